This is an optimization exercise on Yosys and OpenROAD, whose aim is small area, not a production implementation.
In this exercise RTL edits were held to simulation tests only and were not proved equivalent to the original.
Order is by start time. A run may have started before the one above it ended, and the first run may already hold edits.
The series may have gaps, and a smaller design here may also do less where the tests do not look.
The clock port is modelled as an ideal driver, which makes a skipped or thinned clock tree look cheaper than it is; a real chip needs a root buffer or a tree.
Power and IR drop assume default switching activity.

`run.sh`:
```
#!/bin/bash
# synth_recipe.tcl (not shown) runs the flow's synth.tcl, then flattens the netlist and writes it again
# the make line also repeats each setting of config.mk as NAME=value (left out here)
make -C /OpenROAD-flow-scripts/flow DESIGN_CONFIG=/design/flow/config.mk WORK_HOME=/design/flow/orfs CLKGATE_MAP_FILE= SYNTH_SCRIPT=/design/flow/synth_recipe.tcl finish
```
`constraint.sdc`:
```
create_clock -name core_clock -period 12.0 [get_ports {clk}]
set_input_delay 2.4000 -clock core_clock [delete_from_list [all_inputs] [get_ports {clk}]]
set_output_delay 2.4000 -clock core_clock [all_outputs]
set_load 0.01 [all_outputs]
```
`design.v`:
```
`timescale 1ns / 1ps
module pulseDriver  #(
    parameter minPulse = 500,
              maxPulse = 2500,
              clkDiv = 100
    )
    (
    input wire [11:0] value,
    input wire clk, rst_n, en_n,
    output reg pulse
    );
    reg [19:0] counter;  
    always @ (posedge clk, negedge rst_n)
    begin
        if(~rst_n)
        begin
            pulse <= 0;
            counter <= 5'h0_0000;
        end
        else
        begin
            if(value >= minPulse && value <= maxPulse)
            begin
                counter <= counter+1;
                if(counter/clkDiv > value)
                begin
                    counter <= 5'h0_0000;
                    pulse <= ~pulse;
                end
            end
            else
                pulse <= 0;
        end
    end
endmodule
`timescale 1ns / 1ps
module servoDriver  #(
    parameter minPulse = 500,
              maxPulse = 2500,
              clkDiv = 100,
              minAngle = 0,
              maxAngle = 270
    )
    (
    input wire [8:0] angle,
    output wire servoPwm,
    input wire rst_n, clk
    );
    localparam slope = ((maxPulse - minPulse))/((maxAngle - minAngle));
    reg [11:0] transVal;
    pulseDriver #(minPulse, maxPulse, clkDiv) pd1(.value(transVal), .clk(clk), .rst_n(rst_n), .pulse(servoPwm));
    always @ (posedge clk)
    begin
        if(!rst_n)
            transVal <= 0;
        else
            transVal <= 500 + (slope*angle);
    end
endmodule
```
`config.mk`:
```
export PLATFORM = sky130hd
export DESIGN_NAME = servoDriver
export DESIGN_NICKNAME = servoDriver
export VERILOG_FILES = /design/flow/design.v
export SDC_FILE = /design/flow/constraint.sdc
export NUM_CORES = 4
export LEC_CHECK = 0
export CAP_MARGIN = 20
export CORE_MARGIN = 2
export CORE_UTILIZATION = 40
export SLEW_MARGIN = 20
```
==> metrics.cfg, run 1 <==
[synth]
synth-compound-area-share_pct=37.8
syn_area_mm2=0.00543
synth_fp_nets=794
async_reset_ff_share_pct=63.6
synth_xor_area_share_pct=3.68
yosys-top-cells-area=dfrtp_1 9.7%, ha_1 8.3%, o21ai_0 4.7%
synth_flop_cell=dfrtp_1
synth_adder_area_share_pct=11.4
synth_simple_gate_area_share_pct=23.7
yosysTopAreaCellShare_pct=9.67
synthCells=740
syn_area_per_cell_um2=7.34
synth_edf_count=0
ys_seq_elements=33
synth_cell_type_count=95
synthMuxAreaShare_pct=1.52
yosysSeqAreaShare_pct=14.1
ys_warn_count=2
yosys.area.top_type=dfrtp_1
synth_top_family_by_area=compound AO/OA/AOI/OAI gates

[sta]
rsz0062_at_grt=false
setup_viol=0
fin_skew_ns=0.00756
finalMaxSlewViolations=0
period_share_pct=90.5
final.setup.tns_ns=0
final_hold_viol_count=0
fin_crit_ns=10.86
fin_ws_ns=1.14
relSlewSlack_pct=39.1
max_clock_freq_mhz=92.1
worst_pin_slew_ns=0.910

[setup_path]
crit_type=reg -> reg
crit_buf_inv=2
crit_family=compound AO/OA/AOI/OAI gates
timing.rr.end=pd1.counter[16]
reg2reg_from=pd1.counter[18]
end_kind=flop
cp_data_arrival_time_ns=11.05
crit_required_ns=12.20
crit_path_start_kind=flop
worstPathMaxFanout=24
worst-r2r-cell-count=42
slowest_stage=dfrtp_1
cp-startpoint=pd1.counter[18]
critPathMaxStageDelay_ns=0.65
r2r_slack_ns=1.14

[place]
dp_slack_ns=0.829
place_area_mm2=0.00559
place_congestion=0.866
dp_hpwl_um=10300
place_inst=885
portBuffers=11

[pwr]
ir_drop_uv=62.9
cellLeakagePower_nw=2.38
cellPowerDensity_mw_per_mm2=71.1

[grt]
grt_pass1_vias=5203
grt_use_total_pct=19.7
grt_max_degree=34
top_usage_layer=met2
antenna_found_initial=0
met1_usage_pct=27.2
grt_remaining_overflow=0
grtUsageMet3_pct=1.84
grt_pass1_wl_um=24200
grtUsageMet2_pct=33.0

[layout]
final_util_pct=43.6
insertedDiodeCount=0
area_growth_pct=6.33
fill_cells=1355
fin_area_mm2=0.00578
final_common_cell=nor2_1
nets=770
final_cell_mix=62 x nor2_1, 54 x nand2_1, 52 x inv_1
fin_cells=893
multi_input_area_mm2=0.00428
seqCellArea_um2=771
drive_gt1_share_pct=8.79

[die]
ioPinCount=12
die_area_mm2=0.0145
start_util_pct=41.0
core.rowCount=42
core-area_mm2=0.0132
die_w_um=121
fp.dieH_um=121

[detailed_routing]
wl_um=13900
ant_nets=0
wire_per_inst_um=15.6
drt-vias-per-instance=6.18
drtIter0Drc=486
drtPass1Iterations=5
drt_drc_violations_left=0
vias=5519

[clock_network]
clock-sinks=33
insertion_delay_ns=0.28
cts_buffer_depth=2
path_clk_slew_ns=0.05
cts_root_buffer=clkbuf_16
post-cts-setup-buffers=0
ctsHoldBuffers=0
cts_tree=built
cts-buffers-inserted=5
post_cts_resized=0
cts.htree.levels=2

[run_status]
status=no timing/DRC/antenna violations

[hold_path]
hold_path.class=reg -> reg
hold_end=pd1.pulse
min_from=pd1.pulse
hold_path_depth=1

[flow_run]
cap_violations=0

cell usage after synthesis, types with 9 or more instances:
cell and instances:
a21o_1 15, a21oi_1 46, a31oi_1 14, and2_1 18, and3_1 18, buf_2 16
clkbuf_1 26, dfrtp_1 21, dfxtp_1 12, ha_1 36, inv_1 53, nand2_1 54
nand3_1 27, nor2_1 62, nor2b_1 9, nor3_1 13, o211ai_1 12, o21ai_0 51
o31ai_1 11, xnor2_1 13
final cells by class:
cell class	instances	share of cell area, %
Timing Repair Buffer	15	2.43
Clock buffer	8	2.53
Sequential cell	33	13.3
Tap cell	176	3.81
Inverter	57	3.77
Multi-Input combinational cell	604	74.1
flip-flops by register name, summed over array words and instances, names as in the netlist:
signal / count
pd1.counter: 20
transVal: 12
pd1.pulse: 1
stage by stage:
stage / hold WS, ns / total power [mW]
finish: 0.550 / 0.411
global route: 0.573 / 0.443
CTS: 0.544 / 0.413
detailed placement: 0.533 / 0.285
global placement: 0.533 / 0.280
floorplan: 0.509 / 0.244
worst register-to-register path: cells and delay by family, from the launching register on:
family          cells  cell delay (ns)
fa+ha+maj           1             0.22
xor+xnor            1             0.12
compound gates     27             7.46
buf+inv             2             0.45
simple gates       11             1.89
flops               1             0.65
per-layer routing:
metal,wire [µm],part of all wire (%)
met1,6480,47
met2,6690,48
met3,582,4.2
met4,180,1.3
met5,0,0
where the power goes:
group / internal (mW) / switching [mW]
combinational: 0.0599 / 0.0797
clock: 0.0826 / 0.0441
sequential: 0.127 / 0.0174
total: 0.269 / 0.141
cell families after synthesis:
| logic type | after synthesis |
|---|---|
| flip-flops | 33 |
| buffers and inverters | 103 |
| AND/OR/NAND/NOR | 252 |
| AO/OA/AOI/OAI | 276 |
| adder cells (fa/ha/maj) | 46 |
| multiplexers | 8 |
| XOR/XNOR | 22 |
worst max path at each step:
| stage | end | slack, ns | cells past startpoint |
|---|---|---|---|
| detailed placement | pd1.counter[14] | 0.83 | 41 |
| global placement | pd1.counter[17] | 0.92 | 41 |
| global route | pd1.counter[17] | 0.009 | 42 |
| CTS | pd1.counter[14] | 0.75 | 41 |
| finish | pd1.counter[16] | 1.14 | 42 |
| floorplan | pd1.counter[7] | 3.18 | 43 |
==> run 2, diff against run 1 <==
==> design.v (replaced) <==
`timescale 1ns / 1ps
module pulseDriver (
    input  wire [8:0] angle,
    input  wire       clk, rst_n,
    output reg        pulse
    );
    reg [6:0] r;
    reg [2:0] t;
    reg [8:0] k;
    reg       en;     
    reg       fire;   
    wire clr   = fire | ~rst_n;
    wire rwrap = r[6] & r[5] & r[1] & r[0];    
    wire twrap = t[2] & t[1];                  
    wire [6:0] r_n = clr ? 7'd0   : en ? (rwrap ? 7'd0 : r + 7'd1) : r;
    wire [2:0] t_n = clr ? 3'd3   : (en & rwrap) ? (twrap ? 3'd0 : t + 3'd1) : t;
    wire [8:0] k_n = clr ? 9'd440 : (en & rwrap & twrap) ? k + 9'd1 : k;
    wire inr = ~angle[8] | (~angle[7] & ~angle[6] & ~angle[5] &
                            ~(angle[4] & angle[3] & angle[2] & angle[1]));   
    wire neg = k_n[8] & k_n[7];
    always @(posedge clk) begin
        r    <= r_n;
        t    <= t_n;
        k    <= k_n;
        en   <= rst_n & inr;
        fire <= rst_n & inr & ~neg & (k_n >= angle);
    end
    always @(posedge clk, negedge rst_n)
        if (~rst_n)
            pulse <= 1'b0;
        else
            pulse <= en & (pulse ^ fire);
endmodule
`timescale 1ns / 1ps
module servoDriver (
    input  wire [8:0] angle,
    output wire       servoPwm,
    input  wire       rst_n, clk
    );
    pulseDriver pd1 (.angle(angle), .clk(clk), .rst_n(rst_n), .pulse(servoPwm));
endmodule
--- a/config.mk
+++ b/config.mk
@@ -10,2 +10,4 @@
 export CORE_UTILIZATION = 40
+export CTS_BUF_LIST = sky130_fd_sc_hd__clkbuf_8 sky130_fd_sc_hd__clkbuf_16
+export CTS_CLUSTER_SIZE = 30
 export SLEW_MARGIN = 20
==> metrics.cfg, run 2 <==
[run_status]
status=no timing/DRC/antenna violations

[layout]
final_common_cell=dfxtp_1
reg.largest.list=pd1.k (9), pd1.r (7), pd1.t (3)
seqCellArea_um2=445  ; -42%
nets=181  ; -76%
largest_reg_flops=9  ; -55%
final_cell_mix=21 x dfxtp_1, 14 x nor2_1, 13 x nand2_1
insertedDiodeCount=0  ; unchanged
area_growth_pct=17.4
fill_cells=304  ; -78%
drive_gt1_share_pct=7.01  ; -1.8 points
multi_input_area_um2=772  ; -82%
regMostFlops=pd1.k

[clock_network]
cts.htree.levels=1  ; -1
post_cts_resized=0  ; unchanged
clock-sinks=22  ; -33%
cts_tree=built
post-cts-setup-buffers=0  ; unchanged
path_clk_slew_ns=0.09  ; +0.04 ns
cts-buffers-inserted=3  ; -2
insertion_delay_ns=0.26  ; -0.02 ns
ctsHoldBuffers=0  ; unchanged
cts_root_buffer=clkbuf_8
cts_buffer_depth=2  ; unchanged

[synth]
synth_fp_nets=167  ; -79%
ys_warn_count=1  ; -1
synth.most_common_cell=dfxtp_1
yosysTopAreaCellShare_pct=33.1  ; +23 points
yosys-top-cells-count=21 x dfxtp_1, 14 x nor2_1, 13 x nand2_1
syn_area_per_cell_um2=8.82  ; +20%
synth_flop_cell=dfxtp_1
synth_edf_count=0  ; unchanged
yosys-top-cells-area=dfxtp_1 33%, ha_1 12%, xnor2_1 4.8%
syn_area_mm2=0.00127  ; -77%
yosysSeqAreaShare_pct=35.1  ; +21 points
yosys.area.top_type=dfxtp_1
async_reset_ff_share_pct=4.55  ; -59 points
ys_seq_elements=22  ; -33%
synth_cell_type_count=39  ; -59%
synthCells=144  ; -81%

[sta]
setup_viol=0  ; unchanged
fin_crit_ns=4.52  ; -6.34 ns
final_hold_viol_count=0  ; unchanged
max_clock_freq_mhz=221  ; +140%
finalMaxSlewViolations=0  ; unchanged
rsz0062_at_grt=false
worst_pin_slew_ns=0.721  ; -0.189 ns
fin_skew_ns=0.00636  ; -0.00120 ns
period_share_pct=37.7  ; -53 points
final.setup.tns_ns=0  ; unchanged
relSlewSlack_pct=51.9  ; +13 points

[setup_path]
reg2reg_from=pd1.k[0]
crit_path_start_kind=input port
cp-startpoint=rst_n
crit_type=in -> reg
crit_required_ns=12.19  ; about the same
cp_data_arrival_time_ns=4.71  ; -6.34 ns
endpoint=pd1.fire
r2r_slack_ns=9.49  ; +8.35 ns
timing.rr.end=pd1.fire
end_kind=flop
worstPathMaxFanout=10  ; -58%
worst-r2r-cell-count=10  ; -76%

[grt]
antenna_found_initial=0  ; unchanged
grt_max_degree=14  ; -59%
grt_remaining_overflow=0  ; unchanged
grt_pass1_wl_um=3850  ; -84%
grt_pass1_vias=957  ; -82%
grt_use_total_pct=14.1  ; -5.6 points

[pwr]
power_mw=0.156  ; -62%
cellPowerDensity_mw_per_mm2=104  ; +47%
ir_drop_uv=46.7  ; -26%
cellLeakagePower_nw=0.573  ; -76%

[die]
fp.dieH_um=60.3  ; -50%
ioPinCount=12  ; unchanged
die_area_mm2=0.00364  ; -75%
core-area_mm2=0.00303  ; -77%
die_w_um=60.3  ; -50%
core.rowCount=20  ; -52%
start_util_pct=41.9  ; +0.91 points

[detailed_routing]
drt-vias-per-instance=5.23  ; -15%
vias=1051  ; -81%
drtIter0Drc=21  ; -96%
drt_drc_violations_left=0  ; unchanged
wl_um=2360  ; -83%
drtPass1Iterations=4  ; -1
wire_per_inst_um=11.7  ; -25%
ant_nets=0  ; unchanged

[place]
place_congestion=0.865  ; -0.18%
dp_hpwl_um=1880  ; -82%
portBuffers=11  ; unchanged

[flow_run]
cap_violations=0  ; unchanged

[hold_path]
hold_path.class=reg -> reg

run 2: cell count changes in the layout (fill, tap and decap cells not counted), sizes merged, moves of 24 or more:
cell	change
o21ai	-53
a21oi	-46
nand2	-41
inv	-45
nor2	-50
ha	-24
run 2: cell type report:
type,count,area share (%)
clock buffer,3,2.77
clock inverter,1,2.01
timing repair buffer,11,7.38
tap,44,3.69
sequential,22,29.9
multi-input combinational,110,51.8
inverter,10,2.52
run 2: worst max-delay path, stage by stage:
cell             delay (ns)
clkdlybuf4s50_1        0.52
nor2b_1                0.61
nand2_1                0.20
ha_1                   0.33
o2111ai_1              0.12
o221a_2                0.29
nor4_2                 0.24
run 2: logic make-up after synthesis:
kind of cell,share of synthesized area (%)
xor+xnor,8.97
compound gates,10.6
mux,1.58
fa+ha+maj,11.8
buf+inv,4.14
simple gates,27.8
flops,35.1
run 2: power breakdown:
group	internal [mW]	switching [mW]	leakage, nW	total (mW)
logic	0.00623	0.00489	0.353	0.0111
clock network	0.0445	0.0249	0.0357	0.0695
registers	0.0737	0.00144	0.184	0.0752
run 2: worst min path at each step:
stage,cells after the start,startpoint,to
after floorplan,1,pd1.t[0],pd1.t[0]
after global placement,2,pd1.r[4],pd1.r[4]
after detailed placement,1,pd1.t[0],pd1.t[0]
after CTS,1,pd1.t[0],pd1.t[0]
after global routing,1,pd1.t[0],pd1.t[0]
final,1,pd1.t[0],pd1.t[0]
run 2: metrics by stage:
step           setup WS (ns)  instance area [µm²]  hold WS, ns  instances  util, %
6_report                7.48                 1490        0.510        201     49.3
5_1_grt                 7.33                 1490        0.527        201     49.3
4_1_cts                 7.47                 1490        0.513        201     49.3
3_5_place_dp            7.19                 1420        0.497        197     46.9
3_3_place_gp            7.24                 1420        0.492        197     46.9
2_1_floorplan           8.14                 1270        0.472        144        -
run 2: metal layers:
layer | wire [µm] | part of all wire, % | GRT usage [%] | vias up
met2 | 1130 | 48 | 25.2 | 25
li1 | - | - | - | 538
met3 | 80 | 3.4 | 2.56 | 4
met4 | 44 | 1.9 | 7.30 | 0
met5 | 0 | 0 | 0 | -
met1 | 1100 | 47 | 15.9 | 484
==> run 3, diff against run 2 <==
--- a/config.mk
+++ b/config.mk
@@ -10,4 +10,3 @@
 export CORE_UTILIZATION = 40
-export CTS_BUF_LIST = sky130_fd_sc_hd__clkbuf_8 sky130_fd_sc_hd__clkbuf_16
-export CTS_CLUSTER_SIZE = 30
+export CTS_BUF_LIST = sky130_fd_sc_hd__clkbuf_8
 export SLEW_MARGIN = 20
==> metrics.cfg, run 3 <==
[pwr]
seq_power_share_pct=48.3  ; about the same
switching_share_pct=20.1  ; unchanged
cellLeakagePower_nw=0.573  ; unchanged
pwr-share-clk_pct=44.6  ; about the same
comb_power_share_pct=7.1  ; about the same
ir_drop_uv=46.7  ; unchanged
p_switching_mw=0.0313  ; unchanged
internal_power_mw=0.125  ; unchanged
cellPowerDensity_mw_per_mm2=104  ; unchanged

[clock_network]
post-cts-setup-buffers=0  ; unchanged
clock-sinks=22  ; unchanged
cts.htree.levels=1  ; unchanged
post_cts_resized=0  ; unchanged
cts_buffer_depth=2  ; unchanged
ctsHoldBuffers=0  ; unchanged
cts-buffers-inserted=3  ; unchanged
insertion_delay_ns=0.26  ; about the same
path_clk_slew_ns=0.09  ; about the same
cts_root_buffer=clkbuf_8
cts_tree=built

[setup_path]
r2r_slack_ns=9.49  ; about the same
path_cells=clkdlybuf4s50_1, nor2b_1, nand2_1, ha_1, o2111ai_1, o221a_2, nor4_2
crit_type=in -> reg
crit_path_start_kind=input port
crit_required_ns=12.19  ; about the same
reg2reg_from=pd1.k[0]
worst-r2r-cell-count=10  ; unchanged
worstPathMaxFanout=10  ; unchanged
timing.rr.end=pd1.fire
critPathMaxStageDelay_ns=0.61  ; about the same
slowest_stage=nor2b_1
cp_data_arrival_time_ns=4.71  ; about the same
end_kind=flop

[detailed_routing]
ant_nets=0  ; unchanged
drtPass1Iterations=4  ; unchanged
drt-vias-per-instance=5.23  ; unchanged
wl_um=2360  ; unchanged
drtIter0Drc=21  ; unchanged
wire_per_inst_um=11.7  ; unchanged
vias=1051  ; unchanged
drt_drc_violations_left=0  ; unchanged

[die]
ioPinCount=12  ; unchanged
fp.dieH_um=60.3  ; unchanged
core-area_mm2=0.00303  ; unchanged
core.rowCount=20  ; unchanged
die_w_um=60.3  ; unchanged
die_area_mm2=0.00364  ; unchanged
start_util_pct=41.9  ; unchanged

[place]
dp_hpwl_um=1880  ; unchanged
place_inst=197  ; unchanged
portBuffers=11  ; unchanged
place_congestion=0.865  ; unchanged

[synth]
ys_seq_elements=22  ; unchanged
synth_fp_nets=167  ; unchanged
synth_cell_type_count=39  ; unchanged
synth_flop_cell=dfxtp_1
synthCells=144  ; unchanged
synth.most_common_cell=dfxtp_1
async_reset_ff_share_pct=4.55  ; unchanged
yosysTopAreaCellShare_pct=33.1  ; unchanged
syn_area_mm2=0.00127  ; unchanged
syn_area_per_cell_um2=8.82  ; unchanged
synth_edf_count=0  ; unchanged
yosys.area.top_type=dfxtp_1
yosys-top-cells-area=dfxtp_1 33%, ha_1 12%, xnor2_1 4.8%
yosys-top-cells-count=21 x dfxtp_1, 14 x nor2_1, 13 x nand2_1
ys_warn_count=1  ; unchanged
yosysSeqAreaShare_pct=35.1  ; unchanged

[sta]
rsz0062_at_grt=false
fin_skew_ns=0.00636  ; unchanged
final_hold_viol_count=0  ; unchanged
setup_viol=0  ; unchanged
final.setup.tns_ns=0  ; unchanged
period_share_pct=37.7  ; unchanged
worst_pin_slew_ns=0.721  ; unchanged
fin_crit_ns=4.52  ; unchanged
finalMaxSlewViolations=0  ; unchanged
relSlewSlack_pct=51.9  ; unchanged
max_clock_freq_mhz=221  ; unchanged

[layout]
drive_gt1_share_pct=7.01  ; unchanged
nets=181  ; unchanged
fin_cells=201  ; unchanged
regMostFlops=pd1.k
fill_cells=304  ; unchanged
insertedDiodeCount=0  ; unchanged
reg.largest.list=pd1.k (9), pd1.r (7), pd1.t (3)
final_common_cell=dfxtp_1
final_cell_mix=21 x dfxtp_1, 14 x nor2_1, 13 x nand2_1
largest_reg_flops=9  ; unchanged
area_growth_pct=17.4  ; unchanged

[grt]
antenna_found_initial=0  ; unchanged
grt_use_total_pct=14.1  ; unchanged
grt_remaining_overflow=0  ; unchanged
grt_pass1_vias=957  ; unchanged
grt_pass1_wl_um=3850  ; unchanged
grt_max_degree=14  ; unchanged

[hold_path]
min_from=pd1.t[0]
hold_end=pd1.t[0]
hold_path_depth=1  ; unchanged
hold_path.class=reg -> reg

[run_status]
status=no timing/DRC/antenna violations

[flow_run]
cap_violations=0  ; unchanged

==> run 3: cell counts in the layout (fill, tap and decap cells not counted) <==
No cell type changed its count.
==> run 3: worst max-delay path: cells and delay by family <==
kind / cells / cell delay [ns]
simple gates: 3 / 1.05
fa+ha+maj: 1 / 0.33
compound gates: 2 / 0.41
buf+inv: 1 / 0.52
==> run 3: kinds of logic after synthesis <==
group / count (synthesis) / synth area share (%)
compound gates: 19 / 10.6
xor+xnor: 13 / 8.97
fa+ha+maj: 12 / 11.8
buf+inv: 12 / 4.14
flops: 22 / 35.1
mux: 2 / 1.58
simple gates: 64 / 27.8
==> run 3: power groups by stage <==
stage,sequential (mW),combinational (mW),clock [mW]
2_1_floorplan,0.0762,0.00703,0
3_3_place_gp,0.0768,0.0109,0
3_5_place_dp,0.0769,0.0114,0
4_1_cts,0.0752,0.0114,0.0702
5_1_grt,0.0754,0.0124,0.0736
6_report,0.0752,0.0111,0.0695
==> run 3: layout make-up <==
type                    instances  area, µm²  area share (%)
inverters                      10       37.5            2.52
well taps                      44       55.1            3.69
flip-flops and latches         22        445            29.9
clock inverters                 1       30.0            2.01
clock buffers                   3       41.3            2.77
multi-input cells             110        772            51.8
repair buffers                 11        110            7.38
==> run 3: worst max path at each step <==
stage	from	end	cells after the start
global placement	rst_n	pd1.fire	8
global route	rst_n	pd1.fire	7
CTS	rst_n	pd1.fire	7
floorplan	rst_n	pd1.fire	8
finish	rst_n	pd1.fire	7
detailed placement	rst_n	pd1.fire	7
==> run 3: stage by stage <==
| step | cell area, µm² | utilization [%] | total power, mW | hold WS (ns) | setup WS, ns |
|---|---|---|---|---|---|
| 5_1_grt | 1490 | 49.3 | 0.161 | 0.527 | 7.33 |
| 6_report | 1490 | 49.3 | 0.156 | 0.510 | 7.48 |
| 3_5_place_dp | 1420 | 46.9 | 0.0883 | 0.497 | 7.19 |
| 3_3_place_gp | 1420 | 46.9 | 0.0878 | 0.492 | 7.24 |
| 2_1_floorplan | 1270 | - | 0.0833 | 0.472 | 8.14 |
| 4_1_cts | 1490 | 49.3 | 0.157 | 0.513 | 7.47 |
==> run 3: metal layers <==
metal / global-route usage [%] / up-vias / routed length, µm
met5: 0 / - / 0
li1: - / 538 / -
met1: 15.9 / 484 / 1100
met4: 7.30 / 0 / 44
met2: 25.2 / 25 / 1130
met3: 2.56 / 4 / 80
==> run 4, diff against run 3 <==
--- a/design.v
+++ b/design.v
@@ -14,8 +14,28 @@
     wire twrap = t[2] & t[1];                  
-    wire [6:0] r_n = clr ? 7'd0   : en ? (rwrap ? 7'd0 : r + 7'd1) : r;
-    wire [2:0] t_n = clr ? 3'd3   : (en & rwrap) ? (twrap ? 3'd0 : t + 3'd1) : t;
-    wire [8:0] k_n = clr ? 9'd440 : (en & rwrap & twrap) ? k + 9'd1 : k;
+    wire tinc  = en & rwrap;
+    wire kinc  = tinc & twrap;
+    wire [7:0] cr;
+    wire [9:0] ck;
+    wire [9:0] ge;
+    assign cr[0] = en;
+    assign ck[0] = kinc;
+    assign ge[0] = 1'b1;
+    wire [6:0] r_n = (clr | tinc) ? 7'd0 : r ^ cr[6:0];
+    wire [2:0] t_n = clr ? 3'd3 : ~tinc ? t :
+                     twrap ? 3'd0 : {t[2] ^ (t[1] & t[0]), t[1] ^ t[0], ~t[0]};
+    wire [8:0] kk  = k ^ ck[8:0];               
+    wire [8:0] k_n = clr ? 9'd440 : kk;
+    genvar i;
+    generate
+        for (i = 0; i < 7; i = i + 1) begin : rc
+            assign cr[i+1] = cr[i] & r[i];
+        end
+        for (i = 0; i < 9; i = i + 1) begin : kc
+            assign ck[i+1] = ck[i] & k[i];
+            assign ge[i+1] = (kk[i] & ~angle[i]) | ((kk[i] | ~angle[i]) & ge[i]);
+        end
+    endgenerate
     wire inr = ~angle[8] | (~angle[7] & ~angle[6] & ~angle[5] &
                             ~(angle[4] & angle[3] & angle[2] & angle[1]));   
-    wire neg = k_n[8] & k_n[7];
+    wire neg = kk[8] & kk[7];
     always @(posedge clk) begin
@@ -25,3 +45,3 @@
         en   <= rst_n & inr;
-        fire <= rst_n & inr & ~neg & (k_n >= angle);
+        fire <= ~clr & inr & ~neg & ge[9];
     end
==> flow/run.sh (new file) <==
#!/bin/bash
# Layout flow: the standard ORFS flow, with three changes to how the
# layout is made:
#  - synthesis maps with an area-only ABC script (flow/abc_area.script) and
#    without the hard adder cells, so the counters and comparator are mapped
#    as plain gates;
#  - the port buffers are the smallest buffer cell;
#  - clock tree synthesis uses clkbuf_8 and no dummy loads.
# Each make step writes its full output to a log in this folder; ORFS's own
# per-step logs are under orfs/logs/.
set -euo pipefail
cd "$(dirname "$0")/.."
work=$PWD

rm -rf "$work/abc_scripts"
cp -r "$FLOW_HOME/scripts" "$work/abc_scripts"
cp "$work/flow/abc_area.script" "$work/abc_scripts/abc_area.script"

bash standard.sh SCRIPTS_DIR="$work/abc_scripts" ABC_AREA=1 ADDER_MAP_FILE= synth \
  > "$work/synth.log" 2>&1

bash standard.sh \
  BUFFER_PORTS_ARGS="-buffer_cell sky130_fd_sc_hd__buf_1" \
  CTS_ARGS="-sink_clustering_enable -repair_clock_nets -dont_use_dummy_load -buf_list sky130_fd_sc_hd__clkbuf_8" \
  finish > "$work/layout.log" 2>&1
==> flow/abc_area.script (new file) <==
strash
dch
amap
mfs2
strash
dch
amap
topo
==> standard.sh (new file) <==
#!/bin/bash
# synth_recipe.tcl (not shown) runs the flow's synth.tcl, then flattens the netlist and writes it again
# the make line also repeats each setting of config.mk as NAME=value (left out here)
make -C /OpenROAD-flow-scripts/flow DESIGN_CONFIG=/design/flow/config.mk WORK_HOME=/design/flow/orfs CLKGATE_MAP_FILE= SYNTH_SCRIPT=/design/flow/synth_recipe.tcl "${@:-finish}"
--- a/config.mk
+++ b/config.mk
@@ -8,5 +8,4 @@
 export CAP_MARGIN = 20
-export CORE_MARGIN = 2
-export CORE_UTILIZATION = 40
-export CTS_BUF_LIST = sky130_fd_sc_hd__clkbuf_8
+export CORE_AREA = 2 2 60 60
+export DIE_AREA = 0 0 62.1 62.1
 export SLEW_MARGIN = 20
removed: run.sh
==> metrics.cfg, run 4 <==
[sta]
hold_slack_ns=0.450  ; -0.0600 ns
rsz0062_at_grt=false
max_clock_freq_mhz=255  ; +15%
fin_crit_ns=3.92  ; -0.603 ns
fin_ws_ns=8.08  ; +0.603 ns
worst_pin_slew_ns=0.609  ; -0.112 ns
final_hold_viol_count=0  ; unchanged
setup_viol=0  ; unchanged
relSlewSlack_pct=59.2  ; +7.4 points
final.setup.tns_ns=0  ; unchanged
finalMaxSlewViolations=0  ; unchanged
period_share_pct=32.6  ; -5.0 points
fin_skew_ns=0.0156  ; +0.00928 ns

[layout]
insertedDiodeCount=0  ; unchanged
fin_area_mm2=0.00106  ; -29%
final_cell_mix=27 x nor2_1, 21 x dfxtp_1, 16 x clkinv_1
drive_gt1_share_pct=2.21  ; -4.8 points
reg.largest.list=pd1.k (9), pd1.r (7), pd1.t (3)
regMostFlops=pd1.k
final_util_pct=32.3  ; -17 points
area_growth_pct=15.2
nets=149  ; -18%
final_common_cell=nor2_1
fin_cells=182  ; -9.5%
largest_reg_flops=9  ; unchanged

[detailed_routing]
drtIter0Drc=13  ; -38%
wl_um=1870  ; -21%
drtPass1Iterations=4  ; unchanged
drt-vias-per-instance=4.64  ; -11%
wire_per_inst_um=10.2  ; -13%
drt_drc_violations_left=0  ; unchanged
vias=845  ; -20%
ant_nets=0  ; unchanged

[synth]
async_reset_ff_share_pct=4.55  ; unchanged
syn_area_per_cell_um2=7.56  ; -14%
yosys-top-cells-count=27 x nor2_1, 21 x dfxtp_1, 16 x clkinv_1
synthCells=122  ; -15%
syn_area_um2=922  ; -27%
yosysSeqAreaShare_pct=48.3  ; +13 points
synth_edf_count=0  ; unchanged
yosys.area.top_type=dfxtp_1
synth.most_common_cell=nor2_1
synth_flop_cell=dfxtp_1
yosysTopAreaCellShare_pct=45.6  ; +12 points
synth_cell_type_count=21  ; -46%
ys_warn_count=1  ; unchanged
synth_fp_nets=133  ; -20%
yosys-top-cells-area=dfxtp_1 46%, nor2_1 11%, clkinv_1 6.5%
ys_seq_elements=22  ; unchanged

[setup_path]
r2r_slack_ns=8.75  ; -0.74 ns
crit_family=buffers and inverters
worst-r2r-cell-count=19  ; +9
path_common_cell=clkinv_1
crit_path_start_kind=input port
end_kind=flop
cp_data_arrival_time_ns=4.04  ; -0.67 ns
critPathMaxStageDelay_ns=0.53  ; -0.08 ns
path_cells=buf_1, clkinv_1, nor2_1, clkinv_1, a2111oi_0
crit_cells=5  ; -2
reg2reg_from=pd1.r[0]
crit_required_ns=12.12  ; -0.07 ns
timing.rr.end=pd1.fire
slowest_stage=a2111oi_0
worstPathMaxFanout=9  ; -1
crit_buf_inv=3  ; +2
crit_type=in -> reg

[hold_path]
hold_end=pd1.pulse
hold_path_depth=2  ; +1
min_from=pd1.en
hold_path.class=reg -> reg

[clock_network]
post_cts_resized=0  ; unchanged
cts-buffers-inserted=3  ; unchanged
post-cts-setup-buffers=0  ; unchanged
ctsHoldBuffers=0  ; unchanged
clock-sinks=22  ; unchanged
cts_buffer_depth=2  ; unchanged
cts_tree=built
cts.htree.levels=1  ; unchanged
cts_root_buffer=clkbuf_8
insertion_delay_ns=0.26  ; about the same
path_clk_slew_ns=0.08  ; about the same

[flow_run]
cap_violations=0  ; unchanged

[die]
die_w_um=62.1  ; +2.9%
core-area_mm2=0.00328  ; +8.5%
die_area_mm2=0.00386  ; +5.9%
fp.dieH_um=62.1  ; +2.9%
start_util_pct=28.1  ; -14 points
core.rowCount=21  ; +5.0%
ioPinCount=12  ; unchanged

[grt]
grt_max_degree=14  ; unchanged
grt_remaining_overflow=0  ; unchanged
grt_use_total_pct=10.1  ; -4.0 points
antenna_found_initial=0  ; unchanged
grt_pass1_wl_um=3130  ; -19%
grt_pass1_vias=749  ; -22%

[pwr]
cellPowerDensity_mw_per_mm2=118  ; +13%
cellLeakagePower_nw=0.382  ; -33%
power_mw=0.125  ; -19%
ir_drop_uv=79.4  ; +70%

[place]
dp_hpwl_um=1470  ; -22%
place_area_mm2=0.00102  ; -28%
place_inst=179  ; -9.1%
place_congestion=0.802  ; -7.2%
portBuffers=11  ; unchanged
dp_slack_ns=7.80  ; +0.609 ns

[run_status]
status=no timing/DRC/antenna violations

[run 4: cell types whose count changed after synthesis, moves of 5 or more]
cell	change
o21ai_0	+6
clkinv_1	+16
nor2_1	+13
inv_1	-10
nor4_1	-5
xnor2_1	-7
nor3_1	+7
nand4_1	-6
xor2_1	-6
ha_1	-12
nand3_1	-5
[run 4: kinds of logic after synthesis]
group | synth area share (%)
AND/OR/NAND/NOR | 28.8
buffers and inverters | 6.51
flip-flops | 48.3
AO/OA/AOI/OAI | 16.4
[run 4: layer usage]
metal	routed length [µm]	part of all wire, %	GRT usage [%]	up-vias
met5	0	0	0	-
met4	12	0.64	1.67	0
met3	90	4.8	3.99	2
met2	859	46	17.4	21
met1	904	48	12.1	378
li1	-	-	-	444
[run 4: where the power goes]
| part | switching, mW | internal, mW |
|---|---|---|
| clock | 0.0226 | 0.0224 |
| combinational | 0.00406 | 0.00246 |
| sequential | 0.000383 | 0.0737 |
[run 4: final cells by class]
class	count	area [µm²]
Sequential cell	22	445
Multi-Input combinational cell	84	417
Inverter	16	60.1
Timing Repair Buffer	11	41.3
Tap cell	46	57.6
Clock buffer	3	41.3
Fill cell	360	2220
[run 4: worst max path at each step]
| stage | start | endpoint |
|---|---|---|
| final | rst_n | pd1.fire |
| after CTS | rst_n | pd1.fire |
| after global routing | rst_n | pd1.fire |
| after detailed placement | rst_n | pd1.fire |
| after floorplan | angle[3] | pd1.fire |
| after global placement | rst_n | pd1.fire |
[run 4: worst min-delay path, cell delays in order (launching register included)]
cell and delay [ns]:
dfxtp_1 0.33, clkinv_1 0.06, a211oi_1 0.04
==> run 5, diff against run 4 <==
==> run.sh (new file) <==
#!/bin/bash
# synth_recipe.tcl (not shown) runs the flow's synth.tcl, then flattens the netlist and writes it again
# the make line also repeats each setting of config.mk as NAME=value (left out here)
make -C /OpenROAD-flow-scripts/flow DESIGN_CONFIG=/design/flow/config.mk WORK_HOME=/design/flow/orfs CLKGATE_MAP_FILE= SYNTH_SCRIPT=/design/flow/synth_recipe.tcl finish
--- a/config.mk
+++ b/config.mk
@@ -9,2 +9,3 @@
 export CORE_AREA = 2 2 60 60
+export CTS_BUF_LIST = sky130_fd_sc_hd__clkbuf_8
 export DIE_AREA = 0 0 62.1 62.1
removed: flow/run.sh
removed: flow/abc_area.script
removed: standard.sh
==> metrics.cfg, run 5 <==
[layout]
fin_cells=164  ; -9.9%
final_cell_mix=21 x dfxtp_1, 15 x ha_1, 11 x clkdlybuf4s50_1
drive_gt1_share_pct=6.78  ; +4.6 points
area_growth_pct=20.4
fin_area_mm2=0.00126  ; +19%
nets=145  ; -2.7%
insertedDiodeCount=0  ; unchanged
reg.largest.list=pd1.k (9), pd1.r (7), pd1.t (3)
regMostFlops=pd1.k
largest_reg_flops=9  ; unchanged
final_common_cell=dfxtp_1

[grt]
antenna_found_initial=0  ; unchanged
grt_max_degree=17  ; +3
grt_remaining_overflow=0  ; unchanged
grt_pass1_vias=790  ; +5.5%
grt_pass1_wl_um=3210  ; +2.4%
grt_use_total_pct=10.5  ; +0.37 points

[synth]
yosys-top-cells-count=21 x dfxtp_1, 15 x ha_1, 9 x inv_1
ys_warn_count=1  ; unchanged
yosysSeqAreaShare_pct=42.4  ; -5.9 points
synth_cell_type_count=31  ; +48%
ys_seq_elements=22  ; unchanged
synth_fp_nets=131  ; -1.5%
synth_edf_count=0  ; unchanged
synth.most_common_cell=dfxtp_1
yosys-top-cells-area=dfxtp_1 40%, ha_1 18%, and3_1 4.8%
async_reset_ff_share_pct=4.55  ; unchanged
yosysTopAreaCellShare_pct=40.0  ; -5.5 points
synthCells=105  ; -14%
syn_area_mm2=0.00105  ; +14%
synth_flop_cell=dfxtp_1
yosys.area.top_type=dfxtp_1
syn_area_per_cell_um2=10.0  ; +32%

[sta]
final.setup.tns_ns=0  ; unchanged
final_hold_viol_count=0  ; unchanged
relSlewSlack_pct=37.0  ; -22 points
finalMaxSlewViolations=0  ; unchanged
fin_crit_ns=3.84  ; -0.0730 ns
rsz0062_at_grt=false
setup_viol=0  ; unchanged
period_share_pct=32.0  ; -0.61 points
max_clock_freq_mhz=260  ; +1.9%
worst_pin_slew_ns=0.943  ; +0.334 ns
fin_skew_ns=0.00124  ; -0.0144 ns

[die]
die_area_mm2=0.00386  ; unchanged
fp.dieH_um=62.1  ; unchanged
core.rowCount=21  ; unchanged
core-area_mm2=0.00328  ; unchanged
die_w_um=62.1  ; unchanged
start_util_pct=32.0  ; +3.9 points
ioPinCount=12  ; unchanged

[place]
portBuffers=11  ; unchanged
place_congestion=0.733  ; -8.6%
dp_hpwl_um=1420  ; -3.7%
place_area_mm2=0.00121  ; +18%
place_inst=160  ; -11%

[clock_network]
ctsHoldBuffers=0  ; unchanged
post_cts_resized=0  ; unchanged
path_clk_slew_ns=0.08  ; about the same
cts_tree=built
cts-buffers-inserted=3  ; unchanged
cts.htree.levels=1  ; unchanged
cts_root_buffer=clkbuf_8
insertion_delay_ns=0.26  ; about the same
clock-sinks=22  ; unchanged
cts_buffer_depth=2  ; unchanged
post-cts-setup-buffers=0  ; unchanged

[hold_path]
hold_path_depth=1  ; -1
hold_path.class=reg -> reg

[setup_path]
reg2reg_from=pd1.en
crit_path_start_kind=input port
crit_cells=4  ; -1
crit_type=in -> reg
r2r_slack_ns=8.75  ; about the same
crit_family=simple AND/OR/NAND/NOR gates
cp_data_arrival_time_ns=4.04  ; about the same
end_kind=flop
path_cells=clkdlybuf4s50_1, nor2b_1, o2111ai_1, a21oi_1
endpoint=pd1.fire
worstPathMaxFanout=16  ; +7
crit_required_ns=12.19  ; +0.07 ns
worst-r2r-cell-count=15  ; -4
crit_buf_inv=1  ; -2
critPathMaxStageDelay_ns=0.77  ; +0.24 ns
cp-startpoint=rst_n
slowest_stage=nor2b_1
timing.rr.end=pd1.fire

[detailed_routing]
wire_per_inst_um=11.1  ; +8.2%
ant_nets=0  ; unchanged
vias=756  ; -11%
drtPass1Iterations=4  ; unchanged
drt_drc_violations_left=0  ; unchanged
drt-vias-per-instance=4.61  ; -0.71%
wl_um=1820  ; -2.5%
drtIter0Drc=21  ; +8

[flow_run]
cap_violations=0  ; unchanged

[run_status]
status=no timing/DRC/antenna violations

[pwr]
ir_drop_uv=37.9  ; -52%
cellPowerDensity_mw_per_mm2=107  ; -9.5%
cellLeakagePower_nw=0.617  ; +61%

==> run 5: layer usage <==
layer / wire length (µm) / track usage [%] / vias up
met4: 14 / 4.44 / 0
met2: 920 / 18.8 / 11
li1: - / - / 394
met3: 61 / 2.72 / 2
met5: 0 / 0 / -
met1: 822 / 11.7 / 349
==> run 5: logic make-up (layout without fill, tap and decap cells) <==
| family | Yosys count | count (layout) | synth area share, % |
|---|---|---|---|
| simple gates | 37 | 37 | 20.4 |
| fa+ha+maj | 17 | 17 | 19.8 |
| compound gates | 14 | 14 | 10.0 |
| buf+inv | 11 | 24 | 4.05 |
| xor+xnor | 4 | 4 | 3.34 |
| flops | 22 | 22 | 42.4 |
==> run 5: worst min path at each step <==
stage | slack [ns] | startpoint | to
finish | 0.51 | pd1.en | pd1.pulse
global placement | 0.47 | pd1.t[2] | pd1.t[2]
floorplan | 0.46 | pd1.en | pd1.pulse
global route | 0.53 | pd1.en | pd1.pulse
detailed placement | 0.50 | pd1.en | pd1.pulse
CTS | 0.51 | pd1.en | pd1.pulse
==> run 5: power by group <==
part	internal [mW]	leakage (nW)	switching [mW]
registers	0.0737	0.184	0.000416
clock network	0.0292	0.0288	0.0232
logic	0.00497	0.404	0.00372
total	0.108	0.617	0.0273
==> run 5: per-stage QoR <==
stage	utilization [%]	hold WS, ns	setup WS, ns	total power, mW
finish	38.5	0.507	8.16	0.135
global route	38.5	0.529	8.07	0.141
CTS	38.5	0.510	8.16	0.137
detailed placement	36.8	0.497	7.90	0.0846
global placement	36.8	0.472	7.91	0.0844
floorplan	-	0.459	8.85	0.0795
==> run 5: final cells by class <==
type | count | area, µm²
Clock buffer | 4 | 55.1
Fill cell | 336 | 2020
Inverter | 9 | 33.8
Multi-Input combinational cell | 72 | 562
Sequential cell | 22 | 445
Tap cell | 46 | 57.6
Timing Repair Buffer | 11 | 110
==> run 6, diff against run 5 <==
==> flow/run.sh (new file) <==
#!/bin/bash
# Layout flow: the standard ORFS flow, with three changes to how the
# layout is made:
#  - synthesis maps with an area-only ABC script (flow/abc_area.script) and
#    without the hard adder cells, so the counters and comparator are mapped
#    as plain gates;
#  - the port buffers are the smallest buffer cell;
#  - the clock tree is one clkbuf_8 driving every register: CTS runs as usual
#    and flow/flatten_clk.tcl then folds its leaf buffers into the root.
# Each make step writes its full output to a log in this folder; ORFS's own
# per-step logs are under orfs/logs/.
set -euo pipefail
cd "$(dirname "$0")/.."
work=$PWD

rm -rf "$work/abc_scripts"
cp -r "$FLOW_HOME/scripts" "$work/abc_scripts"
cp "$work/flow/abc_area.script" "$work/abc_scripts/abc_area.script"

bash standard.sh SCRIPTS_DIR="$work/abc_scripts" ABC_AREA=1 ADDER_MAP_FILE= synth \
  > "$work/synth.log" 2>&1

bash standard.sh \
  BUFFER_PORTS_ARGS="-buffer_cell sky130_fd_sc_hd__buf_1" \
  CTS_ARGS="-sink_clustering_enable -repair_clock_nets -dont_use_dummy_load -buf_list sky130_fd_sc_hd__clkbuf_8" \
  POST_CTS_TCL="$work/flow/flatten_clk.tcl" \
  finish > "$work/layout.log" 2>&1
==> flow/abc_area.script (new file) <==
strash
dch
amap
mfs2
strash
dch
amap
topo
==> flow/flatten_clk.tcl (new file) <==
# Replace the clock tree that CTS built with its root buffer alone: every
# leaf buffer's sinks move onto the root buffer's output net and the leaf
# buffers are removed. The root buffer is then sized to clkbuf_8.
set block [ord::get_db_block]
set root [$block findInst clkbuf_0_clk]
set root_net [[$root findITerm X] getNet]
foreach inst [$block getInsts] {
  set name [$inst getName]
  if { [string match clkbuf_*_clk $name] && $name ne "clkbuf_0_clk" } {
    set out_net [[$inst findITerm X] getNet]
    foreach it [$out_net getITerms] {
      if { [$it getInst] ne $inst } {
        $it disconnect
        $it connect $root_net
      }
    }
    odb::dbInst_destroy $inst
    odb::dbNet_destroy $out_net
  }
}
$root swapMaster [[ord::get_db] findMaster sky130_fd_sc_hd__clkbuf_8]
detailed_placement
estimate_parasitics -placement
==> standard.sh (new file) <==
#!/bin/bash
# synth_recipe.tcl (not shown) runs the flow's synth.tcl, then flattens the netlist and writes it again
# the make line also repeats each setting of config.mk as NAME=value (left out here)
make -C /OpenROAD-flow-scripts/flow DESIGN_CONFIG=/design/flow/config.mk WORK_HOME=/design/flow/orfs CLKGATE_MAP_FILE= SYNTH_SCRIPT=/design/flow/synth_recipe.tcl "${@:-finish}"
--- a/config.mk
+++ b/config.mk
@@ -9,4 +9,4 @@
 export CORE_AREA = 2 2 60 60
-export CTS_BUF_LIST = sky130_fd_sc_hd__clkbuf_8
 export DIE_AREA = 0 0 62.1 62.1
+export PLACE_DENSITY = 0.85
 export SLEW_MARGIN = 20
removed: run.sh
==> metrics.cfg, run 6 <==
[grt]
grt_max_degree=23  ; +6
grt_use_total_pct=10.2  ; -0.32 points
grt_pass1_vias=704  ; -11%
antenna_found_initial=0  ; unchanged
grt_remaining_overflow=0  ; unchanged
grt_pass1_wl_um=2750  ; -14%

[pwr]
ir_drop_uv=54.0  ; +43%
seq_power_share_pct=69.6  ; +15 points
cellLeakagePower_nw=0.368  ; -40%
pwr-share-clk_pct=24.3  ; -14 points
internal_power_mw=0.0840  ; -22%
power_mw=0.106  ; -21%
p_switching_mw=0.0223  ; -18%
switching_share_pct=21.0  ; +0.82 points
comb_power_share_pct=6.1  ; -0.3 points
cellPowerDensity_mw_per_mm2=103  ; -3.9%

[layout]
fin_cells=180  ; +9.8%
insertedDiodeCount=0  ; unchanged
reg.largest.list=pd1.k (9), pd1.r (7), pd1.t (3)
regMostFlops=pd1.k
drive_gt1_share_pct=0.746  ; -6.0 points
area_growth_pct=12.2
nets=147  ; +1.4%
fin_area_mm2=0.00103  ; -18%
final_util_pct=31.5  ; -7.0 points
final_common_cell=nor2_1
final_cell_mix=27 x nor2_1, 21 x dfxtp_1, 16 x clkinv_1
largest_reg_flops=9  ; unchanged

[sta]
final.setup.tns_ns=0  ; unchanged
relSlewSlack_pct=61.4  ; +24 points
rsz0062_at_grt=false
setup_viol=0  ; unchanged
fin_skew_ns=0.00341  ; +0.00217 ns
finalMaxSlewViolations=0  ; unchanged
final_hold_viol_count=0  ; unchanged
max_clock_freq_mhz=263  ; +1.0%
period_share_pct=31.7  ; -0.33 points
fin_crit_ns=3.81  ; -0.0392 ns
worst_pin_slew_ns=0.577  ; -0.366 ns

[detailed_routing]
wl_met3_um=155  ; +150%
drt_drc_violations_left=0  ; unchanged
vias=821  ; +8.6%
drtIter0Drc=35  ; +67%
ant_nets=0  ; unchanged
wl_um=1580  ; -13%
m1WireLength_um=695  ; -15%
drtPass1Iterations=6  ; +2
top_layer=met4
met2WireLength_um=713  ; -23%
drt-vias-per-instance=4.56  ; -1.1%
wire_per_inst_um=8.78  ; -21%

[setup_path]
end_kind=flop
cp-startpoint=rst_n
timing.rr.end=pd1.fire
crit_required_ns=12.07  ; -0.12 ns
worstPathMaxFanout=9  ; -7
reg2reg_from=pd1.r[1]
r2r_slack_ns=8.96  ; +0.21 ns
worst-r2r-cell-count=19  ; +4
cp_data_arrival_time_ns=3.87  ; -0.17 ns
crit_type=in -> reg
crit_path_start_kind=input port

[synth]
yosys-top-cells-count=27 x nor2_1, 21 x dfxtp_1, 16 x clkinv_1
yosys.area.top_type=dfxtp_1
synth_cell_type_count=21  ; -32%
yosysTopAreaCellShare_pct=45.6  ; +5.5 points
syn_area_per_cell_um2=7.56  ; -24%
synthCells=122  ; +16%
syn_area_um2=922  ; -12%
synth_edf_count=0  ; unchanged
ys_seq_elements=22  ; unchanged
synth.most_common_cell=nor2_1
ys_warn_count=1  ; unchanged
synth_fp_nets=133  ; +1.5%
yosysSeqAreaShare_pct=48.3  ; +5.9 points
yosys-top-cells-area=dfxtp_1 46%, nor2_1 11%, clkinv_1 6.5%
synth_flop_cell=dfxtp_1
async_reset_ff_share_pct=4.55  ; unchanged

[hold_path]
hold_end=pd1.pulse
min_from=pd1.en
hold_path.class=reg -> reg
hold_path_depth=2  ; +1

[clock_network]
path_clk_slew_ns=0.12  ; +0.04 ns
clock-sinks=22  ; unchanged
insertion_delay_ns=0.18  ; -0.08 ns

[die]
ioPinCount=12  ; unchanged
start_util_pct=28.1  ; -3.9 points
core.rowCount=21  ; unchanged
fp.dieH_um=62.1  ; unchanged
die_area_mm2=0.00386  ; unchanged
die_w_um=62.1  ; unchanged
core-area_mm2=0.00328  ; unchanged

[flow_run]
cap_violations=0  ; unchanged

[place]
place_congestion=0.740  ; +0.87%
place_inst=179  ; +12%
portBuffers=11  ; unchanged
place_area_mm2=0.00102  ; -16%
dp_hpwl_um=1260  ; -11%

[run_status]
status=no timing/DRC/antenna violations

run 6: critical path, cell delays in order:
cell and delay (ns):
buf_1 0.10, clkinv_1 0.08, nor2_1 0.47, clkinv_1 0.37
a2111oi_0 0.44
run 6: worst max-delay path by stage:
stage | to | slack, ns | cells past startpoint
global placement | pd1.fire | 8.07 | 5
detailed placement | pd1.fire | 7.97 | 5
finish | pd1.fire | 8.19 | 5
global route | pd1.fire | 7.96 | 5
floorplan | pd1.fire | 8.37 | 10
run 6: layer usage:
layer  global-route usage [%]  vias up
li1                         -      436
met1                     13.6      355
met2                     16.3       28
met3                     2.72        2
met4                     2.50        0
met5                        0        -
run 6: final cells by class:
| cell class | count | area [µm²] |
|---|---|---|
| Sequential cell | 22 | 445 |
| Multi-Input combinational cell | 84 | 417 |
| Inverter | 16 | 60.1 |
| Fill cell | 357 | 2250 |
| Timing Repair Buffer | 11 | 41.3 |
| Tap cell | 46 | 57.6 |
| Clock buffer | 1 | 13.8 |
run 6: kinds of logic (layout without fill, tap and decap cells):
logic type	after synthesis	in the layout	share of synthesized area (%)
and+or+nand+nor	60	60	28.8
DFF	22	22	48.3
buffers and inverters	16	28	6.51
AOI/OAI and AO/OA	24	24	16.4
run 6: power by group through the flow:
stage	clock, mW	sequential, mW	combinational [mW]
finish	0.0259	0.0741	0.00646
global route	0.0294	0.0742	0.00743
detailed placement	0	0.0757	0.00646
global placement	0	0.0757	0.00636
floorplan	0	0.0756	0.00396
run 6: metrics by stage:
stage	setup WS, ns	hold slack [ns]
floorplan	8.37	0.422
global placement	8.07	0.447
detailed placement	7.97	0.451
global route	7.96	0.500
finish	8.19	0.463
==> run 7, diff against run 6 <==
--- a/flow/run.sh
+++ b/flow/run.sh
@@ -7,3 +7,3 @@
 #  - the port buffers are the smallest buffer cell;
-#  - the clock tree is one clkbuf_8 driving every register: CTS runs as usual
+#  - the clock tree is one clkbuf_16 driving every register: CTS runs as usual
 #    and flow/flatten_clk.tcl then folds its leaf buffers into the root.
--- a/flow/flatten_clk.tcl
+++ b/flow/flatten_clk.tcl
@@ -2,3 +2,3 @@
 # leaf buffer's sinks move onto the root buffer's output net and the leaf
-# buffers are removed. The root buffer is then sized to clkbuf_8.
+# buffers are removed. The root buffer is then sized to clkbuf_16.
 set block [ord::get_db_block]
@@ -20,3 +20,3 @@
 }
-$root swapMaster [[ord::get_db] findMaster sky130_fd_sc_hd__clkbuf_8]
+$root swapMaster [[ord::get_db] findMaster sky130_fd_sc_hd__clkbuf_16]
 detailed_placement
==> metrics.cfg, run 7 <==
[run_status]
status=no timing/DRC/antenna violations

[layout]
final_cell_mix=27 x nor2_1, 21 x dfxtp_1, 16 x clkinv_1
reg.largest.list=pd1.k (9), pd1.r (7), pd1.t (3)
regMostFlops=pd1.k
drive_gt1_share_pct=0.746  ; unchanged
final_util_pct=31.8  ; +0.34 points
insertedDiodeCount=0  ; unchanged
fin_cells=180  ; unchanged
final_common_cell=nor2_1
nets=147  ; unchanged
largest_reg_flops=9  ; unchanged
area_growth_pct=13.4
fin_area_mm2=0.00105  ; +1.1%

[die]
fp.dieH_um=62.1  ; unchanged
core.rowCount=21  ; unchanged
core-area_mm2=0.00328  ; unchanged
die_area_mm2=0.00386  ; unchanged
ioPinCount=12  ; unchanged
start_util_pct=28.1  ; unchanged
die_w_um=62.1  ; unchanged

[detailed_routing]
ant_nets=0  ; unchanged
drt-vias-per-instance=4.61  ; +0.97%
drtIter0Drc=35  ; unchanged
wire_per_inst_um=9.08  ; +3.4%
drtPass1Iterations=7  ; +1
vias=829  ; +0.97%
wl_um=1630  ; +3.4%
drt_drc_violations_left=0  ; unchanged

[synth]
synth_fp_nets=133  ; unchanged
yosys.area.top_type=dfxtp_1
syn_area_um2=922  ; unchanged
synth_edf_count=0  ; unchanged
ys_warn_count=1  ; unchanged
yosysSeqAreaShare_pct=48.3  ; unchanged
ys_seq_elements=22  ; unchanged
synthCells=122  ; unchanged
yosys-top-cells-count=27 x nor2_1, 21 x dfxtp_1, 16 x clkinv_1
yosys-top-cells-area=dfxtp_1 46%, nor2_1 11%, clkinv_1 6.5%
async_reset_ff_share_pct=4.55  ; unchanged
synth.most_common_cell=nor2_1
synth_flop_cell=dfxtp_1
yosysTopAreaCellShare_pct=45.6  ; unchanged
syn_area_per_cell_um2=7.56  ; unchanged
synth_cell_type_count=21  ; unchanged

[flow_run]
cap_violations=0  ; unchanged

[grt]
grt_remaining_overflow=0  ; unchanged
grt_max_degree=23  ; unchanged
grt_pass1_vias=716  ; +1.7%
grt_pass1_wl_um=2820  ; +2.3%
grt_use_total_pct=10.5  ; +0.38 points
antenna_found_initial=0  ; unchanged

[sta]
relSlewSlack_pct=61.7  ; +0.33 points
period_share_pct=32.1  ; +0.40 points
rsz0062_at_grt=false
worst_pin_slew_ns=0.572  ; -0.00494 ns
setup_viol=0  ; unchanged
final.setup.tns_ns=0  ; unchanged
finalMaxSlewViolations=0  ; unchanged
hold_slack_ns=0.457  ; -0.00572 ns
max_clock_freq_mhz=260  ; -1.2%
fin_skew_ns=0.00283  ; -0.000578 ns
fin_ws_ns=8.15  ; -0.0479 ns
fin_crit_ns=3.85  ; +0.0479 ns
final_hold_viol_count=0  ; unchanged

[setup_path]
crit_path_start_kind=input port
worstPathMaxFanout=9  ; unchanged
end_kind=flop
crit_required_ns=12.03  ; -0.04 ns
cp_data_arrival_time_ns=3.88  ; about the same
crit_type=in -> reg

[hold_path]
hold_path.class=reg -> reg

[clock_network]
insertion_delay_ns=0.15  ; -0.03 ns
clock-sinks=22  ; unchanged
path_clk_slew_ns=0.08  ; -0.04 ns

[place]
place_area_mm2=0.00102  ; unchanged
dp_hpwl_um=1260  ; unchanged
place_inst=179  ; unchanged
dp_slack_ns=7.97  ; unchanged
portBuffers=11  ; unchanged
place_congestion=0.740  ; unchanged

[pwr]
cellLeakagePower_nw=0.373  ; +1.4%
cellPowerDensity_mw_per_mm2=109  ; +5.7%
power_mw=0.114  ; +6.8%
ir_drop_uv=47.7  ; -12%

run 7: cell count changes in the layout (fill, tap and decap cells not counted):
| cell | previous run | this run |
|---|---|---|
| clkbuf_8 | 1 | 0 |
| clkbuf_16 | 0 | 1 |
run 7: layer usage:
metal | share of wire, % | wire length, µm | up-vias | global-route usage (%)
met5 | 0 | 0 | - | 0
met4 | 1.7 | 27 | 0 | 4.17
met3 | 8.8 | 144 | 2 | 2.72
met2 | 45 | 742 | 31 | 17.3
met1 | 44 | 720 | 358 | 13.3
li1 | - | - | 438 | -
run 7: worst paths after layout:
check	from	endpoint	slack, ns	depth (start not counted)
min	pd1.en	pd1.pulse	0.46	2
max reg2reg	pd1.r[1]	pd1.fire	8.95	19
min reg2reg	pd1.en	pd1.pulse	0.46	2
max	rst_n	pd1.fire	8.15	5
min in group asynchronous	rst_n	pd1.pulse	2.01	1
max in group asynchronous	rst_n	pd1.pulse	9.87	1
run 7: final cells by class:
class	instances	area, µm²
clock buffer	1	25.0
fill	355	2240
inverter	16	60.1
multi-input combinational	84	417
sequential	22	445
tap	46	57.6
timing repair buffer	11	41.3
run 7: cells by family (layout without fill, tap and decap cells):
group | Yosys count | in the layout | synth area share, %
buf+inv | 16 | 28 | 6.51
compound gates | 24 | 24 | 16.4
flops | 22 | 22 | 48.3
simple gates | 60 | 60 | 28.8
run 7: critical path: stages:
cell and delay [ns]:
buf_1 0.10, clkinv_1 0.08, nor2_1 0.46, clkinv_1 0.37, a2111oi_0 0.46
run 7: report_power, final:
group	leakage [nW]	total, mW	internal, mW	switching [mW]
registers	0.184	0.0740	0.0736	0.000355
logic	0.177	0.00650	0.00245	0.00405
clock network	0.0123	0.0332	0.0152	0.0180
total	0.373	0.114	0.0913	0.0224
==> run 8, diff against run 7 <==
--- a/design.v
+++ b/design.v
@@ -21,3 +21,3 @@
     assign ck[0] = kinc;
-    assign ge[0] = 1'b1;
+    assign ge[0] = 1'b0;
     wire [6:0] r_n = (clr | tinc) ? 7'd0 : r ^ cr[6:0];
@@ -34,3 +34,3 @@
             assign ck[i+1] = ck[i] & k[i];
-            assign ge[i+1] = (kk[i] & ~angle[i]) | ((kk[i] | ~angle[i]) & ge[i]);
+            assign ge[i+1] = (angle[i] & ~kk[i]) | ((angle[i] | ~kk[i]) & ge[i]);
         end
@@ -45,3 +45,3 @@
         en   <= rst_n & inr;
-        fire <= ~clr & inr & ~neg & ge[9];
+        fire <= ~clr & inr & ~neg & ~ge[9];
     end
--- a/flow/run.sh
+++ b/flow/run.sh
@@ -1,3 +1,3 @@
 #!/bin/bash
-# Layout flow: the standard ORFS flow, with three changes to how the
+# Layout flow: the standard ORFS flow, with these changes to how the
 # layout is made:
@@ -7,3 +7,5 @@
 #  - the port buffers are the smallest buffer cell;
-#  - the clock tree is one clkbuf_16 driving every register: CTS runs as usual
+#  - the ports are all placed on the bottom edge, which keeps the
+#    placement compact;
+#  - the clock tree is one clkbuf_8 driving every register: CTS runs as usual
 #    and flow/flatten_clk.tcl then folds its leaf buffers into the root.
@@ -25,2 +27,3 @@
   CTS_ARGS="-sink_clustering_enable -repair_clock_nets -dont_use_dummy_load -buf_list sky130_fd_sc_hd__clkbuf_8" \
+  PLACE_PINS_ARGS="-exclude left:* -exclude right:* -exclude top:*" \
   POST_CTS_TCL="$work/flow/flatten_clk.tcl" \
==> flow/abc_area.script (replaced) <==
strash
dc2
dch -f
amap
mfs2
strash
dc2
dch -f
amap
mfs2
strash
dc2
dch -f
amap
topo
--- a/flow/flatten_clk.tcl
+++ b/flow/flatten_clk.tcl
@@ -2,3 +2,3 @@
 # leaf buffer's sinks move onto the root buffer's output net and the leaf
-# buffers are removed. The root buffer is then sized to clkbuf_16.
+# buffers are removed. The root buffer is then sized to clkbuf_8.
 set block [ord::get_db_block]
@@ -20,3 +20,3 @@
 }
-$root swapMaster [[ord::get_db] findMaster sky130_fd_sc_hd__clkbuf_16]
+$root swapMaster [[ord::get_db] findMaster sky130_fd_sc_hd__clkbuf_8]
 detailed_placement
--- a/config.mk
+++ b/config.mk
@@ -10,3 +10,5 @@
 export DIE_AREA = 0 0 62.1 62.1
-export PLACE_DENSITY = 0.85
+export GPL_ROUTABILITY_DRIVEN = 0
+export GPL_TIMING_DRIVEN = 0
+export PLACE_DENSITY = 0.95
 export SLEW_MARGIN = 20
==> metrics.cfg, run 8 <==
[synth]
syn_area_per_cell_um2=7.68  ; +1.6%
yosys-top-cells-count=21 x dfxtp_1, 21 x nor2_1, 15 x nand2_1
ys_seq_elements=22  ; unchanged
yosysTopAreaCellShare_pct=46.8  ; +1.2 points
synth_flop_cell=dfxtp_1
synthCells=117  ; -4.1%
yosysSeqAreaShare_pct=49.6  ; +1.3 points
yosys.area.top_type=dfxtp_1
syn_area_um2=898  ; -2.6%
yosys-top-cells-area=dfxtp_1 47%, nor2_1 8.8%, o21ai_0 6.7%
ys_warn_count=1  ; unchanged
synth_fp_nets=128  ; -3.8%
async_reset_ff_share_pct=4.55  ; unchanged
synth_edf_count=0  ; unchanged
synth_cell_type_count=22  ; +4.8%

[die]
core.rowCount=21  ; unchanged
die_area_mm2=0.00386  ; unchanged
start_util_pct=27.4  ; -0.72 points
die_w_um=62.1  ; unchanged
fp.dieH_um=62.1  ; unchanged
ioPinCount=12  ; unchanged
core-area_mm2=0.00328  ; unchanged

[setup_path]
crit_required_ns=12.11  ; +0.08 ns
crit_path_start_kind=input port
cp-startpoint=rst_n
end_kind=flop
reg2reg_from=pd1.en
worstPathMaxFanout=9  ; unchanged
cp_data_arrival_time_ns=3.62  ; -0.26 ns
worst-r2r-cell-count=22  ; +3
crit_type=in -> reg

[layout]
final_cell_mix=21 x nor2_1, 21 x dfxtp_1, 15 x nand2_1
insertedDiodeCount=0  ; unchanged
fill_cells=351  ; -1.1%
reg.largest.list=pd1.k (9), pd1.r (7), pd1.t (3)
drive_gt1_share_pct=0.775  ; +0.029 points
area_growth_pct=12.5
nets=142  ; -3.4%
regMostFlops=pd1.k
fin_area_mm2=0.00101  ; -3.3%
final_util_pct=30.8  ; -1.1 points
largest_reg_flops=9  ; unchanged

[sta]
final_hold_viol_count=0  ; unchanged
relSlewSlack_pct=63.5  ; +1.8 points
rsz0062_at_grt=false
max_clock_freq_mhz=285  ; +9.7%
fin_crit_ns=3.51  ; -0.340 ns
worst_pin_slew_ns=0.545  ; -0.0274 ns
final.setup.tns_ns=0  ; unchanged
hold_slack_ns=0.453  ; -0.00342 ns
period_share_pct=29.3  ; -2.8 points
finalMaxSlewViolations=0  ; unchanged
fin_skew_ns=0.00222  ; -0.000611 ns
setup_viol=0  ; unchanged

[detailed_routing]
drtPass1Iterations=5  ; -2
ant_nets=0  ; unchanged
top_layer=met4
drt_drc_violations_left=0  ; unchanged
wl_um=1510  ; -7.8%
vias=832  ; +0.36%
wire_per_inst_um=8.61  ; -5.1%
drt-vias-per-instance=4.75  ; +3.2%
met2WireLength_um=745  ; +0.40%
m1WireLength_um=655  ; -9.0%
wl_met3_um=60  ; -58%
drtIter0Drc=34  ; -2.9%

[grt]
antenna_found_initial=0  ; unchanged
grt_use_total_pct=9.68  ; -0.85 points
grt_pass1_vias=719  ; +0.42%
grt_remaining_overflow=0  ; unchanged
grt_max_degree=23  ; unchanged
grt_pass1_wl_um=2630  ; -6.6%

[pwr]
cellLeakagePower_nw=0.372  ; -0.22%
p_switching_mw=0.0216  ; -3.3%
cellPowerDensity_mw_per_mm2=104  ; -4.0%
ir_drop_uv=39.2  ; -18%
internal_power_mw=0.0839  ; -8.1%
power_mw=0.105  ; -7.2%
seq_power_share_pct=70.3  ; +5.2 points
pwr-share-clk_pct=24.3  ; -4.9 points
switching_share_pct=20.5  ; +0.82 points
comb_power_share_pct=5.5  ; -0.2 points

[hold_path]
min_from=pd1.fire
hold_path.class=reg -> reg
hold_path_depth=1  ; -1

[run_status]
status=no timing/DRC/antenna violations

[clock_network]
insertion_delay_ns=0.17  ; +0.02 ns
path_clk_slew_ns=0.12  ; +0.04 ns
clock-sinks=22  ; unchanged

[place]
portBuffers=11  ; unchanged
dp_hpwl_um=1220  ; -3.7%
place_area_um2=997  ; -2.3%

[flow_run]
cap_violations=0  ; unchanged

run 8: stage by stage:
step                      std cells  worst slack, ns
after floorplan                 117             8.56
final                           175             8.49
after global routing            175             8.32
after global placement          174             8.31
after detailed placement        174             8.26
run 8: power by group through the flow:
stage	registers (mW)	clock network, mW	logic [mW]
floorplan	0.0756	0	0.00332
global placement	0.0757	0	0.00552
detailed placement	0.0758	0	0.00582
global route	0.0743	0.0293	0.00653
finish	0.0741	0.0256	0.00578
run 8: layout make-up:
type / count / area (µm²) / area share (%)
sequential: 22 / 445 / 44.1
multi-input combinational: 82 / 404 / 40.0
tap: 46 / 57.6 / 5.69
inverter: 13 / 48.8 / 4.83
timing repair buffer: 11 / 41.3 / 4.08
clock buffer: 1 / 13.8 / 1.36
run 8: final timing paths:
check / end / slack, ns
max in group asynchronous: pd1.pulse / 9.91
min reg2reg: pd1.pulse / 0.45
max reg2reg: pd1.fire / 8.96
min in group asynchronous: pd1.pulse / 1.98
min: pd1.pulse / 0.45
max: pd1.r[1] / 8.49
run 8: kinds of logic (layout without fill, tap and decap cells):
kind of cell	count (synthesis)	after routing	synth area share, %
and+or+nand+nor	56	56	27.6
AOI/OAI and AO/OA	26	26	17.4
DFF	22	22	49.6
buffers and inverters	13	25	5.43
run 8: metal layers:
metal	up-vias	global-route usage, %
met5	-	0
met4	0	5.00
met3	4	0.725
met2	28	16.7
met1	369	12.1
li1	431	-
run 8: critical path: stages:
cell and delay [ns]:
buf_1 0.11, clkinv_1 0.10, nor2_1 0.45, clkinv_1 0.34, nor3_1 0.23
==> run 9, diff against run 8 <==
--- a/config.mk
+++ b/config.mk
@@ -10,5 +10,3 @@
 export DIE_AREA = 0 0 62.1 62.1
-export GPL_ROUTABILITY_DRIVEN = 0
-export GPL_TIMING_DRIVEN = 0
-export PLACE_DENSITY = 0.95
+export PLACE_DENSITY = 0.85
 export SLEW_MARGIN = 20
==> metrics.cfg, run 9 <==
[detailed_routing]
drt-vias-per-instance=4.52  ; -4.9%
drt_drc_violations_left=0  ; unchanged
wire_per_inst_um=8.89  ; +3.3%
m1WireLength_um=736  ; +12%
drtPass1Iterations=5  ; unchanged
vias=791  ; -4.9%
met2WireLength_um=727  ; -2.4%
wl_um=1560  ; +3.3%
ant_nets=0  ; unchanged
top_layer=met4
wl_met3_um=72  ; +20%
drtIter0Drc=58  ; +71%

[pwr]
cellLeakagePower_nw=0.372  ; unchanged
internal_power_mw=0.0838  ; about the same
ir_drop_uv=34.9  ; -11%
switching_share_pct=20.0  ; -0.48 points
pwr-share-clk_pct=23.7  ; -0.6 points
cellPowerDensity_mw_per_mm2=104  ; -0.64%
seq_power_share_pct=70.8  ; +0.5 points
p_switching_mw=0.0210  ; -3.0%
comb_power_share_pct=5.6  ; about the same

[layout]
seqCellArea_um2=445  ; unchanged
drive_gt1_share_pct=0.775  ; unchanged
nets=142  ; unchanged
final_cell_mix=21 x nor2_1, 21 x dfxtp_1, 15 x nand2_1
largest_reg_flops=9  ; unchanged
regMostFlops=pd1.k
area_growth_pct=12.5  ; unchanged
multi_input_area_um2=404  ; unchanged
reg.largest.list=pd1.k (9), pd1.r (7), pd1.t (3)
fill_cells=355  ; +1.1%
insertedDiodeCount=0  ; unchanged

[setup_path]
timing.rr.end=pd1.fire
end_kind=flop
r2r_slack_ns=8.93  ; -0.03 ns
crit_path_start_kind=input port
crit_type=in -> reg
cp_data_arrival_time_ns=3.68  ; +0.06 ns
worstPathMaxFanout=9  ; unchanged
reg2reg_from=pd1.en
worst-r2r-cell-count=22  ; unchanged
crit_required_ns=12.09  ; -0.02 ns

[sta]
max_clock_freq_mhz=278  ; -2.2%
period_share_pct=29.9  ; +0.65 points
finalMaxSlewViolations=0  ; unchanged
rsz0062_at_grt=false
relSlewSlack_pct=61.3  ; -2.2 points
worst_pin_slew_ns=0.578  ; +0.0334 ns
fin_crit_ns=3.59  ; +0.0778 ns
final_hold_viol_count=0  ; unchanged
fin_skew_ns=0.00256  ; +0.000343 ns
final.setup.tns_ns=0  ; unchanged
fin_ws_ns=8.41  ; -0.0778 ns
setup_viol=0  ; unchanged

[synth]
yosys-top-cells-count=21 x dfxtp_1, 21 x nor2_1, 15 x nand2_1
yosysTopAreaCellShare_pct=46.8  ; unchanged
synth_flop_cell=dfxtp_1
async_reset_ff_share_pct=4.55  ; unchanged
yosys.area.top_type=dfxtp_1
ys_seq_elements=22  ; unchanged
ys_warn_count=1  ; unchanged
yosys-top-cells-area=dfxtp_1 47%, nor2_1 8.8%, o21ai_0 6.7%
synth_edf_count=0  ; unchanged
synth_cell_type_count=22  ; unchanged
synth_fp_nets=128  ; unchanged
synthCells=117  ; unchanged
yosysSeqAreaShare_pct=49.6  ; unchanged
syn_area_um2=898  ; unchanged
syn_area_per_cell_um2=7.68  ; unchanged

[die]
start_util_pct=27.4  ; unchanged
core-area_mm2=0.00328  ; unchanged
die_w_um=62.1  ; unchanged
die_area_mm2=0.00386  ; unchanged
ioPinCount=12  ; unchanged
core.rowCount=21  ; unchanged
fp.dieH_um=62.1  ; unchanged

[place]
dp_slack_ns=8.26  ; -0.00276 ns
portBuffers=11  ; unchanged
place_congestion=0.704
dp_hpwl_um=1210  ; -0.78%

[hold_path]
hold_path_depth=1  ; unchanged
min_from=pd1.fire
hold_end=pd1.pulse
hold_path.class=reg -> reg

[grt]
grt_remaining_overflow=0  ; unchanged
antenna_found_initial=0  ; unchanged
grt_pass1_wl_um=2680  ; +1.9%
grt_pass1_vias=669  ; -7.0%
grt_max_degree=23  ; unchanged
grt_use_total_pct=9.92  ; +0.24 points

[flow_run]
cap_violations=0  ; unchanged

[clock_network]
insertion_delay_ns=0.17  ; about the same
path_clk_slew_ns=0.12  ; about the same
clock-sinks=22  ; unchanged

[run_status]
status=no timing/DRC/antenna violations

## run 9: cell families (layout without fill, tap and decap cells)
group                  Yosys count  in the layout  synth area share, %
DFF                             22             22                 49.6
and+or+nand+nor                 56             56                 27.6
buffers and inverters           13             25                 5.43
AOI/OAI and AO/OA               26             26                 17.4
## run 9: worst max-delay path by stage
stage                     startpoint        to  slack (ns)  depth (start not counted)
final                          rst_n  pd1.r[1]        8.41                          5
after detailed placement       rst_n  pd1.r[1]        8.26                          5
after global placement      angle[1]  pd1.fire        8.33                          9
after global routing        angle[1]  pd1.fire        8.22                          9
after floorplan             angle[1]  pd1.fire        8.56                          8
## run 9: per-stage QoR
step	util (%)	std cells	cell area, µm²	hold WS, ns	power (mW)
floorplan	-	117	898	0.417	0.0789
global route	30.8	175	1010	0.511	0.110
detailed placement	30.4	174	997	0.449	0.0815
finish	30.8	175	1010	0.460	0.105
global placement	30.4	174	997	0.436	0.0813
## run 9: power by group through the flow
| stage | logic, mW | registers [mW] | clock network (mW) |
|---|---|---|---|
| 5_1_grt | 0.00693 | 0.0743 | 0.0291 |
| 3_5_place_dp | 0.00574 | 0.0758 | 0 |
| 6_report | 0.00584 | 0.0742 | 0.0248 |
| 2_1_floorplan | 0.00332 | 0.0756 | 0 |
| 3_3_place_gp | 0.00549 | 0.0758 | 0 |
## run 9: worst max-delay path, cell delays in order
cell      delay (ns)
buf_1           0.12
clkinv_1        0.10
nor2_1          0.47
clkinv_1        0.32
nor3_1          0.27
## run 9: layout make-up
cell class              count  share of cell area (%)
flip-flops and latches     22                    44.1
inverters                  13                    4.83
well taps                  46                    5.69
multi-input cells          82                    40.0
repair buffers             11                    4.08
clock buffers               1                    1.36
## run 9: layer usage
layer	up-vias	global-route usage [%]
met1	343	13.5
li1	426	-
met4	0	2.50
met5	-	0
met2	20	16.4
met3	2	1.63
==> run 10, diff against run 9 <==
--- a/flow/run.sh
+++ b/flow/run.sh
@@ -9,3 +9,3 @@
 #    placement compact;
-#  - the clock tree is one clkbuf_8 driving every register: CTS runs as usual
+#  - the clock tree is one clkbuf_16 driving every register: CTS runs as usual
 #    and flow/flatten_clk.tcl then folds its leaf buffers into the root.
--- a/flow/flatten_clk.tcl
+++ b/flow/flatten_clk.tcl
@@ -2,3 +2,3 @@
 # leaf buffer's sinks move onto the root buffer's output net and the leaf
-# buffers are removed. The root buffer is then sized to clkbuf_8.
+# buffers are removed. The root buffer is then sized to clkbuf_16.
 set block [ord::get_db_block]
@@ -20,3 +20,3 @@
 }
-$root swapMaster [[ord::get_db] findMaster sky130_fd_sc_hd__clkbuf_8]
+$root swapMaster [[ord::get_db] findMaster sky130_fd_sc_hd__clkbuf_16]
 detailed_placement
==> metrics.cfg, run 10 <==
[run_status]
status=no timing/DRC/antenna violations

[synth]
ys_warn_count=1  ; unchanged
synth_fp_nets=128  ; unchanged
yosysTopAreaCellShare_pct=46.8  ; unchanged
ys_seq_elements=22  ; unchanged
synth_cell_type_count=22  ; unchanged
yosys-top-cells-count=21 x dfxtp_1, 21 x nor2_1, 15 x nand2_1
synth_edf_count=0  ; unchanged
yosys-top-cells-area=dfxtp_1 47%, nor2_1 8.8%, o21ai_0 6.7%
async_reset_ff_share_pct=4.55  ; unchanged
yosysSeqAreaShare_pct=49.6  ; unchanged
syn_area_um2=898  ; unchanged
yosys.area.top_type=dfxtp_1
syn_area_per_cell_um2=7.68  ; unchanged
synth_flop_cell=dfxtp_1
synthCells=117  ; unchanged

[clock_network]
clock-sinks=22  ; unchanged
insertion_delay_ns=0.15  ; -0.02 ns
path_clk_slew_ns=0.08  ; -0.04 ns

[setup_path]
critPathMaxStageDelay_ns=0.45  ; -0.02 ns
crit_type=in -> reg
path_common_cell=clkinv_1
path_cells=buf_1, clkinv_1, nor2_1, clkinv_1, nor3_1
slowest_stage=nor2_1
worstPathMaxFanout=9  ; unchanged
crit_required_ns=12.06  ; -0.03 ns
crit_path_start_kind=input port
end_kind=flop
cp_data_arrival_time_ns=3.65  ; -0.03 ns

[sta]
finalMaxSlewViolations=0  ; unchanged
setup_viol=0  ; unchanged
worst_pin_slew_ns=0.546  ; -0.0325 ns
fin_crit_ns=3.58  ; -0.00916 ns
hold_slack_ns=0.454  ; -0.00620 ns
max_clock_freq_mhz=279  ; +0.26%
relSlewSlack_pct=63.5  ; +2.2 points
rsz0062_at_grt=false
fin_skew_ns=0.00266  ; +0.0000946 ns
fin_ws_ns=8.42  ; +0.00916 ns
period_share_pct=29.9  ; -0.076 points
final_hold_viol_count=0  ; unchanged
final.setup.tns_ns=0  ; unchanged

[die]
core-area_mm2=0.00328  ; unchanged
start_util_pct=27.4  ; unchanged
die_w_um=62.1  ; unchanged
die_area_mm2=0.00386  ; unchanged
ioPinCount=12  ; unchanged
core.rowCount=21  ; unchanged
fp.dieH_um=62.1  ; unchanged

[detailed_routing]
drtIter0Drc=52  ; -10%
vias=804  ; +1.6%
drt_drc_violations_left=0  ; unchanged
drtPass1Iterations=8  ; +3
drt-vias-per-instance=4.59  ; +1.6%
ant_nets=0  ; unchanged
wl_um=1550  ; -0.39%
wire_per_inst_um=8.86  ; -0.39%

[layout]
final_cell_mix=21 x nor2_1, 21 x dfxtp_1, 15 x nand2_1
drive_gt1_share_pct=0.775  ; unchanged
fill_cells=355  ; unchanged
reg.largest.list=pd1.k (9), pd1.r (7), pd1.t (3)
nets=142  ; unchanged
insertedDiodeCount=0  ; unchanged
area_growth_pct=13.8
largest_reg_flops=9  ; unchanged
regMostFlops=pd1.k

[grt]
antenna_found_initial=0  ; unchanged
grt_pass1_vias=671  ; +0.30%
grt_use_total_pct=10.0  ; +0.077 points
grt_pass1_wl_um=2690  ; +0.52%
grt_remaining_overflow=0  ; unchanged
grt_max_degree=23  ; unchanged

[place]
dp_slack_ns=8.26  ; unchanged
dp_hpwl_um=1210  ; unchanged
place_congestion=0.704  ; unchanged
portBuffers=11  ; unchanged

[pwr]
cellPowerDensity_mw_per_mm2=110  ; +6.1%
ir_drop_uv=44.1  ; +26%
cellLeakagePower_nw=0.377  ; +1.4%

[hold_path]
hold_path.class=reg -> reg

[flow_run]
cap_violations=0  ; unchanged

==> run 10: cell counts after synthesis <==
Identical to the previous run, type by type.
==> run 10: cell families after synthesis <==
family | count (synthesis) | synth area share, %
simple gates | 56 | 27.6
buf+inv | 13 | 5.43
compound gates | 26 | 17.4
flops | 22 | 49.6
==> run 10: cell type report <==
class	instances	area [µm²]	share of cell area [%]
inverter	13	48.8	4.77
sequential	22	445	43.6
tap	46	57.6	5.63
timing repair buffer	11	41.3	4.04
multi-input combinational	82	404	39.5
clock buffer	1	25.0	2.45
==> run 10: routing by layer <==
layer,GRT usage [%],wire (µm)
met2,16.8,751
met4,2.50,37
met1,13.4,680
met5,0,0
met3,1.63,81
==> run 10: stage by stage <==
step / instances / power, mW / cell area, µm² / utilization, %
finish: 175 / 0.112 / 1020 / 31.1
global route: 175 / 0.118 / 1020 / 31.1
detailed placement: 174 / 0.0815 / 997 / 30.4
global placement: 174 / 0.0813 / 997 / 30.4
floorplan: 117 / 0.0789 / 898 / -
==> run 10: critical path, delay by kind of cell <==
kind                   cells  cell delay (ns)
and+or+nand+nor            2             0.72
buffers and inverters      3             0.53
==> run 10: final timing paths <==
| kind | endpoint | from | slack, ns | cells past startpoint |
|---|---|---|---|---|
| worst max-delay path | pd1.r[1] | rst_n | 8.42 | 5 |
| worst min-delay path | pd1.pulse | pd1.fire | 0.45 | 1 |
| worst max register to register | pd1.fire | pd1.r[1] | 8.94 | 22 |
| worst min register to register | pd1.pulse | pd1.fire | 0.45 | 1 |
| max in group asynchronous | pd1.pulse | rst_n | 9.85 | 1 |
| min in group asynchronous | pd1.pulse | rst_n | 2.02 | 1 |
==> run 10: where the power goes <==
group	internal, mW	total [mW]	leakage, nW	switching, mW
Sequential	0.0736	0.0741	0.184	0.000475
Clock	0.0152	0.0326	0.0123	0.0174
Combinational	0.00230	0.00582	0.181	0.00352
Total	0.0911	0.112	0.377	0.0214
==> run 11, diff against run 10 <==
==> design.v (replaced) <==
`timescale 1ns / 1ps
module pulseDriver (
    input  wire [8:0] angle,
    input  wire       clk, rst_n,
    output reg        pulse
    );
    reg [6:0] r;
    reg [2:0] t;
    reg [8:0] k;
    reg       q;
    wire inr  = ~angle[8] | (~angle[7] & ~angle[6] & ~angle[5] &
                             ~(angle[4] & angle[3] & angle[2] & angle[1]));
    wire en   = rst_n & inr;
    wire [9:0] gt;
    assign gt[0] = 1'b0;
    wire neg  = k[8] & k[7];
    wire fire = en & ~neg & ~gt[9];            
    wire clr   = fire | ~rst_n;
    wire rwrap = r[6] & r[5] & r[1] & r[0];    
    wire twrap = t[2] & t[1];                  
    wire tinc  = en & rwrap;
    wire kinc  = tinc & twrap;
    wire [7:0] cr;
    wire [9:0] ck;
    assign cr[0] = en;
    assign ck[0] = kinc;
    genvar i;
    generate
        for (i = 0; i < 7; i = i + 1) begin : rc
            assign cr[i+1] = cr[i] & r[i];
        end
        for (i = 0; i < 9; i = i + 1) begin : kc
            assign ck[i+1] = ck[i] & k[i];
            assign gt[i+1] = (angle[i] & ~k[i]) | ((angle[i] | ~k[i]) & gt[i]);
        end
    endgenerate
    wire [6:0] r_n = (clr | tinc) ? 7'd0 : r ^ cr[6:0];
    wire [2:0] t_n = clr ? 3'd3 : ~tinc ? t :
                     twrap ? 3'd0 : {t[2] ^ (t[1] & t[0]), t[1] ^ t[0], ~t[0]};
    wire [8:0] k_n = clr ? 9'd440 : k ^ ck[8:0];
    always @(posedge clk) begin
        r <= r_n;
        t <= t_n;
        k <= k_n;
        q <= en & (q ^ fire);
    end
    always @(posedge clk, negedge rst_n)
        if (~rst_n)
            pulse <= 1'b0;
        else
            pulse <= q;
endmodule
`timescale 1ns / 1ps
module servoDriver (
    input  wire [8:0] angle,
    output wire       servoPwm,
    input  wire       rst_n, clk
    );
    pulseDriver pd1 (.angle(angle), .clk(clk), .rst_n(rst_n), .pulse(servoPwm));
endmodule
--- a/flow/run.sh
+++ b/flow/run.sh
@@ -9,3 +9,3 @@
 #    placement compact;
-#  - the clock tree is one clkbuf_16 driving every register: CTS runs as usual
+#  - the clock tree is one clkbuf_8 driving every register: CTS runs as usual
 #    and flow/flatten_clk.tcl then folds its leaf buffers into the root.
--- a/flow/flatten_clk.tcl
+++ b/flow/flatten_clk.tcl
@@ -2,3 +2,3 @@
 # leaf buffer's sinks move onto the root buffer's output net and the leaf
-# buffers are removed. The root buffer is then sized to clkbuf_16.
+# buffers are removed. The root buffer is then sized to clkbuf_8.
 set block [ord::get_db_block]
@@ -20,3 +20,3 @@
 }
-$root swapMaster [[ord::get_db] findMaster sky130_fd_sc_hd__clkbuf_16]
+$root swapMaster [[ord::get_db] findMaster sky130_fd_sc_hd__clkbuf_8]
 detailed_placement
==> metrics.cfg, run 11 <==
[grt]
antenna_found_initial=0  ; unchanged
grt_pass1_vias=673  ; +0.30%
grt_use_total_pct=9.66  ; -0.34 points
grt_max_degree=22  ; -4.3%
grt_pass1_wl_um=2630  ; -2.3%
grt_remaining_overflow=0  ; unchanged

[detailed_routing]
drt-vias-per-instance=4.49  ; -2.4%
drtPass1Iterations=5  ; -3
wire_per_inst_um=8.82  ; -0.36%
vias=794  ; -1.2%
drt_drc_violations_left=0  ; unchanged
drtIter0Drc=61  ; +17%
ant_nets=0  ; unchanged
wl_um=1560  ; +0.77%

[layout]
fill_cells=351  ; -1.1%
seqCellArea_um2=425  ; -4.5%
area_growth_pct=12.7
insertedDiodeCount=0  ; unchanged
nets=144  ; +1.4%
final_common_cell=nor2_1
final_util_pct=30.5  ; -0.61 points
multi_input_area_um2=397  ; -1.9%
regMostFlops=pd1.k
largest_reg_flops=9  ; unchanged
fin_cells=177  ; +1.1%
final_cell_mix=24 x nor2_1, 20 x dfxtp_1, 18 x clkinv_1
drive_gt1_share_pct=0.763  ; -0.012 points
reg.largest.list=pd1.k (9), pd1.r (7), pd1.t (3)

[setup_path]
crit_family=simple AND/OR/NAND/NOR gates
r2r_slack_ns=9.14  ; +0.20 ns
crit_path_start_kind=input port
crit_required_ns=12.11  ; +0.05 ns
slowest_stage=o21ai_0
crit_buf_inv=7  ; +4
worstPathMaxFanout=5  ; -4
crit_type=in -> reg
path_common_cell=clkinv_1
path_cells=buf_1, clkinv_1, nor4_1, nor4_1, o21ai_0, clkinv_1, and3_1, nand3_1, clkinv_1, nand3_1, nor2_1, nand2_1, clkinv_1, nand2_1, clkinv_1, and3_1, and3_1, nand2_1, clkinv_1, o21ai_0
cp_data_arrival_time_ns=5.25  ; +1.60 ns
end_kind=flop
critPathMaxStageDelay_ns=0.36  ; -0.09 ns

[synth]
synth.most_common_cell=nor2_1
synth_flop_cell=dfxtp_1
synthCells=119  ; +1.7%
ys_warn_count=1  ; unchanged
yosys.area.top_type=dfxtp_1
syn_area_um2=890  ; -0.97%
synth_edf_count=0  ; unchanged
yosysSeqAreaShare_pct=47.8  ; -1.8 points
async_reset_ff_share_pct=4.76  ; +0.22 points
yosys-top-cells-count=24 x nor2_1, 20 x dfxtp_1, 18 x clkinv_1
synth_cell_type_count=20  ; -9.1%
syn_area_per_cell_um2=7.48  ; -2.6%
synth_fp_nets=130  ; +1.6%
yosysTopAreaCellShare_pct=45.0  ; -1.8 points
yosys-top-cells-area=dfxtp_1 45%, nor2_1 10%, clkinv_1 7.6%
ys_seq_elements=21  ; -4.5%

[place]
dp_hpwl_um=1140  ; -5.1%
place_inst=176  ; +1.1%
place_congestion=0.810  ; +15%
portBuffers=11  ; unchanged
dp_slack_ns=6.67  ; -1.59 ns

[die]
ioPinCount=12  ; unchanged
core-area_mm2=0.00328  ; unchanged
die_w_um=62.1  ; unchanged
fp.dieH_um=62.1  ; unchanged
core.rowCount=21  ; unchanged
start_util_pct=27.1  ; -0.27 points
die_area_mm2=0.00386  ; unchanged

[sta]
fin_skew_ns=0.00261  ; -0.0000479 ns
finalMaxSlewViolations=0  ; unchanged
final_hold_viol_count=0  ; unchanged
worst_pin_slew_ns=0.707  ; +0.162 ns
fin_ws_ns=6.87  ; -1.55 ns
fin_crit_ns=5.13  ; +1.55 ns
period_share_pct=42.8  ; +13 points
max_clock_freq_mhz=195  ; -30%
relSlewSlack_pct=51.6  ; -12 points
final.setup.tns_ns=0  ; unchanged
rsz0062_at_grt=false
setup_viol=0  ; unchanged

[pwr]
cellLeakagePower_nw=0.366  ; -2.9%
ir_drop_uv=41.3  ; -6.3%
power_mw=0.104  ; -7.4%
cellPowerDensity_mw_per_mm2=104  ; -5.5%

[run_status]
status=no timing/DRC/antenna violations

[flow_run]
cap_violations=0  ; unchanged

[clock_network]
path_clk_slew_ns=0.12  ; +0.04 ns
insertion_delay_ns=0.17  ; +0.02 ns
clock-sinks=21  ; -4.5%

[hold_path]
hold_path.class=reg -> reg

## run 11: cell count changes after synthesis, sizes merged, moves of 2 or more
cell,change
nor4,+2
a211oi,+3
nor3,-3
clkinv,+5
nand2,-3
nor2,+3
## run 11: final timing paths
path / start / end / cells after the start
max: angle[2] / pd1.k[7] / 20
min: pd1.q / pd1.pulse / 0
max reg2reg: pd1.k[2] / pd1.k[0] / 15
min reg2reg: pd1.q / pd1.pulse / 0
max in group asynchronous: rst_n / pd1.pulse / 1
min in group asynchronous: rst_n / pd1.pulse / 1
## run 11: logic make-up (layout without fill, tap and decap cells)
| kind of cell | after synthesis | in the layout | share of synthesized area, % |
|---|---|---|---|
| AO/OA/AOI/OAI | 26 | 26 | 17.9 |
| buffers and inverters | 18 | 30 | 7.59 |
| flip-flops | 21 | 21 | 47.8 |
| AND/OR/NAND/NOR | 54 | 54 | 26.7 |
## run 11: cell type report
cell class / count / area share, %
multi-input combinational: 80 / 39.6
timing repair buffer: 11 / 4.12
sequential: 21 / 42.4
clock buffer: 1 / 1.37
inverter: 18 / 6.74
tap: 46 / 5.74
## run 11: worst register-to-register path, stage by stage (launching register included)
cell	delay, ns
dfxtp_1	0.35
o22ai_1	0.15
a31oi_1	0.06
a221oi_1	0.23
a21oi_1	0.07
o21ai_0	0.08
a21oi_1	0.08
a221oi_1	0.21
nor2_1	0.08
a21oi_1	0.11
nor2_1	0.05
a21oi_1	0.10
a2111oi_0	0.10
nor2b_1	0.51
clkinv_1	0.34
a211oi_1	0.27
## run 11: where the power goes
group / total [mW] / switching (mW) / internal [mW]
clock network: 0.0253 / 0.0175 / 0.00785
logic: 0.00728 / 0.00439 / 0.00289
registers: 0.0716 / 0.000558 / 0.0710
total: 0.104 / 0.0224 / 0.0818
## run 11: layer usage
layer	vias to the layer above	track usage, %	part of all wire (%)
met3	4	2.17	6.3
met2	24	15.6	46
met5	-	0	0
li1	428	-	-
met1	338	12.5	45
met4	0	3.89	2.6
## run 11: stage by stage
step | area [µm²] | hold WS (ns)
floorplan | 890 | 0.342
global placement | 988 | 0.346
detailed placement | 988 | 0.349
global route | 1000 | 0.382
finish | 1000 | 0.368
==> run 12, diff against run 11 <==
--- a/design.v
+++ b/design.v
@@ -6,6 +6,9 @@
     );
-    reg [6:0] r;
+    reg [6:0] rb;    
+    wire [6:0] r = ~rb;
     reg [2:0] t;
-    reg [8:0] k;
-    reg       q;
+    reg [8:0] kb;    
+    wire [8:0] k = ~kb;
+    reg       qb;    
+    wire      q = ~qb;
     wire inr  = ~angle[8] | (~angle[7] & ~angle[6] & ~angle[5] &
@@ -41,6 +44,6 @@
     always @(posedge clk) begin
-        r <= r_n;
+        rb <= ~r_n;
         t <= t_n;
-        k <= k_n;
-        q <= en & (q ^ fire);
+        kb <= ~k_n;
+        qb <= ~(en & (q ^ fire));
     end
==> flow/abc_area.script (replaced) <==
strash
dc2
dch
amap
mfs2
strash
dc2
dch
amap
mfs2
strash
dch
amap
topo
==> metrics.cfg, run 12 <==
[layout]
nets=131  ; -9.0%
insertedDiodeCount=0  ; unchanged
drive_gt1_share_pct=0.847  ; +0.084 points
reg.largest.list=pd1.kb (9), pd1.rb (7), pd1.t (3)
regMostFlops=pd1.kb
final_common_cell=dfxtp_1
area_growth_pct=13.3
final_cell_mix=20 x dfxtp_1, 17 x nand2_1, 16 x nor2_1
largest_reg_flops=9  ; unchanged
fill_cells=333  ; -5.1%

[setup_path]
end_kind=flop
r2r_slack_ns=9.25  ; +0.11 ns
reg2reg_from=pd1.rb[0]
slowest_stage=nor3_1
worst-r2r-cell-count=15  ; unchanged
worstPathMaxFanout=5  ; unchanged
crit_required_ns=12.10  ; about the same
cp_data_arrival_time_ns=5.45  ; +0.20 ns
critPathMaxStageDelay_ns=0.36  ; about the same
crit_type=in -> reg
crit_path_start_kind=input port
timing.rr.end=pd1.kb[8]
path_cells=buf_1, and4_1, nor4_1, o21ai_0, nor2_1, nand2_1, nor3_1, nand3_1, nor2_1, nand2_1, nor2_1, clkinv_1, nor2_1, nand2_1, nor2_1, nand2_1, nor2_1, nand2_1, o31ai_1
path_common_cell=nor2_1

[synth]
synth_xor_area_share_pct=0  ; unchanged
yosysTopAreaCellShare_pct=47.3  ; +2.3 points
synth.most_common_cell=dfxtp_1
ys_seq_elements=21  ; unchanged
synth-compound-area-share_pct=24.0  ; +6.1 points
synth_edf_count=0  ; unchanged
async_reset_ff_share_pct=4.76  ; unchanged
yosys-top-cells-area=dfxtp_1 47%, nand2_1 7.5%, nor2_1 7.1%
syn_area_per_cell_um2=7.98  ; +6.7%
yosys.area.top_type=dfxtp_1
synthCells=106  ; -11%
synth_cell_type_count=24  ; +20%
synth_simple_gate_area_share_pct=20.0  ; -6.8 points
synth_flop_cell=dfxtp_1
synth_adder_area_share_pct=0  ; unchanged
ys_warn_count=1  ; unchanged
yosysSeqAreaShare_pct=50.3  ; +2.5 points
yosys-top-cells-count=20 x dfxtp_1, 17 x nand2_1, 16 x nor2_1
synth_top_family_by_area=compound AO/OA/AOI/OAI gates
syn_area_um2=846  ; -4.9%
synthMuxAreaShare_pct=0  ; unchanged
synth_fp_nets=117  ; -10%

[sta]
finalMaxSlewViolations=0  ; unchanged
final_hold_viol_count=0  ; unchanged
max_clock_freq_mhz=187  ; -4.1%
period_share_pct=44.6  ; +1.8 points
setup_viol=0  ; unchanged
fin_crit_ns=5.35  ; +0.218 ns
worst_pin_slew_ns=0.374  ; -0.333 ns
final.setup.tns_ns=0  ; unchanged
relSlewSlack_pct=74.9  ; +23 points
rsz0062_at_grt=false
fin_skew_ns=0.00245  ; -0.000157 ns

[flow_run]
cap_violations=0  ; unchanged

[hold_path]
min_from=pd1.qb
hold_path.class=reg -> reg
hold_path_depth=1  ; +1
hold_end=pd1.pulse

[pwr]
ir_drop_uv=50.8  ; +23%
power_mw=0.101  ; -3.5%
cellLeakagePower_nw=0.319  ; -13%
cellPowerDensity_mw_per_mm2=105  ; +0.92%

[place]
dp_hpwl_um=1110  ; -2.8%
portBuffers=11  ; unchanged
place_congestion=0.732  ; -9.6%

[grt]
grt_pass1_vias=613  ; -8.9%
grt_max_degree=22  ; unchanged
grt_pass1_wl_um=2550  ; -2.9%
grt_use_total_pct=9.45  ; -0.21 points
antenna_found_initial=0  ; unchanged
grt_remaining_overflow=0  ; unchanged

[detailed_routing]
ant_nets=0  ; unchanged
vias=718  ; -9.6%
drt-vias-per-instance=4.38  ; -2.4%
drtPass1Iterations=5  ; unchanged
drt_drc_violations_left=0  ; unchanged
drtIter0Drc=40  ; -34%
wl_um=1440  ; -7.7%
wire_per_inst_um=8.79  ; -0.36%

[die]
core.rowCount=21  ; unchanged
ioPinCount=12  ; unchanged
core-area_mm2=0.00328  ; unchanged
fp.dieH_um=62.1  ; unchanged
die_area_mm2=0.00386  ; unchanged
start_util_pct=25.8  ; -1.3 points
die_w_um=62.1  ; unchanged

[clock_network]
clock-sinks=21  ; unchanged
path_clk_slew_ns=0.12  ; about the same
insertion_delay_ns=0.17  ; about the same

[run_status]
status=no timing/DRC/antenna violations

[run 12: cell types whose count changed after synthesis, moves of 4 or more]
cell	previous run	this run
a21oi_1	4	11
and3_1	4	0
clkinv_1	18	13
nand2_1	12	17
nor2_1	24	16
nor3_1	6	1
o211ai_1	2	6
o21ai_0	11	6
[run 12: worst max path at each step]
stage / startpoint / end
after floorplan: angle[3] / pd1.kb[8]
after global placement: angle[3] / pd1.kb[8]
after detailed placement: angle[3] / pd1.kb[8]
after global routing: angle[3] / pd1.kb[8]
final: angle[3] / pd1.kb[8]
[run 12: report_power, final]
group          internal (mW)  leakage (nW)  switching [mW]
sequential            0.0702         0.176        0.000178
combinational        0.00210         0.136         0.00325
clock                0.00784       0.00719          0.0170
total                 0.0801         0.319          0.0204
[run 12: metal layers]
metal  part of all wire, %  track usage [%]
met1                    48             13.6
met2                    45             14.7
met3                   5.4             1.09
met4                   1.9             3.33
met5                     0                0
[run 12: final cells by class]
type	instances	area [µm²]	share of cell area [%]
Clock buffer	1	13.8	1.44
Inverter	13	48.8	5.09
Multi-Input combinational cell	72	372	38.8
Sequential cell	21	425	44.4
Tap cell	46	57.6	6.01
Timing Repair Buffer	11	41.3	4.31
[run 12: worst max-delay path, delay by kind of cell]
family | cells | cell delay [ns]
AND/OR/NAND/NOR | 15 | 2.62
AO/OA/AOI/OAI | 2 | 0.24
buffers and inverters | 2 | 0.20
[run 12: logic make-up (layout without fill, tap and decap cells)]
| logic type | after synthesis | after routing |
|---|---|---|
| and+or+nand+nor | 40 | 40 |
| buffers and inverters | 13 | 25 |
| AOI/OAI and AO/OA | 32 | 32 |
| DFF | 21 | 21 |
[run 12: through the flow]
stage / area, µm² / setup slack (ns) / hold WS [ns] / util [%] / cells
6_report: 958 / 6.65 / 0.408 / 29.2 / 164
5_1_grt: 958 / 6.04 / 0.434 / 29.2 / 164
3_5_place_dp: 945 / 6.47 / 0.379 / 28.8 / 163
3_3_place_gp: 945 / 6.63 / 0.378 / 28.8 / 163
2_1_floorplan: 846 / 7.03 / 0.362 / - / 106
==> run 13, diff against run 12 <==
--- a/flow/run.sh
+++ b/flow/run.sh
@@ -9,3 +9,3 @@
 #    placement compact;
-#  - the clock tree is one clkbuf_8 driving every register: CTS runs as usual
+#  - the clock tree is one clkbuf_16 driving every register: CTS runs as usual
 #    and flow/flatten_clk.tcl then folds its leaf buffers into the root.
--- a/flow/flatten_clk.tcl
+++ b/flow/flatten_clk.tcl
@@ -2,3 +2,3 @@
 # leaf buffer's sinks move onto the root buffer's output net and the leaf
-# buffers are removed. The root buffer is then sized to clkbuf_8.
+# buffers are removed. The root buffer is then sized to clkbuf_16.
 set block [ord::get_db_block]
@@ -20,3 +20,3 @@
 }
-$root swapMaster [[ord::get_db] findMaster sky130_fd_sc_hd__clkbuf_8]
+$root swapMaster [[ord::get_db] findMaster sky130_fd_sc_hd__clkbuf_16]
 detailed_placement
==> metrics.cfg, run 13 <==
[synth]
synth_flop_cell=dfxtp_1
yosys.area.top_type=dfxtp_1
yosysTopAreaCellShare_pct=47.3  ; unchanged
syn_area_um2=846  ; unchanged
ys_warn_count=1  ; unchanged
synth_fp_nets=117  ; unchanged
yosys-top-cells-count=20 x dfxtp_1, 17 x nand2_1, 16 x nor2_1
synth.most_common_cell=dfxtp_1
syn_area_per_cell_um2=7.98  ; unchanged
yosysSeqAreaShare_pct=50.3  ; unchanged
synthCells=106  ; unchanged
synth_cell_type_count=24  ; unchanged
async_reset_ff_share_pct=4.76  ; unchanged
ys_seq_elements=21  ; unchanged
yosys-top-cells-area=dfxtp_1 47%, nand2_1 7.5%, nor2_1 7.1%
synth_edf_count=0  ; unchanged

[sta]
setup_viol=0  ; unchanged
rsz0062_at_grt=false
final.setup.tns_ns=0  ; unchanged
fin_ws_ns=6.60  ; -0.0437 ns
finalMaxSlewViolations=0  ; unchanged
relSlewSlack_pct=74.2  ; -0.64 points
hold_slack_ns=0.400  ; -0.00810 ns
fin_skew_ns=0.00273  ; +0.000277 ns
worst_pin_slew_ns=0.384  ; +0.00954 ns
fin_crit_ns=5.40  ; +0.0437 ns
period_share_pct=45.0  ; +0.36 points
max_clock_freq_mhz=185  ; -0.81%
final_hold_viol_count=0  ; unchanged

[grt]
grt_use_total_pct=9.68  ; +0.23 points
grt_pass1_wl_um=2560  ; +0.24%
grt_pass1_vias=613  ; unchanged
grt_remaining_overflow=0  ; unchanged
antenna_found_initial=0  ; unchanged
grt_max_degree=22  ; unchanged

[pwr]
switching_share_pct=19.2  ; -1.1 points
power_mw=0.108  ; +7.5%
seq_power_share_pct=65.0  ; -5.0 points
cellPowerDensity_mw_per_mm2=112  ; +6.3%
ir_drop_uv=38.5  ; -24%
p_switching_mw=0.0208  ; +1.6%
comb_power_share_pct=5.0  ; -0.3 points
internal_power_mw=0.0874  ; +9.1%
cellLeakagePower_nw=0.324  ; +1.6%
pwr-share-clk_pct=30.1  ; +5.4 points

[layout]
seqCellArea_um2=425  ; unchanged
regMostFlops=pd1.kb
fill_cells=332  ; -0.30%
insertedDiodeCount=0  ; unchanged
final_common_cell=dfxtp_1
largest_reg_flops=9  ; unchanged
nets=131  ; unchanged
reg.largest.list=pd1.kb (9), pd1.rb (7), pd1.t (3)
fin_cells=164  ; unchanged
area_growth_pct=14.6
multi_input_area_um2=372  ; unchanged
final_cell_mix=20 x dfxtp_1, 17 x nand2_1, 16 x nor2_1
drive_gt1_share_pct=0.847  ; unchanged

[setup_path]
path_cells=buf_1, and4_1, nor4_1, o21ai_0, nor2_1, nand2_1, nor3_1, nand3_1, nor2_1, nand2_1, nor2_1, clkinv_1, nor2_1, nand2_1, nor2_1, nand2_1, nor2_1, nand2_1, o31ai_1
path_common_cell=nor2_1
end_kind=flop
crit_type=in -> reg
crit_path_start_kind=input port
crit_required_ns=12.07  ; -0.03 ns
slowest_stage=nor3_1
crit_buf_inv=2  ; unchanged
worstPathMaxFanout=5  ; unchanged
cp_data_arrival_time_ns=5.46  ; about the same
critPathMaxStageDelay_ns=0.36  ; about the same
crit_family=simple AND/OR/NAND/NOR gates

[die]
start_util_pct=25.8  ; unchanged
fp.dieH_um=62.1  ; unchanged
die_area_mm2=0.00386  ; unchanged
core.rowCount=21  ; unchanged
die_w_um=62.1  ; unchanged
ioPinCount=12  ; unchanged
core-area_mm2=0.00328  ; unchanged

[clock_network]
insertion_delay_ns=0.15  ; -0.02 ns
path_clk_slew_ns=0.08  ; -0.04 ns
clock-sinks=21  ; unchanged

[place]
dp_hpwl_um=1110  ; unchanged
dp_slack_ns=6.47  ; unchanged
place_congestion=0.732  ; unchanged
portBuffers=11  ; unchanged
place_inst=163  ; unchanged

[flow_run]
cap_violations=0  ; unchanged

[detailed_routing]
drt_drc_violations_left=0  ; unchanged
drtIter0Drc=24  ; -40%
wire_per_inst_um=9.00  ; +2.4%
vias=729  ; +1.5%
drt-vias-per-instance=4.45  ; +1.5%
drtPass1Iterations=5  ; unchanged
ant_nets=0  ; unchanged
wl_um=1480  ; +2.4%

[run_status]
status=no timing/DRC/antenna violations

[hold_path]
hold_path.class=reg -> reg

-- run 13: worst paths after layout --
| kind | endpoint | slack, ns | cells after the start | from |
|---|---|---|---|---|
| worst min register to register | pd1.pulse | 0.40 | 1 | pd1.qb |
| max in group asynchronous | pd1.pulse | 9.84 | 1 | rst_n |
| worst min-delay path | pd1.pulse | 0.40 | 1 | pd1.qb |
| worst max register to register | pd1.kb[8] | 9.25 | 15 | pd1.rb[0] |
| min in group asynchronous | pd1.pulse | 2.03 | 1 | rst_n |
| worst max-delay path | pd1.kb[8] | 6.60 | 19 | angle[3] |
-- run 13: cell families (layout without fill, tap and decap cells) --
logic type,count (synthesis),count (layout),synth area share [%]
flip-flops,21,21,50.3
AO/OA/AOI/OAI,32,32,24.0
buffers and inverters,13,25,5.77
AND/OR/NAND/NOR,40,40,20.0
-- run 13: power groups by stage --
stage / combinational (mW) / clock (mW) / sequential [mW]
after detailed placement: 0.00537 / 0 / 0.0719
after global placement: 0.00528 / 0 / 0.0719
final: 0.00536 / 0.0325 / 0.0703
after floorplan: 0.00299 / 0 / 0.0719
after global routing: 0.00639 / 0.0358 / 0.0703
-- run 13: routing by layer --
layer / track usage [%] / part of all wire (%) / vias up
li1: - / - / 394
met1: 13.6 / 48 / 313
met2: 14.7 / 44 / 20
met3: 1.09 / 5.2 / 2
met4: 5.00 / 2.8 / 0
met5: 0 / 0 / -
-- run 13: cell type report --
cell class | count | share of cell area, %
inverter | 13 | 5.03
sequential | 21 | 43.9
multi-input combinational | 72 | 38.3
timing repair buffer | 11 | 4.26
tap | 46 | 5.94
clock buffer | 1 | 2.58
-- run 13: stage by stage --
step | util, % | instance area (µm²)
after floorplan | - | 846
after global placement | 28.8 | 945
after detailed placement | 28.8 | 945
after global routing | 29.5 | 970
final | 29.5 | 970

## separate check: timing with driven ports
No port has a modelled driver above. Below, the same layouts with a new extraction and two added sets of constraints. Step 1 (the two cells are an assumption about what drives the block):
set clk [get_ports {clk}]
set_driving_cell -lib_cell sky130_fd_sc_hd__clkbuf_16 $clk
set_driving_cell -lib_cell sky130_fd_sc_hd__buf_2 [delete_from_list [all_inputs] $clk]
Step 2 times the ports against the registers' clock, not the clock port: input delays grow and output delays shrink by t, the midpoint of the rising clock arrivals with the driver on. Slacks: no drivers / after step 1 / after step 2; pairs: no drivers / after step 1.
run	t (ns)	setup WS [ns]	worst setup path at the end	worst register clock-pin slew, ns
run 1	0.307	1.144 / 1.144 / 1.144	register to register	0.05 / 0.05
run 2	0.285	7.480 / 7.482 / 7.197	input to register	0.09 / 0.09
run 3	0.285	7.480 / 7.482 / 7.197	input to register	0.09 / 0.09
run 4	0.278	8.083 / 8.078 / 7.800	input to register	0.08 / 0.08
run 5	0.279	8.156 / 8.154 / 7.876	input to register	0.08 / 0.08
run 6	0.198	8.195 / 8.195 / 7.998	input to register	0.12 / 0.12
run 7	0.178	8.147 / 8.155 / 7.977	input to register	0.08 / 0.08
run 8	0.198	8.487 / 8.489 / 8.291	input to register	0.12 / 0.12
run 9	0.194	8.409 / 8.411 / 8.217	input to register	0.12 / 0.12
run 10	0.173	8.418 / 8.424 / 8.251	input to register	0.08 / 0.08
run 11	0.196	6.866 / 6.868 / 6.672	input to register	0.12 / 0.12
run 12	0.194	6.648 / 6.652 / 6.459	input to register	0.12 / 0.12
run 13	0.174	6.604 / 6.614 / 6.439	input to register	0.08 / 0.08
After both steps every run listed still meets setup and hold.
